This is an optimization exercise on Yosys and OpenROAD, whose aim is small area, not a production implementation.
At most, simulation tests tie the RTL to the original design; equivalence was not proved.
Runs are listed by start time; runs that overlapped did not see each other's results, and the first one shown may already differ from the original design.
Some runs may be left out. An edit can pass the tests and still lose a function that they never use.
Only the layout flow was run in run 4; the RTL was not checked for function there.
The clock cells of runs 8 to 11 come from the design's own scripts or RTL, not from TritonCTS.
The clock input has no modelled driver; a real chip could not lean on it and would need a root buffer or a full tree.
Power and IR drop assume default switching activity.

File: config.mk
export PLATFORM = sky130hd
export DESIGN_NAME = ex4_t
export DESIGN_NICKNAME = ex4_t
export VERILOG_FILES = /design/flow/design.v
export SDC_FILE = /design/flow/constraint.sdc
export NUM_CORES = 4
export LEC_CHECK = 0
export CAP_MARGIN = 20
export CORE_MARGIN = 2
export CORE_UTILIZATION = 40
export PLACE_DENSITY = 0.6
export SLEW_MARGIN = 20
File: constraint.sdc
create_clock -name core_clock -period 30.0 [get_ports {clk}]
set_input_delay 6.0000 -clock core_clock [delete_from_list [all_inputs] [get_ports {clk}]]
set_output_delay 6.0000 -clock core_clock [all_outputs]
set_load 0.01 [all_outputs]
File: design.v
`timescale 1ns / 1ps
module ex4_s(    
input [3:0] NUM, 
output reg[6:0] a_to_g 
); 
always @(*) 
case(NUM) 
0:a_to_g=7'b0000001; 
1:a_to_g=7'b1001111; 
2:a_to_g=7'b0010010; 
3:a_to_g=7'b0000110; 
4:a_to_g=7'b1001100; 
5:a_to_g=7'b0100100; 
6:a_to_g=7'b0100000; 
7:a_to_g=7'b0001111; 
8:a_to_g=7'b0000000; 
9:a_to_g=7'b0000100; 
'hA: a_to_g=7'b0001000; 
'hB: a_to_g=7'b1100000; 
'hC: a_to_g=7'b0110001; 
'hD: a_to_g=7'b1000010; 
'hE: a_to_g=7'b0110000; 
'hF: a_to_g=7'b0111000; 
default: a_to_g=7'b0000001; 
endcase 
endmodule 
module ex4_t( 
input clk,       
input rst,       
input temp_a,    
input temp_b,
input temp_c,
input temp_d,
input switch1,   
input switch2,
input switch5,   
input switch6,
input switch7,
input switch8,
output[3:0]ans, 
output[6:0]a_to_g,  
output reg[7:0]light 
); 
reg[3:0]an;  
reg[7:0] clk_cnt;  
reg[9:0] delay;    
reg [3:0] NUM;      
reg [3:0] equal;    
reg [2:0]rightpos;  
reg [2:0]rightnum; 
reg [4:0] s ;     
reg [16:0] t;
reg [16:0] r;
reg [3:0]answer1; 
reg [3:0]answer2;
reg [3:0]answer3;
reg [3:0]answer4;
reg [3:0] temp_1 ;  
reg [3:0] temp_2 ; 
reg [3:0] temp_3 ; 
reg [3:0] temp_4 ; 
reg[3:0] life;  
reg flag;       
reg flag1;
reg [3:0] an_v, NUM_v, equal_v, life_v;
reg [2:0] rightpos_v, rightnum_v;
reg [7:0] light_v;
reg [9:0] delay_v;
reg flag_v, flag1_v;
reg [16:0] tv;
wire tick = (clk_cnt == 8'h7f);
always @(posedge clk) 
begin 
if(rst) clk_cnt <= 0;
else clk_cnt <= clk_cnt + 1; 
end
always @(posedge clk)  
begin
if(rst) temp_1 <= 0;
else if(tick)
begin
if((switch1)&(~switch2)&(temp_a)) temp_1 <= (temp_1+4'd1 == 4'd10) ? 4'd0 : temp_1+4'd1;
if(~switch1)temp_1 <= 0;
end
end 
always @(posedge clk) 
begin 
if(rst) temp_2 <= 0;
else if(tick)
begin
if((switch1)&(~switch2)&(temp_b)) temp_2 <= (temp_2+4'd1 == 4'd10) ? 4'd0 : temp_2+4'd1;
if(~switch1)temp_2 <= 0;
end
end 
always @(posedge clk) 
begin 
if(rst) temp_3 <= 0;
else if(tick)
begin
if((switch1)&(~switch2)&(temp_c)) temp_3 <= (temp_3+4'd1 == 4'd10) ? 4'd0 : temp_3+4'd1;
if(~switch1)temp_3 <= 0;
end
end 
always @(posedge clk) 
begin 
if(rst) temp_4 <= 0;
else if(tick)
begin
if((switch1)&(~switch2)&(temp_d)) temp_4 <= (temp_4+4'd1 == 4'd10) ? 4'd0 : temp_4+4'd1;
if(~switch1)temp_4 <= 0;
end
end 
always @( posedge clk)  
begin 
if(rst) s <= 0;
else if(s[3:0] == 4'hf) s <= 0;
else s <= s+1; 
end
always @( posedge clk) 
begin
if(rst) r <= 0;
else if(~switch1)
begin 
if(r[15:0] == 16'hffff) r <= 0;
else r <= r+1;
end 
end
always @( posedge clk)  
begin
if(rst)
begin
t <= 0;
answer1 <= 0; answer2 <= 0; answer3 <= 0; answer4 <= 0;
end
else if(tick & (switch1)&(life>0))
begin 
tv = t;
if(r[3:0]>9)tv[3:0]=r[3:0]-8;
if(r[7:4]>9)tv[7:4]=r[7:4]-9; 
if(r[11:8]>9)tv[11:8]=r[11:8]-6;
if(r[15:12]>9)tv[15:12]=r[15:12]-7;
if(r[3:0]<9)tv[3:0]=r[3:0];
if(r[7:4]<9)tv[7:4]=r[7:4]; 
if(r[11:8]<9)tv[11:8]=r[11:8];
if(r[15:12]<9)tv[15:12]=r[15:12];
if(tv[15:12]==tv[11:8])begin if(tv[11:8]==9)tv[11:8]=0;tv[11:8]=tv[11:8]+1;end
if(tv[15:12]==tv[11:8])begin if(tv[11:8]==9)tv[11:8]=0;tv[11:8]=tv[11:8]+1;end
if(tv[15:12]==tv[11:8])begin if(tv[11:8]==9)tv[11:8]=0;tv[11:8]=tv[11:8]+1;end
if(tv[15:12]==tv[11:8])begin if(tv[11:8]==9)tv[11:8]=0;tv[11:8]=tv[11:8]+1;end
if(tv[15:12]==tv[11:8])begin if(tv[11:8]==9)tv[11:8]=0;tv[11:8]=tv[11:8]+1;end
if(tv[15:12]==tv[11:8])begin if(tv[11:8]==9)tv[11:8]=0;tv[11:8]=tv[11:8]+1;end
if(tv[15:12]==tv[11:8])begin if(tv[11:8]==9)tv[11:8]=0;tv[11:8]=tv[11:8]+1;end
if(tv[15:12]==tv[11:8])begin if(tv[11:8]==9)tv[11:8]=0;tv[11:8]=tv[11:8]+1;end
if(tv[15:12]==tv[11:8])begin if(tv[11:8]==9)tv[11:8]=0;tv[11:8]=tv[11:8]+1;end
if((tv[7:4]==tv[15:12])|(tv[7:4]==tv[11:8]))begin if(tv[7:4]==9)tv[7:4]=0;tv[7:4]=tv[7:4]+1; end
if((tv[7:4]==tv[15:12])|(tv[7:4]==tv[11:8]))begin if(tv[7:4]==9)tv[7:4]=0;tv[7:4]=tv[7:4]+1; end
if((tv[7:4]==tv[15:12])|(tv[7:4]==tv[11:8]))begin if(tv[7:4]==9)tv[7:4]=0;tv[7:4]=tv[7:4]+1; end
if((tv[7:4]==tv[15:12])|(tv[7:4]==tv[11:8]))begin if(tv[7:4]==9)tv[7:4]=0;tv[7:4]=tv[7:4]+1; end
if((tv[7:4]==tv[15:12])|(tv[7:4]==tv[11:8]))begin if(tv[7:4]==9)tv[7:4]=0;tv[7:4]=tv[7:4]+1; end
if((tv[7:4]==tv[15:12])|(tv[7:4]==tv[11:8]))begin if(tv[7:4]==9)tv[7:4]=0;tv[7:4]=tv[7:4]+1; end
if((tv[7:4]==tv[15:12])|(tv[7:4]==tv[11:8]))begin if(tv[7:4]==9)tv[7:4]=0;tv[7:4]=tv[7:4]+1; end
if((tv[7:4]==tv[15:12])|(tv[7:4]==tv[11:8]))begin if(tv[7:4]==9)tv[7:4]=0;tv[7:4]=tv[7:4]+1; end
if((tv[7:4]==tv[15:12])|(tv[7:4]==tv[11:8]))begin if(tv[7:4]==9)tv[7:4]=0;tv[7:4]=tv[7:4]+1; end
if((tv[3:0]==tv[15:12])|(tv[3:0]==tv[11:8])|(tv[3:0]==tv[7:4]))begin if(tv[3:0]==9)tv[3:0]=0;tv[3:0]=tv[3:0]+1; end 
if((tv[3:0]==tv[15:12])|(tv[3:0]==tv[11:8])|(tv[3:0]==tv[7:4]))begin if(tv[3:0]==9)tv[3:0]=0;tv[3:0]=tv[3:0]+1; end 
if((tv[3:0]==tv[15:12])|(tv[3:0]==tv[11:8])|(tv[3:0]==tv[7:4]))begin if(tv[3:0]==9)tv[3:0]=0;tv[3:0]=tv[3:0]+1; end 
if((tv[3:0]==tv[15:12])|(tv[3:0]==tv[11:8])|(tv[3:0]==tv[7:4]))begin if(tv[3:0]==9)tv[3:0]=0;tv[3:0]=tv[3:0]+1; end 
if((tv[3:0]==tv[15:12])|(tv[3:0]==tv[11:8])|(tv[3:0]==tv[7:4]))begin if(tv[3:0]==9)tv[3:0]=0;tv[3:0]=tv[3:0]+1; end 
if((tv[3:0]==tv[15:12])|(tv[3:0]==tv[11:8])|(tv[3:0]==tv[7:4]))begin if(tv[3:0]==9)tv[3:0]=0;tv[3:0]=tv[3:0]+1; end 
if((tv[3:0]==tv[15:12])|(tv[3:0]==tv[11:8])|(tv[3:0]==tv[7:4]))begin if(tv[3:0]==9)tv[3:0]=0;tv[3:0]=tv[3:0]+1; end 
if((tv[3:0]==tv[15:12])|(tv[3:0]==tv[11:8])|(tv[3:0]==tv[7:4]))begin if(tv[3:0]==9)tv[3:0]=0;tv[3:0]=tv[3:0]+1; end 
if((tv[3:0]==tv[15:12])|(tv[3:0]==tv[11:8])|(tv[3:0]==tv[7:4]))begin if(tv[3:0]==9)tv[3:0]=0;tv[3:0]=tv[3:0]+1; end 
t <= tv;
answer1 <= tv[3:0];
answer2 <= tv[7:4];
answer3 <= tv[11:8];
answer4 <= tv[15:12];
end 
end
assign ans=an; 
always @(posedge clk)
begin
an_v=an; NUM_v=NUM; equal_v=equal; life_v=life; rightpos_v=rightpos; rightnum_v=rightnum;
light_v=light; delay_v=delay; flag_v=flag; flag1_v=flag1;
if(rst)
begin
an_v=4'b1111; NUM_v=0; equal_v=0; life_v=8; rightpos_v=0; rightnum_v=0;
light_v=8'b11111111; delay_v=0; flag_v=0; flag1_v=0;
end
else
begin
if((switch1)&(~switch5)&(~switch2)&(life_v>0)&(rightpos_v<4)) 
begin 
equal_v=0;
flag_v=0;
rightpos_v=0;
rightnum_v=0;
case(s[3:2]) 
0:begin NUM_v = temp_1;an_v[0]=1;an_v[1]=1;an_v[2]=1;an_v[3]=0;end  
1:begin NUM_v = temp_2;an_v[0]=1;an_v[1]=1;an_v[2]=0;an_v[3]=1;end 
2:begin NUM_v = temp_3;an_v[0]=1;an_v[1]=0;an_v[2]=1;an_v[3]=1;end  
3:begin NUM_v = temp_4;an_v[0]=0;an_v[1]=1;an_v[2]=1;an_v[3]=1;end 
endcase
end
else if((switch1)&(switch5)&(switch6)&(switch7)&(switch8)&(~switch2)) 
begin
case(s[3:2]) 
0:begin NUM_v = answer1;an_v[0]=1;an_v[1]=1;an_v[2]=1;an_v[3]=0;end  
1:begin NUM_v = answer2;an_v[0]=1;an_v[1]=1;an_v[2]=0;an_v[3]=1;end 
2:begin NUM_v = answer3;an_v[0]=1;an_v[1]=0;an_v[2]=1;an_v[3]=1;end  
3:begin NUM_v = answer4;an_v[0]=0;an_v[1]=1;an_v[2]=1;an_v[3]=1;end
endcase 
end
else if(~switch1) 
begin
an_v[0]=1;an_v[1]=1;an_v[2]=1;an_v[3]=1;flag_v=0;life_v=8;
light_v=8'b11111111;delay_v=0;flag1_v=0;rightnum_v=0;rightpos_v=0;equal_v=0;
end
else if((switch1)&(switch2)) 
	begin 
	if(temp_1==temp_2)begin equal_v[0]=1;equal_v[1]=1;end
	if(temp_1==temp_3)begin equal_v[0]=1;equal_v[2]=1;end
	if(temp_1==temp_4)begin equal_v[0]=1;equal_v[3]=1;end
	if(temp_2==temp_3)begin equal_v[1]=1;equal_v[2]=1;end
	if(temp_2==temp_4)begin equal_v[1]=1;equal_v[3]=1;end
	if(temp_3==temp_4)begin equal_v[2]=1;equal_v[3]=1;end
	if(equal_v[3:0]==0) 
		begin
		if(flag_v==0)
		begin
		flag_v=1; 
		if(life_v>0)life_v=life_v-1;
		if(life_v==8)light_v=8'b11111111;
		else if(life_v==7)light_v=8'b11111110;
		else if(life_v==6)light_v=8'b11111100;
		else if(life_v==5)light_v=8'b11111000;
		else if(life_v==4)light_v=8'b11110000;
		else if(life_v==3)light_v=8'b11100000;
		else if(life_v==2)light_v=8'b11000000;
		else if(life_v==1)light_v=8'b10000000;
		else if(life_v==0)light_v=8'b00000000;
		end
		rightpos_v=(temp_1==answer1)+(temp_4==answer4)+(temp_2==answer2)+(temp_3==answer3);
		rightnum_v=(temp_1==answer2)+(temp_1==answer3)+(temp_1==answer4)+(temp_2==answer1)+(temp_2==answer3)+(temp_2==answer4)+(temp_3==answer1)+(temp_3==answer2)+(temp_3==answer4)+(temp_4==answer1)+(temp_4==answer2)+(temp_4==answer3);
		case(s[3:2])  
		0:begin NUM_v = 11;an_v[0]=1;an_v[1]=1;an_v[2]=1;an_v[3]=0;end  
		1:begin NUM_v = rightnum_v;an_v[0]=1;an_v[1]=1;an_v[2]=0;an_v[3]=1;end 
		2:begin NUM_v = 10;an_v[0]=1;an_v[1]=0;an_v[2]=1;an_v[3]=1;end  
		3:begin NUM_v = rightpos_v;an_v[0]=0;an_v[1]=1;an_v[2]=1;an_v[3]=1;end
		endcase
		if(rightpos_v==4)  
			begin
				begin			
				if(clk_cnt[7])
				an_v=4'b1111;
				else
					begin
					case(s[3:2]) 
						0:begin NUM_v = 11;an_v[0]=1;an_v[1]=1;an_v[2]=1;an_v[3]=0;end  
						1:begin NUM_v = rightnum_v;an_v[0]=1;an_v[1]=1;an_v[2]=0;an_v[3]=1;end 
						2:begin NUM_v = 10;an_v[0]=1;an_v[1]=0;an_v[2]=1;an_v[3]=1;end  
						3:begin NUM_v = rightpos_v;an_v[0]=0;an_v[1]=1;an_v[2]=1;an_v[3]=1;end
					endcase
					end
				end
			end
		else if(life_v==0)  
			begin
			if(flag1_v==0)delay_v=delay_v+1;
			if(delay_v[9]==1)
				begin
				flag1_v=1;
				if(clk_cnt[7])
				an_v=4'b1111;
				else
					begin
					case(s[3:2]) 
					0:begin NUM_v = answer1;an_v[0]=1;an_v[1]=1;an_v[2]=1;an_v[3]=0;end  
					1:begin NUM_v = answer2;an_v[0]=1;an_v[1]=1;an_v[2]=0;an_v[3]=1;end 
					2:begin NUM_v = answer3;an_v[0]=1;an_v[1]=0;an_v[2]=1;an_v[3]=1;end  
					3:begin NUM_v = answer4;an_v[0]=0;an_v[1]=1;an_v[2]=1;an_v[3]=1;end 
					endcase
					end
				end
			end
		end
	else
		begin
		if(clk_cnt[7])
	    an_v=4'b1111;
		else
			begin
				case(s[3:2]) 
			0:begin NUM_v = temp_1;an_v[0]=1;an_v[1]=1;an_v[2]=1;an_v[3]=~equal_v[0];end  
			1:begin NUM_v = temp_2;an_v[0]=1;an_v[1]=1;an_v[2]=~equal_v[1];an_v[3]=1;end 
			2:begin NUM_v = temp_3;an_v[0]=1;an_v[1]=~equal_v[2];an_v[2]=1;an_v[3]=1;end  
			3:begin NUM_v = temp_4;an_v[0]=~equal_v[3];an_v[1]=1;an_v[2]=1;an_v[3]=1;end 
				endcase
			end
		end
	end
	else if((switch1)&(~switch5)&(~switch2)&(life_v==0)&(rightpos_v<4)) 
		begin			
			if(clk_cnt[7])
			an_v=4'b1111;
			else
				begin
				case(s[3:2]) 
				0:begin NUM_v = answer1;an_v[0]=1;an_v[1]=1;an_v[2]=1;an_v[3]=0;end  
				1:begin NUM_v = answer2;an_v[0]=1;an_v[1]=1;an_v[2]=0;an_v[3]=1;end 
				2:begin NUM_v = answer3;an_v[0]=1;an_v[1]=0;an_v[2]=1;an_v[3]=1;end  
				3:begin NUM_v = answer4;an_v[0]=0;an_v[1]=1;an_v[2]=1;an_v[3]=1;end 
				endcase
				end
		end
	else if((switch1)&(~switch5)&(~switch2)&(rightpos_v==4))  
		begin			
					if(clk_cnt[7])
					an_v=4'b1111;
					else
					begin
						case(s[3:2]) 
						0:begin NUM_v = 11;an_v[0]=1;an_v[1]=1;an_v[2]=1;an_v[3]=0;end  
						1:begin NUM_v = rightnum_v;an_v[0]=1;an_v[1]=1;an_v[2]=0;an_v[3]=1;end 
						2:begin NUM_v = 10;an_v[0]=1;an_v[1]=0;an_v[2]=1;an_v[3]=1;end  
						3:begin NUM_v = rightpos_v;an_v[0]=0;an_v[1]=1;an_v[2]=1;an_v[3]=1;end
						endcase
					end
		end
end
an <= an_v; NUM <= NUM_v; equal <= equal_v; life <= life_v; rightpos <= rightpos_v; rightnum <= rightnum_v;
light <= light_v; delay <= delay_v; flag <= flag_v; flag1 <= flag1_v;
end
ex4_s A1(.NUM(NUM),
.a_to_g(a_to_g));
endmodule
File: run.sh
#!/bin/bash
# synth_recipe.tcl (not shown) runs the flow's synth.tcl, then flattens the netlist and writes it again
# the make line also repeats each setting of config.mk as NAME=value (left out here)
make -C /OpenROAD-flow-scripts/flow DESIGN_CONFIG=/design/flow/config.mk WORK_HOME=/design/flow/orfs CLKGATE_MAP_FILE= SYNTH_SCRIPT=/design/flow/synth_recipe.tcl finish
==> summary.md, run 1 <==
| Metric | Value |
|---|---|
| Cts repair resizes | 0 |
| Worst Skew | 17.7 ps |
| Global-route wire length before repair | 71200 µm |
| Upper clock frequency limit | 0.0380 GHz |
| WP data required | 30220 ps |
| Antenna violations before repair | 0 |
| Post-synth top flop | dfxtp_1 |
| Slowest stage cell on the critical path | o31ai_4 |
| CP arrival | 26510 ps |
| Setup TNS | 0 ps |
| Slew margin rel. | 32.6% |
| Clock Latency Late Sink | 380 ps |
| Drt total wl | 44300 µm |
| Die area | 38600 µm² |
| GR Util All Layers | 22.5% |
| Mapped Cells | 1962 |
| Worst Reg-to-Reg Cells | 102 |
| # IOs | 31 |
| Hold Path Stages | 2 |
| Hold Path Origin | rightnum[1]$_SDFFE_PP0P_ |
| CTS tree | yes |
| Asr flop ratio synth | 0% |
| R2r setup slk | 3720 ps |
| Hold buffers post-CTS | 0 |
| Diodes inserted | 0 |
| Final setup viols | 0 |
| Total gr overflow | 0 |
| Ys Warns | 2 |
| DR iter-0 viols | 1093 |
| Mapped cell area | 14800 µm² |
| Endpoints failing hold | 0 |
| Distinct cells, synth | 136 |
| Period utilization | 87.6% |
| Min Tclk post-route | 26280 ps |
| CP top delay family | compound AO/OA/AOI/OAI gates |
| Clk slew on worst S/H paths | 80 ps |
| Initial Util | 40.5% |
| CP Capture Type | register |
| # DRC | 0 |
| DR vias/cell | 6.11 |
| # rows | 70 |
| Max cap viols | 0 |
| Most used cell, CP | ha_1 |
| Synth Register Bits | 109 |
| Longest Clk Path Bufs | 2 |
| Worst-path maximum fanout | 16 |
| Die W | 196 µm |
| Die Ht | 196 µm |
| TritonCTS Buffers | 9 |
| Final Wtd Congestion | 0.885 |
| Hold Path Class | reg -> reg |
| RSZ-0062 raised after global routing | no |
| Area grow syn2layout | 5.81% |
| Hold EP | rightnum[1]$_SDFFE_PP0P_ |
| Htree depth | 3 |
| Reg2reg end | t[3]$_SDFFE_PP0P_ |
| Seq/Total Area, Yosys | 14.7% |
| Syn_nets | 2036 |
| Max stage delay on crit path | 860 ps |
| Post-Synthesis Mean Instance Area | 7.55 µm² |
| R2R Path Start | r[13]$_SDFFE_PP0N_ |
| Nets | 1977 |
| Buffer count from post-CTS setup fixing | 0 |
| Status | timing/DRC/antenna clean |
| Buffers and inverters on the worst path | 9 |
| Post-route ant nets | 0 |
| Hpwl dp | 31900 µm |
| Worst-Margin Slew | 1010 ps |
| Crit path from | r[13]$_SDFFE_PP0N_ |
| Largest net degree at the start of global routing | 60 |
| Vias | 14527 |
| Number of synthesized flops with an enable pin | 0 |
| CTS Root Buffer Type | clkbuf_16 |
| Clock net sink count | 109 |
| Share of layout cells above drive strength 1 | 9.12% |
| Number of global-route vias before repair | 13439 |
| Pre-antenna DRT Iters | 5 |
| IO buf count | 30 |
| Routed length per instance | 18.7 µm |
| Setup CP Type | reg -> reg |
| Startpoint types | register |
| Core area | 36500 µm² |
| Slew Viols, Final | 0 |
==> layer usage <==
metal / part of all wire (%) / wire [µm] / global-route usage, % / up-vias
met3: 5.1 / 2280 / 2.34 / 85
met4: 3.1 / 1400 / 8.75 / 0
li1: - / - / - / 7082
met5: 0 / 0 / 0 / -
met2: 47 / 20900 / 38.4 / 437
met1: 45 / 19800 / 29.1 / 6923
==> stage by stage <==
step / cells / hold WS [ps] / util, % / area (µm²) / setup WS, ps
global placement: 2360 / 443 / 42.0 / 15400 / 4790
CTS: 2376 / 462 / 42.9 / 15700 / 3910
finish: 2376 / 465 / 42.9 / 15700 / 3720
global route: 2376 / 471 / 42.9 / 15700 / 1440
detailed placement: 2360 / 448 / 42.0 / 15400 / 4020
floorplan: 1962 / 426 / - / 14800 / 7910
==> Yosys cell counts, types with 10 or more instances <==
cell type | number | area [µm²]
nor4_1 | 31 | 194
o2111ai_1 | 17 | 149
a31o_2 | 10 | 87.6
nor3_1 | 52 | 260
a211oi_1 | 30 | 225
nand2b_1 | 27 | 169
xnor2_1 | 178 | 1560
nor2_1 | 193 | 724
o21ai_1 | 12 | 60.1
mux2_2 | 16 | 180
buf_1 | 14 | 52.6
a21o_1 | 13 | 97.6
buf_2 | 17 | 85.1
o31ai_1 | 13 | 97.6
nor2b_1 | 15 | 93.8
and3_1 | 22 | 138
inv_1 | 67 | 251
mux2i_1 | 42 | 420
dfxtp_1 | 109 | 2180
and2_1 | 32 | 200
nand4_1 | 30 | 188
o21ai_0 | 64 | 320
a22oi_1 | 13 | 97.6
o21a_1 | 10 | 75.1
ha_1 | 54 | 676
or3_1 | 25 | 156
a31oi_1 | 30 | 188
a21oi_1 | 126 | 631
nand2_1 | 166 | 623
clkbuf_1 | 88 | 330
nand3_1 | 50 | 250
xor2_1 | 68 | 596
a211o_1 | 13 | 114
o211ai_1 | 24 | 180
o22ai_1 | 19 | 119
==> area by class of cell <==
| class | instances | area (µm²) |
|---|---|---|
| clock inverter | 6 | 62.6 |
| sequential | 109 | 2180 |
| fill | 3685 | 20900 |
| clock buffer | 10 | 239 |
| inverter | 74 | 278 |
| multi-input combinational | 1653 | 11800 |
| timing repair buffer | 56 | 490 |
| tap | 468 | 586 |
==> logic make-up (layout without fill, tap and decap cells) <==
family / after synthesis / in the layout / share of synthesized area [%]
multiplexers: 76 / 76 / 6.40
adder cells (fa/ha/maj): 62 / 62 / 5.64
buffers and inverters: 200 / 146 / 5.47
flip-flops: 109 / 109 / 14.7
AO/OA/AOI/OAI: 541 / 541 / 26.8
XOR/XNOR: 259 / 259 / 16.3
AND/OR/NAND/NOR: 715 / 715 / 24.7
==> layout by cell type, fill, tap and decap left out, types with 52 or more instances in the layout <==
cell type / netlist / layout
a21oi_1: 126 / 126
dfxtp_1: 109 / 109
ha_1: 54 / 54
inv_1: 67 / 67
nand2_1: 166 / 166
nor2_1: 193 / 193
nor3_1: 52 / 52
o21ai_0: 64 / 64
xnor2_1: 178 / 178
xor2_1: 68 / 68
==> how the worst max path moves through the flow <==
stage / end / depth (start not counted) / slack, ps
2_1_floorplan: t[3]$_SDFFE_PP0P_ / 106 / 7910
3_3_place_gp: t[3]$_SDFFE_PP0P_ / 94 / 4790
3_5_place_dp: t[3]$_SDFFE_PP0P_ / 97 / 4020
4_1_cts: t[3]$_SDFFE_PP0P_ / 97 / 3910
5_1_grt: t[3]$_SDFFE_PP0P_ / 100 / 1440
6_report: t[3]$_SDFFE_PP0P_ / 102 / 3720
==> state kept, by name, summed over array words and instances (netlist names), 6 cells and up <==
signal	cells
a_to_g	7
r	16
t	6
clk_cnt	8
delay	10
light	8
==> worst register-to-register path: cells and delay by family (launching register included) <==
kind            cells  cell delay (ps)
compound gates     38            11040
xor+xnor           12             3280
fa+ha+maj          12             3440
buf+inv             9              990
flops               1              480
mux                 6             2220
simple gates       25             4640
Power of run 1 is not shown: default switching activity piles up to over one toggle a cycle in this logic, so the estimate is an artifact.
==> run 2, diff against run 1 <==
==> design.v (replaced) <==
module ex4_t(
input clk,
input rst,
input temp_a,
input temp_b,
input temp_c,
input temp_d,
input switch1,
input switch2,
input switch5,
input switch6,
input switch7,
input switch8,
output [3:0] ans,
output [6:0] a_to_g,
output [7:0] light
);
reg [7:0] cnt;
wire tick = (cnt == 8'h7f);
wire blink = cnt[7];
wire [1:0] sel = cnt[3:2];
always @(posedge clk)
  if (rst) cnt <= 8'd0;
  else cnt <= cnt + 8'd1;
reg [3:0] d1, d2, d3, d4;
function [3:0] inc10(input [3:0] x);
  inc10 = (x == 4'd9) ? 4'd0 : x + 4'd1;
endfunction
wire tclr = rst | (tick & ~switch1);
wire tinc = tick & switch1 & ~switch2;
always @(posedge clk) begin
  if (tclr) begin d1 <= 0; d2 <= 0; d3 <= 0; d4 <= 0; end
  else if (tinc) begin
    if (temp_a) d1 <= inc10(d1);
    if (temp_b) d2 <= inc10(d2);
    if (temp_c) d3 <= inc10(d3);
    if (temp_d) d4 <= inc10(d4);
  end
end
reg [15:0] r;
always @(posedge clk)
  if (rst) r <= 16'd0;
  else if (~switch1) r <= r + 16'd1;
reg [3:0] a1, a2, a3, a4;
reg [3:0] life;
wire life_nz = |life;
function [3:0] inc9(input [3:0] x);
  inc9 = (x == 4'd9) ? 4'd1 : x + 4'd1;
endfunction
wire [3:0] m1 = (r[3:0]   < 9) ? r[3:0]   : (r[3:0]   == 9) ? a1 : r[3:0]   - 4'd8;
wire [3:0] m2 = (r[7:4]   < 9) ? r[7:4]   : (r[7:4]   == 9) ? a2 : r[7:4]   - 4'd9;
wire [3:0] m3 = (r[11:8]  < 9) ? r[11:8]  : (r[11:8]  == 9) ? a3 : r[11:8]  - 4'd6;
wire [3:0] m4 = (r[15:12] < 9) ? r[15:12] : (r[15:12] == 9) ? a4 : r[15:12] - 4'd7;
wire [3:0] n3  = (m3 == m4) ? inc9(m3) : m3;
wire [3:0] n2a = ((m2 == m4) | (m2 == n3)) ? inc9(m2) : m2;
wire [3:0] n2  = ((n2a == m4) | (n2a == n3)) ? inc9(n2a) : n2a;
wire [3:0] n1a = ((m1 == m4) | (m1 == n3) | (m1 == n2)) ? inc9(m1) : m1;
wire [3:0] n1b = ((n1a == m4) | (n1a == n3) | (n1a == n2)) ? inc9(n1a) : n1a;
wire [3:0] n1  = ((n1b == m4) | (n1b == n3) | (n1b == n2)) ? inc9(n1b) : n1b;
always @(posedge clk)
  if (rst) begin a1 <= 0; a2 <= 0; a3 <= 0; a4 <= 0; end
  else if (tick & switch1 & life_nz) begin a1 <= n1; a2 <= n2; a3 <= n3; a4 <= m4; end
wire e12 = d1 == d2, e13 = d1 == d3, e14 = d1 == d4;
wire e23 = d2 == d3, e24 = d2 == d4, e34 = d3 == d4;
reg [3:0] equal;
wire [3:0] eqn = equal | {e14 | e24 | e34, e13 | e23 | e34, e12 | e23 | e24, e12 | e13 | e14};
wire eqz = ~|eqn;
wire [3:0] p = {d4 == a4, d3 == a3, d2 == a2, d1 == a1};
wire [3:0] q = {(d1 == a4) | (d2 == a4) | (d3 == a4),
                (d1 == a3) | (d2 == a3) | (d4 == a3),
                (d1 == a2) | (d3 == a2) | (d4 == a2),
                (d2 == a1) | (d3 == a1) | (d4 == a1)};
wire [2:0] rp = p[0] + p[1] + p[2] + p[3];
wire [2:0] rn = q[0] + q[1] + q[2] + q[3];
wire rp4 = &p;
reg flag, win;
reg [9:0] delay;
reg [3:0] NUM;
reg [3:0] an;
wire [3:0] life_dec = life_nz ? life - 4'd1 : life;
wire [3:0] life_n = (~flag) ? life_dec : life;
wire life_n_z = ~|life_n;
wire dly_inc = ~rp4 & life_n_z & ~delay[9];
wire [9:0] delay_n = delay + {9'd0, dly_inc};
wire lose_show = ~rp4 & life_n_z & delay_n[9];
reg [3:0] dsel, asel, mab;
always @(*) begin
  case (sel)
    2'd0: begin dsel = d1; asel = a1; mab = 4'd11; end
    2'd1: begin dsel = d2; asel = a2; mab = {1'b0, rn}; end
    2'd2: begin dsel = d3; asel = a3; mab = 4'd10; end
    default: begin dsel = d4; asel = a4; mab = {1'b0, rp}; end
  endcase
end
wire [3:0] oh = ~(4'b1000 >> sel);
wire [3:0] mab6 = {~sel[0], sel == 2'd3, ~sel[0], sel == 2'd0};
wire eqsel = eqn[sel];
always @(posedge clk) begin
  if (rst) begin
    an <= 4'b1111; NUM <= 0; equal <= 0; life <= 8; win <= 0;
    delay <= 0; flag <= 0;
  end else if (~switch1) begin
    an <= 4'b1111; flag <= 0; life <= 8; delay <= 0; win <= 0; equal <= 0;
  end else if (switch2) begin
    equal <= eqn;
    if (eqz) begin
      flag <= 1;
      life <= life_n;
      win <= rp4;
      delay <= delay_n;
      NUM <= (lose_show & ~blink) ? asel : mab;
      an <= ((rp4 | lose_show) & blink) ? 4'b1111 : oh;
    end else if (blink) begin
      an <= 4'b1111;
    end else begin
      NUM <= dsel;
      an <= eqsel ? oh : 4'b1111;
    end
  end else if (~switch5) begin
    if (~win & life_nz) begin
      equal <= 0; flag <= 0;
      NUM <= dsel; an <= oh;
    end else if (blink) begin
      an <= 4'b1111;
    end else begin
      NUM <= win ? mab6 : asel;
      an <= oh;
    end
  end else if (switch6 & switch7 & switch8) begin
    NUM <= asel; an <= oh;
  end
end
assign ans = an;
assign light = {life_nz, life > 1, life > 2, life > 3, life > 4, life > 5, life > 6, life > 7};
wire [6:0] seg_lo = (NUM[2:0] == 3'd0) ? 7'b0000001 :
                    (NUM[2:0] == 3'd1) ? 7'b1001111 :
                    (NUM[2:0] == 3'd2) ? 7'b0010010 :
                    (NUM[2:0] == 3'd3) ? 7'b0000110 :
                    (NUM[2:0] == 3'd4) ? 7'b1001100 :
                    (NUM[2:0] == 3'd5) ? 7'b0100100 :
                    (NUM[2:0] == 3'd6) ? 7'b0100000 : 7'b0001111;
wire [6:0] seg_hi = (NUM[1:0] == 2'd0) ? 7'b0000000 :
                    (NUM[1:0] == 2'd1) ? 7'b0000100 :
                    (NUM[1:0] == 2'd2) ? 7'b0001000 : 7'b1100000;
wire [6:0] seg = NUM[3] ? seg_hi : seg_lo;
assign a_to_g = seg;
endmodule
--- a/config.mk
+++ b/config.mk
@@ -6,4 +6,5 @@
 export NUM_CORES = 4
 export LEC_CHECK = 0
+export ABC_AREA = 1
 export CAP_MARGIN = 20
 export CORE_MARGIN = 2
==> summary.md, run 2 <==
| Metric | Value |
|---|---|
| Yosys top cell area share | 20.5% |
| Cts repair resizes | 0 |
| Endpoints failing hold | 0 |
| Clock Latency Late Sink | 350 ps |
| Most frequent cells after synthesis | nand2_1 (325), inv_1 (158), nand3_1 (124) |
| Biggest register | r |
| Slew margin rel. | 39.8% |
| Hold Path Class | reg -> reg |
| Die Ht | 147 µm |
| Die W | 147 µm |
| Largest registers | r: 16 flops, delay: 10 flops, cnt: 8 flops |
| Mapped Cells | 1332 |
| TritonCTS Buffers | 9 |
| Buffer count from post-CTS setup fixing | 0 |
| Min Tclk post-route | 9090 ps |
| CP arrival | 9350 ps |
| Worst-Margin Slew | 900 ps |
| Hold Path Origin | cnt[0]$_SDFF_PP0_ |
| CTS tree | yes |
| Post-synth top flop | dfxtp_1 |
| Hold Path Stages | 1 |
| Most frequent cell after synthesis | nand2_1 |
| Number of synthesized flops with an enable pin | 0 |
| Synth Register Bits | 84 |
| Setup CP Type | in -> reg |
| Hold EP | cnt[0]$_SDFF_PP0_ |
| Upper clock frequency limit | 0.110 GHz |
| R2R Path Start | r[12]$_SDFFE_PP0N_ |
| CTS Root Buffer Type | clkbuf_16 |
| Buffers and inverters on the worst path | 3 |
| IO buf count | 30 |
| Max IR drop VDD | 0.0258 mV |
| Worst Skew | 10.8 ps |
| Total gr overflow | 0 |
| # DRC | 0 |
| Distinct cells, synth | 52 |
| Worst Reg-to-Reg Cells | 46 |
| Hpwl dp | 17700 µm |
| Global-route wire length before repair | 38900 µm |
| Post-synth top area cell | dfxtp_1 |
| Initial Util | 40.6% |
| # IOs | 31 |
| Worst path cell trace | clkdlybuf4s50_1, nor2_1, inv_1, o21ai_0, inv_1, nor4_1 |
| FILL cells | 2168 |
| Vias | 8454 |
| Share of layout cells above drive strength 1 | 6.55% |
| Final Wtd Congestion | 0.866 |
| Syn_nets | 1375 |
| Die area | 21600 µm² |
| Most used cell, CP | inv_1 |
| R2r setup slk | 24020 ps |
| Worst slack, placed | 20570 ps |
| Setup ws final | 20910 ps |
| Asr flop ratio synth | 0% |
| Synth area leaders | dfxtp_1 (21%), nand2_1 (15%), xnor2_1 (8.5%) |
| Number of global-route vias before repair | 7665 |
| CP Capture Type | register |
| Power Dens Cells | 35.0 nW/µm² |
| RSZ-0062 raised after global routing | no |
| Max FFs per register | 16 |
| Max cap viols | 0 |
| DR iter-0 viols | 646 |
| GR Util All Layers | 22.0% |
| Most frequent cells in the layout | nand2_1 (325), inv_1 (158), nand3_1 (124) |
| Pre-antenna DRT Iters | 5 |
| Largest net degree at the start of global routing | 28 |
| Seq/Total Area, Yosys | 20.5% |
| Status | timing/DRC/antenna clean |
| Clk slew on worst S/H paths | 60 ps |
| Hold buffers post-CTS | 0 |
| WP data required | 30260 ps |
| Reg2reg end | a1[2]$_SDFFE_PP0P_ |
| Htree depth | 3 |
| Diodes inserted | 0 |
| Max stage delay on crit path | 900 ps |
| # rows | 52 |
| Drt total wl | 23500 µm |
| Mapped cell area | 8180 µm² |
| Post-route ant nets | 0 |
| Period utilization | 30.3% |
| Slew Viols, Final | 0 |
| Ys Warns | 1 |
| Worst-path maximum fanout | 20 |
| DR vias/cell | 5.29 |
| Longest Clk Path Bufs | 2 |
| Nets | 1367 |
| Post-Synthesis Mean Instance Area | 6.14 µm² |
| Setup TNS | 0 ps |
| Antenna violations before repair | 0 |
| Commonest non-fill, non-tap cell in the layout | nand2_1 |
| Startpoint types | input pin |
| Core area | 20200 µm² |
| CP top delay family | buffers and inverters |
| Slowest stage cell on the critical path | nor2_1 |
| Area grow syn2layout | 9.42% |
| Final setup viols | 0 |
| Clock net sink count | 84 |
| Static leakage | 3.82 nW |
| Routed length per instance | 14.7 µm |
## run 2: cell types whose count changed after synthesis, sizes merged, moves of 58 or more
cell,change
inv,+94
nand2,+202
nor2,-70
a21oi,-58
xnor2,-106
nand3,+75
## run 2: area by class of cell
class / instances / area, µm² / share of cell area [%]
clock buffer: 12 / 267 / 2.98
tap: 270 / 338 / 3.77
sequential: 84 / 1680 / 18.8
timing repair buffer: 32 / 315 / 3.52
multi-input combinational: 1030 / 5670 / 63.3
inverter: 167 / 627 / 7.00
clock inverter: 4 / 55.1 / 0.615
## run 2: kinds of logic (layout without fill, tap and decap cells)
logic type	Yosys count	count (layout)	share of synthesized area, %
AO/OA/AOI/OAI	197	197	14.1
XOR/XNOR	102	102	10.9
adder cells (fa/ha/maj)	31	31	4.92
flip-flops	84	84	20.5
buffers and inverters	218	215	10.2
AND/OR/NAND/NOR	700	700	39.4
## run 2: worst max-delay path by stage
stage	start	end	depth (start not counted)
after floorplan	switch2	NUM[1]$_SDFFE_PP0P_	7
after global placement	rst	d4[1]$_SDFFE_PP0P_	6
after detailed placement	rst	d4[1]$_SDFFE_PP0P_	6
after CTS	rst	d4[1]$_SDFFE_PP0P_	6
after global routing	rst	d1[3]$_SDFFE_PP0P_	6
final	rst	d4[1]$_SDFFE_PP0P_	6
## run 2: through the flow
step	hold slack [ps]	total power, mW	instances	cell area [µm²]	util [%]
final	448	0.313	1599	8950	44.4
after floorplan	418	0.178	1332	8180	-
after global routing	492	0.331	1599	8950	44.4
after CTS	455	0.315	1599	8950	44.4
after global placement	435	0.195	1583	8630	42.8
after detailed placement	440	0.195	1583	8630	42.8
## run 2: per-layer routing
| layer | up-vias | share of wire (%) | GRT usage [%] |
|---|---|---|---|
| met4 | 0 | 1.9 | 6.49 |
| met3 | 34 | 4.3 | 2.80 |
| met5 | - | 0 | 0 |
| met1 | 3863 | 47 | 29.1 |
| li1 | 4356 | - | - |
| met2 | 201 | 47 | 37.5 |
## run 2: report_power, final
part | switching [mW] | internal (mW)
registers | 0.00134 | 0.113
logic | 0.0520 | 0.0271
clock network | 0.0479 | 0.0718
==> run 3, diff against run 2 <==
==> flow/run.sh (new file) <==
#!/bin/bash
# Own flow: the standard synthesis, then its combinational logic mapped again for area
# (registers kept as they are, by name and cell), then the standard layout steps.
set -euo pipefail
W=$(pwd)
R=$W/orfs/results/$FLOW_PLATFORM/ex4_t/base
LIB=$FLOW_HOME/platforms/$FLOW_PLATFORM/lib/sky130_fd_sc_hd__tt_025C_1v80.lib
F=$W/flow

bash standard.sh synth > $W/log_1_synth.txt 2>&1
cp $R/1_2_yosys.v $W/std_synth.v

# 1: cells back to logic, registers left as cells
cat > $W/remap1.ys <<EOY
read_liberty -ignore_miss_func $LIB
blackbox sky130_fd_sc_hd__df* sky130_fd_sc_hd__edf* sky130_fd_sc_hd__sdf* sky130_fd_sc_hd__dl* sky130_fd_sc_hd__conb_1
read_verilog $W/std_synth.v
hierarchy -top $FLOW_TOP
flatten
opt_clean -purge
select -module $FLOW_TOP
write_verilog -noattr -selected $W/generic.v
EOY
yosys -s $W/remap1.ys > $W/log_2_remap1.txt 2>&1

# 2: map the logic again for area
cat > $W/remap2.ys <<EOY
read_liberty -lib $LIB
read_verilog $W/generic.v
hierarchy -top $FLOW_TOP
techmap
opt -fast -purge
abc -liberty $LIB -dont_use *lpflow* -dont_use *probe* -script $F/area.abc
setundef -zero
splitnets
opt_clean -purge
hilomap -singleton -hicell sky130_fd_sc_hd__conb_1 HI -locell sky130_fd_sc_hd__conb_1 LO
insbuf -buf sky130_fd_sc_hd__buf_4 A X
check -assert -mapped
stat -liberty $LIB
write_verilog -noattr -nohex -nodec $W/remapped.v
EOY
yosys -s $W/remap2.ys > $W/log_3_remap2.txt 2>&1

cp $W/remapped.v $R/1_2_yosys.v
rm -f $R/1_synth.odb $R/1_synth.sdc
export BUFFER_PORTS_ARGS="-buffer_cell sky130_fd_sc_hd__buf_1"
bash standard.sh > $W/log_4_layout.txt 2>&1
==> flow/area.abc (new file) <==
strash
&get -n
&deepsyn -T 60
&put
dch -f
amap
==> standard.sh (new file) <==
#!/bin/bash
# synth_recipe.tcl (not shown) runs the flow's synth.tcl, then flattens the netlist and writes it again
# the make line also repeats each setting of config.mk as NAME=value (left out here)
make -C /OpenROAD-flow-scripts/flow DESIGN_CONFIG=/design/flow/config.mk WORK_HOME=/design/flow/orfs CLKGATE_MAP_FILE= SYNTH_SCRIPT=/design/flow/synth_recipe.tcl "${@:-finish}"
removed: run.sh
==> summary.md, run 3 <==
| Metric | Value |
|---|---|
| Share of layout cells above drive strength 1 | 2.27% |
| Final Wtd Congestion | 1.06 |
| CP Capture Type | register |
| Biggest register | r |
| Diodes inserted | 0 |
| DR iter-0 viols | 942 |
| Core area | 13700 µm² |
| Mapped cell area | 5550 µm² |
| Max cap viols | 0 |
| Die area | 14800 µm² |
| Period utilization | 41.2% |
| # rows | 43 |
| Setup TNS | 0 ps |
| Post-route ant nets | 0 |
| Clock Latency Late Sink | 350 ps |
| Post-Synthesis Mean Instance Area | 6.87 µm² |
| CP arrival | 12610 ps |
| Syn_nets | 819 |
| Slowest stage cell on the critical path | o32ai_1 |
| IO buf count | 30 |
| RSZ-0062 raised after global routing | no |
| Routed length per instance | 18.7 µm |
| Upper clock frequency limit | 0.0809 GHz |
| Cts repair resizes | 0 |
| CTS Root Buffer Type | clkbuf_16 |
| Largest registers | r: 16 flops, delay: 10 flops, cnt: 8 flops |
| Hpwl dp | 13900 µm |
| Largest net degree at the start of global routing | 24 |
| Drt total wl | 19000 µm |
| Setup CP Type | reg -> reg |
| CTS tree | yes |
| Longest Clk Path Bufs | 2 |
| Power Total | 0.246 mW |
| Antenna violations before repair | 0 |
| Initial Util | 40.4% |
| Global-route wire length before repair | 30800 µm |
| Pre-antenna DRT Iters | 8 |
| Most used cell, CP | clkinv_1 |
| Number of global-route vias before repair | 5761 |
| GR Util All Layers | 26.2% |
| Slew margin rel. | 40.7% |
| Commonest non-fill, non-tap cell in the layout | o22ai_1 |
| Area grow syn2layout | 9.07% |
| TritonCTS Buffers | 9 |
| Max FFs per register | 16 |
| Max stage delay on crit path | 760 ps |
| Vias | 6597 |
| Mapped Cells | 807 |
| Status | timing/DRC/antenna clean |
| Clock net sink count | 84 |
| Power Dens Cells | 40.6 nW/µm² |
| # IOs | 31 |
| Most frequent cells in the layout | o22ai_1 (136), nor2_1 (127), clkinv_1 (112) |
| Static leakage | 1.93 nW |
| Slew Viols, Final | 0 |
| Nets | 845 |
| Max IR drop VDD | 0.0281 mV |
| WP data required | 30250 ps |
| Buffer count from post-CTS setup fixing | 0 |
| Total gr overflow | 0 |
| Clk slew on worst S/H paths | 60 ps |
| Htree depth | 3 |
| Endpoints failing hold | 0 |
| Startpoint types | register |
| Worst-path maximum fanout | 7 |
| Die Ht | 122 µm |
| Min Tclk post-route | 12360 ps |
| Die W | 122 µm |
| DR vias/cell | 6.48 |
| Hold buffers post-CTS | 0 |
| Ys Warns | 1 |
| Worst-Margin Slew | 884 ps |
| Hold Path Class | reg -> reg |
| # DRC | 0 |
| Final setup viols | 0 |
| Worst Skew | 8.66 ps |
-- run 3: path summary, 6_finish.rpt --
path / from / end / slack, ps / cells after the start
worst max-delay path: r[13]$_SDFFE_PP0N_ / a1[0]$_SDFFE_PP0P_ / 17640 / 46
worst min-delay path: delay[8]$_SDFFE_PP0P_ / delay[8]$_SDFFE_PP0P_ / 450 / 1
worst max register to register: r[13]$_SDFFE_PP0N_ / a1[0]$_SDFFE_PP0P_ / 17640 / 46
worst min register to register: delay[8]$_SDFFE_PP0P_ / delay[8]$_SDFFE_PP0P_ / 450 / 1
-- run 3: layout make-up --
type                       instances  area (µm²)
multi-input combinational        592        3300
timing repair buffer              34         143
inverter                         112         420
clock buffer                      11         243
sequential                        84        1680
fill                            1448        7670
tap                              180         225
clock inverter                     5        35.0
-- run 3: metal layers --
metal | vias to the layer above | part of all wire, % | track usage [%]
li1 | 3133 | - | -
met1 | 2941 | 44 | 37.5
met2 | 443 | 41 | 38.0
met3 | 80 | 11 | 5.66
met4 | 0 | 3.7 | 10.3
met5 | - | 0 | 0
-- run 3: stage by stage --
| step | setup slack, ps | utilization [%] | instances | cell area (µm²) | hold slack [ps] |
|---|---|---|---|---|---|
| 6_report | 17640 | 44.1 | 1018 | 6050 | 451 |
| 5_1_grt | 16450 | 44.1 | 1018 | 6050 | 483 |
| 4_1_cts | 18170 | 44.1 | 1018 | 6050 | 456 |
| 3_5_place_dp | 18250 | 42.1 | 1002 | 5770 | 441 |
| 3_3_place_gp | 18310 | 42.1 | 1002 | 5770 | 438 |
| 2_1_floorplan | 20170 | - | 807 | 5550 | 423 |
-- run 3: worst max-delay path: cells and delay by family (launching register included) --
family | cells | cell delay (ps)
AOI/OAI and AO/OA | 23 | 7220
and+or+nand+nor | 10 | 2390
buffers and inverters | 13 | 2270
DFF | 1 | 360
-- run 3: where the power goes --
part           switching (mW)  internal, mW  leakage [nW]
logic                  0.0181       0.00869          1.12
registers             0.00116         0.113         0.679
clock network          0.0463        0.0585         0.136
total                  0.0656         0.180          1.93
==> run 4, diff against run 3 <==
==> design.v (replaced) <==
module ex4_t(
input clk,
input rst,
input temp_a,
input temp_b,
input temp_c,
input temp_d,
input switch1,
input switch2,
input switch5,
input switch6,
input switch7,
input switch8,
output [3:0] ans,
output [6:0] a_to_g,
output [7:0] light
);
reg [7:0] cnt;
wire tick = (cnt == 8'h7f);
wire blink = cnt[7];
wire [1:0] sel = cnt[3:2];
always @(posedge clk)
  if (rst) cnt <= 8'd0;
  else cnt <= cnt + 8'd1;
reg [3:0] d1, d2, d3, d4;
function [3:0] inc10(input [3:0] x);
  inc10 = {(x[0] & x[1] & x[2]) | (~x[0] & x[3]), (~x[0] & x[2]) | (~x[1] & x[2]) | (x[0] & x[1] & ~x[2]), (~x[0] & x[1]) | (x[0] & ~x[1] & ~x[3]), (~x[0])};
endfunction
wire tclr = rst | (tick & ~switch1);
wire tinc = tick & switch1 & ~switch2;
always @(posedge clk) begin
  if (tclr) begin d1 <= 0; d2 <= 0; d3 <= 0; d4 <= 0; end
  else if (tinc) begin
    if (temp_a) d1 <= inc10(d1);
    if (temp_b) d2 <= inc10(d2);
    if (temp_c) d3 <= inc10(d3);
    if (temp_d) d4 <= inc10(d4);
  end
end
reg [15:0] r;
always @(posedge clk)
  if (rst) r <= 16'd0;
  else if (~switch1) r <= r + 16'd1;
reg [3:0] a1, a2, a3, a4;
reg [9:0] z;
wire life_nz = ~|z[9:3];
function [3:0] inc9(input [3:0] x);
  inc9 = {(x[0] & x[1] & x[2]) | (~x[0] & x[3]), (~x[0] & x[2]) | (~x[1] & x[2]) | (x[0] & x[1] & ~x[2]), (~x[0] & x[1]) | (x[0] & ~x[1] & ~x[3]), (~x[0]) | (x[3])};
endfunction
function [3:0] g0(input [3:0] x);
  g0 = {(~x[1] & ~x[2] & x[3]), (x[2]), (x[1]), (x[0])};
endfunction
function [3:0] g1(input [3:0] x);
  g1 = {(~x[1] & ~x[2] & x[3]), (x[0] & x[2]) | (x[1] & x[2]) | (x[2] & ~x[3]), (x[0] & x[1]) | (x[1] & ~x[3]) | (~x[0] & ~x[1] & x[2] & x[3]), (x[0] & ~x[3]) | (~x[0] & x[1] & x[3]) | (~x[0] & x[2] & x[3])};
endfunction
function [3:0] g2(input [3:0] x);
  g2 = {(~x[1] & ~x[2] & x[3]) | (x[1] & x[2] & x[3]), (~x[1] & x[2]) | (x[2] & ~x[3]) | (x[1] & ~x[2] & x[3]), (x[1] & ~x[3]) | (~x[1] & x[2] & x[3]), (x[0])};
endfunction
function [3:0] g3(input [3:0] x);
  g3 = {(~x[1] & ~x[2] & x[3]) | (x[0] & x[1] & x[2] & x[3]), (~x[0] & x[2]) | (~x[1] & x[2]) | (x[2] & ~x[3]) | (x[0] & ~x[2] & x[3]), (~x[0] & x[1]) | (x[1] & ~x[3]) | (x[0] & ~x[1] & x[3]), (x[0] & ~x[3]) | (~x[0] & x[1] & x[3]) | (~x[0] & x[2] & x[3])};
endfunction
wire [3:0] m1 = (r[3:0]   == 4'd9) ? a1 : g0(r[3:0]);
wire [3:0] m2 = (r[7:4]   == 4'd9) ? a2 : g1(r[7:4]);
wire [3:0] m3 = (r[11:8]  == 4'd9) ? a3 : g2(r[11:8]);
wire [3:0] m4 = (r[15:12] == 4'd9) ? a4 : g3(r[15:12]);
wire [3:0] n3  = (m3 == m4) ? inc9(m3) : m3;
wire [3:0] n2a = ((m2 == m4) | (m2 == n3)) ? inc9(m2) : m2;
wire [3:0] n2  = ((n2a == m4) | (n2a == n3)) ? inc9(n2a) : n2a;
wire [3:0] n1a = ((m1 == m4) | (m1 == n3) | (m1 == n2)) ? inc9(m1) : m1;
wire [3:0] n1b = ((n1a == m4) | (n1a == n3) | (n1a == n2)) ? inc9(n1a) : n1a;
wire [3:0] n1  = ((n1b == m4) | (n1b == n3) | (n1b == n2)) ? inc9(n1b) : n1b;
always @(posedge clk)
  if (rst) begin a1 <= 0; a2 <= 0; a3 <= 0; a4 <= 0; end
  else if (tick & switch1 & life_nz) begin a1 <= n1; a2 <= n2; a3 <= n3; a4 <= m4; end
wire e12 = d1 == d2, e13 = d1 == d3, e14 = d1 == d4;
wire e23 = d2 == d3, e24 = d2 == d4, e34 = d3 == d4;
reg [3:0] equal;
wire [3:0] eqn = equal | {e14 | e24 | e34, e13 | e23 | e34, e12 | e23 | e24, e12 | e13 | e14};
wire eqz = ~|eqn;
wire [3:0] p = {d4 == a4, d3 == a3, d2 == a2, d1 == a1};
wire [2:0] rp = p[0] + p[1] + p[2] + p[3];
reg [2:0] rnacc;
wire [3:0] aj = cnt[1] ? (cnt[0] ? a4 : a3) : (cnt[0] ? a2 : a1);
wire [3:0] hit = {d4 == aj, d3 == aj, d2 == aj, d1 == aj};
wire qj = |(hit & ~(4'b0001 << cnt[1:0]));
always @(posedge clk)
  if (cnt[3:2] == 2'd0) rnacc <= (cnt[1:0] == 2'd0 ? 3'd0 : rnacc) + {2'd0, qj};
wire [2:0] rn = rnacc;
wire rp4 = &p;
reg flag, win;
reg [3:0] NUM;
reg dark;
reg [1:0] pos;
wire judge_ok = switch1 & switch2 & eqz;
wire lose1 = judge_ok & ~flag;
wire z_lt8 = ~|z[9:3];
wire life_n_z = ~z_lt8 | (lose1 & (z[2:0] == 3'd7));
wire done = z[9] & z[3];
wire dly_inc = judge_ok & ~rp4 & life_n_z & ~done;
wire [9:0] z_n = z + {8'd0, lose1 & dly_inc, lose1 ^ dly_inc};
wire lose_show = ~rp4 & life_n_z & (done | (z == 10'd519));
reg [3:0] dsel, asel, mab;
always @(*) begin
  case (sel)
    2'd0: begin dsel = d1; asel = a1; mab = 4'd11; end
    2'd1: begin dsel = d2; asel = a2; mab = {1'b0, rn}; end
    2'd2: begin dsel = d3; asel = a3; mab = 4'd10; end
    default: begin dsel = d4; asel = a4; mab = {1'b0, rp}; end
  endcase
end
wire [3:0] mab6 = {~sel[0], sel == 2'd3, ~sel[0], sel == 2'd0};
wire eqsel = eqn[sel];
always @(posedge clk) begin
  if (rst) begin
    dark <= 1; NUM <= 0; equal <= 0; z <= 0; win <= 0; flag <= 0;
  end else if (~switch1) begin
    dark <= 1; flag <= 0; z <= 0; win <= 0; equal <= 0;
  end else if (switch2) begin
    equal <= eqn;
    if (eqz) begin
      flag <= 1;
      z <= z_n;
      win <= rp4;
      NUM <= (lose_show & ~blink) ? asel : mab;
      dark <= (rp4 | lose_show) & blink;
    end else begin
      if (~blink) NUM <= dsel;
      dark <= blink | ~eqsel;
    end
  end else if (~switch5) begin
    if (~win & life_nz) begin
      equal <= 0; flag <= 0;
      NUM <= dsel; dark <= 0;
    end else begin
      if (~blink) NUM <= win ? mab6 : asel;
      dark <= blink;
    end
  end else if (switch6 & switch7 & switch8) begin
    NUM <= asel; dark <= 0;
  end
end
wire hold_an = switch1 & ~switch2 & switch5 & ~(switch6 & switch7 & switch8);
always @(posedge clk)
  if (~hold_an) pos <= sel;
assign ans = dark ? 4'b1111 : ~(4'b1000 >> pos);
assign light = {8{life_nz}} & {1'b1, z[2:0] <= 3'd6, z[2:0] <= 3'd5, z[2:0] <= 3'd4,
                               z[2:0] <= 3'd3, z[2:0] <= 3'd2, z[2:0] <= 3'd1, z[2:0] == 3'd0};
wire [6:0] seg = {(~NUM[0] & ~NUM[1] & NUM[2]) | (NUM[0] & NUM[1] & NUM[3]) | (NUM[0] & ~NUM[1] & ~NUM[2] & ~NUM[3]), (NUM[0] & ~NUM[1] & NUM[2]) | (~NUM[0] & NUM[1] & NUM[2]) | (NUM[0] & NUM[1] & NUM[3]), (~NUM[0] & NUM[1] & ~NUM[2] & ~NUM[3]), (~NUM[0] & ~NUM[1] & NUM[2]) | (NUM[0] & NUM[1] & NUM[2]) | (~NUM[0] & NUM[1] & NUM[3]) | (NUM[0] & ~NUM[1] & ~NUM[2] & ~NUM[3]), (NUM[0] & ~NUM[1]) | (~NUM[1] & NUM[2]) | (NUM[0] & ~NUM[3]), (NUM[0] & NUM[1] & NUM[2]) | (NUM[0] & ~NUM[2] & ~NUM[3]) | (NUM[1] & ~NUM[2] & ~NUM[3]), (NUM[0] & NUM[1] & NUM[2]) | (~NUM[1] & ~NUM[2] & ~NUM[3])};
assign a_to_g = seg;
endmodule
--- a/flow/run.sh
+++ b/flow/run.sh
@@ -1,5 +1,6 @@
 #!/bin/bash
-# Own flow: the standard synthesis, then its combinational logic mapped again for area
-# (registers kept as they are, by name and cell), then the standard layout steps.
+# Own flow: the standard synthesis, then its combinational logic mapped again for
+# area (every register kept as the same cell under the same name), then the standard
+# layout steps. Each tool writes its full output to a log_*.txt file here.
 set -euo pipefail
 W=$(pwd)
@@ -7,9 +8,10 @@
 LIB=$FLOW_HOME/platforms/$FLOW_PLATFORM/lib/sky130_fd_sc_hd__tt_025C_1v80.lib
 F=$W/flow
+source $F/knobs.sh
 
 bash standard.sh synth > $W/log_1_synth.txt 2>&1
 cp $R/1_2_yosys.v $W/std_synth.v
 
-# 1: cells back to logic, registers left as cells
+# 1: the standard netlist's cells back to logic; registers stay cells
 cat > $W/remap1.ys <<EOY
 read_liberty -ignore_miss_func $LIB
@@ -18,4 +20,5 @@
 hierarchy -top $FLOW_TOP
 flatten
+rename -hide w:*.*
 opt_clean -purge
 select -module $FLOW_TOP
@@ -24,5 +27,5 @@
 yosys -s $W/remap1.ys > $W/log_2_remap1.txt 2>&1
 
-# 2: map the logic again for area
+# 2: map that logic again, for area
 cat > $W/remap2.ys <<EOY
 read_liberty -lib $LIB
@@ -36,5 +39,5 @@
 opt_clean -purge
 hilomap -singleton -hicell sky130_fd_sc_hd__conb_1 HI -locell sky130_fd_sc_hd__conb_1 LO
-insbuf -buf sky130_fd_sc_hd__buf_4 A X
+insbuf -buf sky130_fd_sc_hd__buf_1 A X
 check -assert -mapped
 stat -liberty $LIB
@@ -46,3 +49,4 @@
 rm -f $R/1_synth.odb $R/1_synth.sdc
 export BUFFER_PORTS_ARGS="-buffer_cell sky130_fd_sc_hd__buf_1"
+export CTS_ARGS="-sink_clustering_enable -repair_clock_nets $CTS_EXTRA"
 bash standard.sh > $W/log_4_layout.txt 2>&1
==> flow/area.abc (replaced) <==
strash
&get -n
&deepsyn -T 10
&put
dc2
dch -f
amap
==> flow/knobs.sh (new file) <==
CTS_EXTRA="-buf_list sky130_fd_sc_hd__clkbuf_8 -dont_use_dummy_load"
==> summary.md, run 4 <==
| Metric | Value |
|---|---|
| Total gr overflow | 0 |
| FILL cells | 1391 |
| Largest net degree at the start of global routing | 29 |
| Share of layout cells above drive strength 1 | 1.84% |
| Fin area | 5720 µm² |
| Die W | 118 µm |
| DR vias/cell | 6.42 |
| CP arrival | 12050 ps |
| Buffer count from post-CTS setup fixing | 0 |
| Clk slew on worst S/H paths | 70 ps |
| Ys Warns | 1 |
| Nets | 830 |
| GR Util All Layers | 26.4% |
| Sw Ratio | 29.5% |
| Most frequent cells in the layout | clkinv_1 (137), nor2_1 (135), o22ai_1 (116) |
| Routed length per instance | 19.4 µm |
| Hold buffers post-CTS | 0 |
| Upper clock frequency limit | 0.0845 GHz |
| Psw | 0.0638 mW |
| Flop pwr share | 53.4% |
| Cts repair resizes | 0 |
| Syn_nets | 786 |
| Post-route ant nets | 0 |
| Slowest stage cell on the critical path | o22ai_1 |
| Vias | 6339 |
| Max IR drop VDD | 0.0248 mV |
| Die Ht | 118 µm |
| Power Total | 0.216 mW |
| DR iter-0 viols | 675 |
| # rows | 41 |
| Top layer in use | met4 |
| Clock Latency Late Sink | 370 ps |
| Worst-path maximum fanout | 8 |
| Power Dens Cells | 37.8 nW/µm² |
| Period utilization | 39.4% |
| Endpoints failing hold | 0 |
| Max FFs per register | 16 |
| Global-route wire length before repair | 29200 µm |
| Core area | 12700 µm² |
| Max cap viols | 0 |
| Biggest register | r |
| Htree depth | 3 |
| Number of global-route vias before repair | 5471 |
| Mapped cell area | 5240 µm² |
| Final Wtd Congestion | 0.991 |
| Worst Skew | 22.4 ps |
| Clk pwr share | 29.3% |
| Clock net sink count | 82 |
| Largest registers | r: 16 flops, z: 10 flops, cnt: 8 flops |
| Startpoint types | register |
| Mapped Cells | 774 |
| Met3 routed WL | 1330 µm |
| RSZ-0062 raised after global routing | no |
| Routed metal-1 wire length | 8270 µm |
| Setup TNS | 0 ps |
| Most used cell, CP | nor2_1 |
| Min Tclk post-route | 11830 ps |
| Pre-antenna DRT Iters | 6 |
| WP data required | 30210 ps |
| Hold Path Class | reg -> reg |
| Diodes inserted | 0 |
| Worst-Margin Slew | 917 ps |
| Max stage delay on crit path | 560 ps |
| Antenna violations before repair | 0 |
| Final setup viols | 0 |
| Area post-placement | 5600 µm² |
| Combinational share of power | 17.2% |
| Metal2 WL | 8570 µm |
| Slew Viols, Final | 0 |
| CP Capture Type | register |
| # IOs | 31 |
| Die area | 14000 µm² |
| TritonCTS Buffers | 9 |
| Initial Util | 41.2% |
| Setup CP Type | reg -> reg |
| Drt total wl | 19100 µm |
| # DRC | 0 |
| CTS Root Buffer Type | clkbuf_8 |
| CTS tree | yes |
| Post-Synthesis Mean Instance Area | 6.77 µm² |
| Commonest non-fill, non-tap cell in the layout | clkinv_1 |
| Static leakage | 1.85 nW |
| Status | timing/DRC/antenna clean |
| Slew margin rel. | 38.9% |
| Power Internal | 0.153 mW |
| Area grow syn2layout | 9.27% |
| IO buf count | 30 |
| Hpwl dp | 14500 µm |
| Longest Clk Path Bufs | 2 |
==> run 4: worst paths after layout <==
kind	from	endpoint	slack, ps	cells past startpoint
setup / recovery	r[15]$_SDFFE_PP0N_	a1[2]$_SDFFE_PP0P_	18170	56
hold / removal	cnt[0]$_SDFF_PP0_	cnt[0]$_SDFF_PP0_	470	1
setup reg to reg	r[15]$_SDFFE_PP0N_	a1[2]$_SDFFE_PP0P_	18170	56
hold reg to reg	cnt[0]$_SDFF_PP0_	cnt[0]$_SDFF_PP0_	470	1
==> run 4: power by group through the flow <==
| stage | sequential [mW] | combinational, mW | clock [mW] |
|---|---|---|---|
| final | 0.116 | 0.0373 | 0.0635 |
| after global routing | 0.116 | 0.0410 | 0.0696 |
| after CTS | 0.116 | 0.0358 | 0.0657 |
| after detailed placement | 0.118 | 0.0358 | 0 |
| after global placement | 0.118 | 0.0357 | 0 |
| after floorplan | 0.117 | 0.0268 | 0 |
==> run 4: critical path, delay by kind of cell, from the launching register on <==
kind | cells | cell delay [ps]
AO/OA/AOI/OAI | 20 | 5540
AND/OR/NAND/NOR | 23 | 3110
buffers and inverters | 13 | 2660
flip-flops | 1 | 360
==> run 4: per-stage QoR <==
stage	hold WS, ps	utilization, %	setup WS, ps	std cells
after floorplan	425	-	20960	774
after global placement	444	44.0	18680	979
after detailed placement	454	44.0	18620	979
after CTS	468	45.0	18610	988
after global routing	485	45.0	17120	988
final	468	45.0	18170	988
==> run 4: cell type report <==
cell class                      instances  area, µm²  area share, %
Multi-Input combinational cell        552       3020           52.8
Sequential cell                        82       1690           29.6
Inverter                              137        514           8.99
Tap cell                              172        215           3.76
Timing Repair Buffer                   36        158           2.76
Clock buffer                            9        124           2.16
==> run 4: metal layers <==
| layer | track usage, % | vias to the layer above |
|---|---|---|
| met4 | 13.4 | 0 |
| met5 | 0 | - |
| met3 | 5.74 | 64 |
| met1 | 33.7 | 2953 |
| li1 | - | 2975 |
| met2 | 42.0 | 347 |
==> run 5, diff against run 4 <==
--- a/design.v
+++ b/design.v
@@ -79,12 +79,11 @@
 wire eqz = ~|eqn;
 wire [3:0] p = {d4 == a4, d3 == a3, d2 == a2, d1 == a1};
-wire [2:0] rp = p[0] + p[1] + p[2] + p[3];
-reg [2:0] rnacc;
+reg [2:0] acc;
 wire [3:0] aj = cnt[1] ? (cnt[0] ? a4 : a3) : (cnt[0] ? a2 : a1);
 wire [3:0] hit = {d4 == aj, d3 == aj, d2 == aj, d1 == aj};
-wire qj = |(hit & ~(4'b0001 << cnt[1:0]));
+wire [3:0] jmask = 4'b0001 << cnt[1:0];
+wire bitj = cnt[3] ? |(hit & jmask) : |(hit & ~jmask);
 always @(posedge clk)
-  if (cnt[3:2] == 2'd0) rnacc <= (cnt[1:0] == 2'd0 ? 3'd0 : rnacc) + {2'd0, qj};
-wire [2:0] rn = rnacc;
+  if (~cnt[2]) acc <= (cnt[1:0] == 2'd0 ? 3'd0 : acc) + {2'd0, bitj};
 wire rp4 = &p;
 reg flag, win;
@@ -104,7 +103,7 @@
   case (sel)
     2'd0: begin dsel = d1; asel = a1; mab = 4'd11; end
-    2'd1: begin dsel = d2; asel = a2; mab = {1'b0, rn}; end
+    2'd1: begin dsel = d2; asel = a2; mab = {1'b0, acc}; end
     2'd2: begin dsel = d3; asel = a3; mab = 4'd10; end
-    default: begin dsel = d4; asel = a4; mab = {1'b0, rp}; end
+    default: begin dsel = d4; asel = a4; mab = {1'b0, acc}; end
   endcase
 end
==> flow/knobs.sh (replaced) <==
CTS_EXTRA="-buf_list sky130_fd_sc_hd__clkbuf_4 sky130_fd_sc_hd__clkbuf_8 -dont_use_dummy_load"
--- a/config.mk
+++ b/config.mk
@@ -10,4 +10,5 @@
 export CORE_MARGIN = 2
 export CORE_UTILIZATION = 40
+export GPL_TIMING_DRIVEN = 0
 export PLACE_DENSITY = 0.6
 export SLEW_MARGIN = 20
==> summary.md, run 5 <==
| Metric | Value |
|---|---|
| Last stage | 4_1_cts |
| Hpwl dp | 13400 µm |
| Initial Util | 40.8% |
| Error msg | [ERROR STA-0564] clock_tree_synthesis positional arguments not supported. |
| # IOs | 31 |
| Status | stopped before the end |
| Syn_nets | 759 |
| Mapped Cells | 747 |
| Die W | 117 µm |
| DP Cell Count | 949 |
| Ys Warns | 1 |
| Worst slack, placed | 17860 ps |
| Mapped cell area | 5150 µm² |
| Die Ht | 117 µm |
| IO buf count | 30 |
| Post-Synthesis Mean Instance Area | 6.90 µm² |
| # rows | 41 |
| Final Wtd Congestion | 0.965 |
[run 5: worst min-delay path by stage]
stage	start	endpoint
detailed placement	cnt[0]$_SDFF_PP0_	cnt[0]$_SDFF_PP0_
global placement	equal[0]$_SDFFE_PP0P_	equal[0]$_SDFFE_PP0P_
floorplan	equal[0]$_SDFFE_PP0P_	equal[0]$_SDFFE_PP0P_
[run 5: stage by stage]
stage	hold slack, ps	instance area [µm²]
detailed placement	449	5480
global placement	440	5480
floorplan	425	5150
==> run 6, diff against run 5 <==
==> flow/knobs.sh (replaced) <==
CTS_EXTRA="-buf_list {sky130_fd_sc_hd__clkbuf_4 sky130_fd_sc_hd__clkbuf_8} -dont_use_dummy_load"
==> summary.md, run 6 <==
| Metric | Value |
|---|---|
| Clk slew on worst S/H paths | 80 ps |
| Clock Latency Late Sink | 370 ps |
| Largest registers | r: 16 flops, z: 10 flops, cnt: 8 flops |
| Drt total wl | 17700 µm |
| Most frequent cells in the layout | clkinv_1 (131), nor2_1 (109), o22ai_1 (107) |
| Min Tclk post-route | 12680 ps |
| # DRC | 0 |
| Initial Util | 40.8% |
| Setup TNS | 0 ps |
| IO buf count | 30 |
| Routed length per instance | 18.5 µm |
| # rows | 41 |
| Area grow syn2layout | 8.84% |
| Setup CP Type | reg -> reg |
| CTS Root Buffer Type | clkbuf_8 |
| Post-route ant nets | 0 |
| Hold buffers post-CTS | 0 |
| Worst-Margin Slew | 1040 ps |
| Vias | 6041 |
| WP data required | 30290 ps |
| Largest net degree at the start of global routing | 23 |
| CP arrival | 12970 ps |
| Syn_nets | 759 |
| Max cap viols | 0 |
| Sw Ratio | 28.7% |
| DR vias/cell | 6.31 |
| Diodes inserted | 0 |
| Global-route wire length before repair | 28100 µm |
| CP Capture Type | register |
| Status | timing/DRC/antenna clean |
| Most used cell, CP | clkinv_1 |
| Clock net sink count | 82 |
| Max IR drop VDD | 0.0237 mV |
| Final setup viols | 0 |
| Max stage delay on crit path | 820 ps |
| Psw | 0.0611 mW |
| Crit path from | r[12]$_SDFFE_PP0N_ |
| Post-route insts no fill | 958 |
| Cts repair resizes | 0 |
| Flop pwr share | 54.2% |
| GR Util All Layers | 25.2% |
| Power Internal | 0.152 mW |
| Fin area | 5610 µm² |
| # IOs | 31 |
| TritonCTS Buffers | 9 |
| Longest Clk Path Bufs | 2 |
| Combinational share of power | 16.4% |
| Startpoint types | register |
| Mapped Cells | 747 |
| Antenna violations before repair | 0 |
| Die W | 117 µm |
| Power Dens Cells | 37.9 nW/µm² |
| Htree depth | 3 |
| Hpwl dp | 13400 µm |
| Nets | 800 |
| Worst slack, placed | 17860 ps |
| Power Total | 0.213 mW |
| Die area | 13800 µm² |
| Max FFs per register | 16 |
| Endpoints failing hold | 0 |
| Setup ws final | 17320 ps |
| CTS tree | yes |
| R2R Path Start | r[12]$_SDFFE_PP0N_ |
| Final Util | 44.4% |
| Mapped cell area | 5150 µm² |
| Static leakage | 1.74 nW |
| DP Cell Count | 949 |
| Hold_ws | 462 ps |
| Upper clock frequency limit | 0.0788 GHz |
| Number of global-route vias before repair | 5457 |
| Clk pwr share | 29.4% |
| Ys Warns | 1 |
| Post-Synthesis Mean Instance Area | 6.90 µm² |
| Hold Path Origin | cnt[0]$_SDFF_PP0_ |
| Pre-antenna DRT Iters | 5 |
| Total gr overflow | 0 |
| Final Wtd Congestion | 0.965 |
| FILL cells | 1363 |
| Slew margin rel. | 30.6% |
| Die Ht | 117 µm |
| Hold Path Class | reg -> reg |
| Core area | 12600 µm² |
| Area post-placement | 5480 µm² |
| DR iter-0 viols | 679 |
| Slew Viols, Final | 0 |
| Worst-path maximum fanout | 8 |
| Buffer count from post-CTS setup fixing | 0 |
| Worst Skew | 17.0 ps |
| Slowest stage cell on the critical path | o22ai_1 |
| RSZ-0062 raised after global routing | no |
| Period utilization | 42.3% |
| Biggest register | r |
| Commonest non-fill, non-tap cell in the layout | clkinv_1 |
| Share of layout cells above drive strength 1 | 1.27% |
run 6: metal layers:
metal | routed length (µm) | GRT usage (%) | vias up
met5 | 0 | 0 | -
met4 | 442 | 8.89 | 0
met2 | 8100 | 39.9 | 295
met1 | 7640 | 34.1 | 2794
met3 | 1510 | 5.28 | 36
li1 | - | - | 2916
run 6: layout make-up:
| class | count | area, µm² | area share, % |
|---|---|---|---|
| plain buffers | 3 | 11.3 | 0.201 |
| multi-input cells | 531 | 2960 | 52.8 |
| inverters | 131 | 492 | 8.77 |
| repair buffers | 30 | 113 | 2.01 |
| well taps | 172 | 215 | 3.84 |
| flip-flops and latches | 82 | 1690 | 30.2 |
| clock buffers | 9 | 124 | 2.21 |
run 6: power by group through the flow:
stage	clock, mW	sequential (mW)	combinational [mW]
floorplan	0	0.117	0.0257
global placement	0	0.118	0.0331
detailed placement	0	0.118	0.0336
CTS	0.0642	0.115	0.0338
global route	0.0684	0.116	0.0381
finish	0.0625	0.115	0.0348
run 6: path summary, 6_finish.rpt:
kind	slack, ps	end	cells past startpoint
min	460	cnt[0]$_SDFF_PP0_	1
max reg2reg	17320	a1[2]$_SDFFE_PP0P_	49
max	17320	a1[2]$_SDFFE_PP0P_	49
min reg2reg	460	cnt[0]$_SDFF_PP0_	1
run 6: worst max-delay path: cells and delay by family, from the launching register on:
family                 cells  cell delay [ps]
AOI/OAI and AO/OA         20             6770
and+or+nand+nor           17             2700
buffers and inverters     12             2680
DFF                        1              410
==> run 7, diff against run 6 <==
==> flow/area.abc (replaced) <==
strash
&get -n
&deepsyn -T 60
&put
dc2
dch -f
amap
==> flow/knobs.sh (replaced) <==
CTS_EXTRA="-buf_list sky130_fd_sc_hd__clkbuf_8 -dont_use_dummy_load"
==> summary.md, run 7 <==
| Metric | Value |
|---|---|
| FILL cells | 1330 |
| Die Ht | 118 µm |
| Status | timing/DRC/antenna clean |
| Clock Latency Late Sink | 390 ps |
| # rows | 41 |
| Largest net degree at the start of global routing | 21 |
| Cts repair resizes | 0 |
| TritonCTS Buffers | 9 |
| Met3 routed WL | 1480 µm |
| Worst-Margin Slew | 972 ps |
| Mapped Cells | 739 |
| Startpoint types | register |
| Biggest register | r |
| CTS Root Buffer Type | clkbuf_8 |
| Share of layout cells above drive strength 1 | 1.54% |
| Slowest stage cell on the critical path | a2111oi_0 |
| Htree depth | 3 |
| Vias | 6140 |
| Initial Util | 40.8% |
| WP data required | 30290 ps |
| Routed length per instance | 19.1 µm |
| # IOs | 31 |
| Worst Skew | 29.3 ps |
| Hpwl dp | 13600 µm |
| CTS tree | yes |
| Pre-antenna DRT Iters | 7 |
| Syn_nets | 751 |
| Final Wtd Congestion | 0.988 |
| GR Util All Layers | 25.7% |
| Longest Clk Path Bufs | 2 |
| CP Capture Type | register |
| Sequential cell area | 1690 µm² |
| Upper clock frequency limit | 0.0859 GHz |
| Endpoints failing hold | 0 |
| Area grow syn2layout | 9.03% |
| Clock net sink count | 82 |
| Buffers and inverters on the worst path | 11 |
| Metal2 WL | 8340 µm |
| IO buf count | 30 |
| Ys Warns | 1 |
| Most used cell, CP | clkinv_1 |
| Hold buffers post-CTS | 0 |
| Antenna violations before repair | 0 |
| Nets | 794 |
| Most frequent cells in the layout | clkinv_1 (129), nor2_1 (104), o22ai_1 (94) |
| DP Cell Count | 943 |
| Largest registers | r: 16 flops, z: 10 flops, cnt: 8 flops |
| Mapped cell area | 5150 µm² |
| Buffer count from post-CTS setup fixing | 0 |
| Total gr overflow | 0 |
| Die area | 13800 µm² |
| Post-route insts no fill | 952 |
| CP arrival | 11930 ps |
| Multi-input combinational cell area | 2970 µm² |
| # DRC | 0 |
| Clk slew on worst S/H paths | 100 ps |
| Post-Synthesis Mean Instance Area | 6.97 µm² |
| Setup CP Type | reg -> reg |
| Hold Path Class | reg -> reg |
| RSZ-0062 raised after global routing | no |
| Slew Viols, Final | 0 |
| Period utilization | 38.8% |
| Die W | 118 µm |
| Top layer in use | met4 |
| Diodes inserted | 0 |
| CP top delay family | compound AO/OA/AOI/OAI gates |
| Global-route wire length before repair | 28900 µm |
| Routed metal-1 wire length | 7680 µm |
| Final Util | 44.5% |
| DR vias/cell | 6.45 |
| Max IR drop VDD | 0.0296 mV |
| Number of global-route vias before repair | 5702 |
| Drt total wl | 18200 µm |
| R2r setup slk | 18360 ps |
| Worst-path maximum fanout | 8 |
| Power Dens Cells | 38.2 nW/µm² |
| DR iter-0 viols | 794 |
| Setup TNS | 0 ps |
| Static leakage | 1.73 nW |
| Commonest non-fill, non-tap cell in the layout | clkinv_1 |
| Worst slack, placed | 18980 ps |
| Post-route ant nets | 0 |
| Max cap viols | 0 |
| Max stage delay on crit path | 550 ps |
| Max FFs per register | 16 |
| Core area | 12600 µm² |
| Min Tclk post-route | 11640 ps |
| Final setup viols | 0 |
| Setup ws final | 18360 ps |
| Slew margin rel. | 34.5% |
## run 7: worst register-to-register path, delay by kind of cell (launching register included)
kind | cells | cell delay [ps]
AND/OR/NAND/NOR | 17 | 3750
flip-flops | 1 | 360
buffers and inverters | 11 | 2440
AO/OA/AOI/OAI | 20 | 4970
## run 7: per-stage QoR
step	hold slack, ps	total power, mW	cell area, µm²
2_1_floorplan	425	0.143	5150
3_3_place_gp	441	0.151	5480
3_5_place_dp	454	0.152	5500
6_report	470	0.215	5620
4_1_cts	469	0.215	5620
5_1_grt	499	0.224	5620
## run 7: where the power goes
| group | internal, mW | switching, mW | total, mW |
|---|---|---|---|
| clock network | 0.0269 | 0.0375 | 0.0643 |
| registers | 0.113 | 0.00226 | 0.116 |
| logic | 0.0118 | 0.0229 | 0.0348 |
| total | 0.152 | 0.0627 | 0.215 |
## run 7: worst paths after layout
kind	from	end	cells after the start
worst min register to register	equal[2]$_SDFFE_PP0P_	equal[2]$_SDFFE_PP0P_	2
worst min-delay path	equal[2]$_SDFFE_PP0P_	equal[2]$_SDFFE_PP0P_	2
worst max-delay path	r[14]$_SDFFE_PP0N_	a1[2]$_SDFFE_PP0P_	48
worst max register to register	r[14]$_SDFFE_PP0N_	a1[2]$_SDFFE_PP0P_	48
## run 7: cell type report
| type | count | area share [%] |
|---|---|---|
| Sequential cell | 82 | 30.1 |
| Multi-Input combinational cell | 525 | 52.9 |
| Timing Repair Buffer | 32 | 2.18 |
| Tap cell | 172 | 3.83 |
| Buffer | 3 | 0.200 |
| Inverter | 129 | 8.62 |
| Clock buffer | 9 | 2.20 |
## run 7: metal layers
metal,global-route usage (%),vias to the layer above
li1,-,2896
met1,32.8,2832
met2,42.0,337
met3,5.18,75
met4,11.7,0
met5,0,-
==> run 8, diff against run 7 <==
--- a/flow/run.sh
+++ b/flow/run.sh
@@ -49,4 +49,8 @@
 rm -f $R/1_synth.odb $R/1_synth.sdc
 export BUFFER_PORTS_ARGS="-buffer_cell sky130_fd_sc_hd__buf_1"
-export CTS_ARGS="-sink_clustering_enable -repair_clock_nets $CTS_EXTRA"
+if [[ -n "${CLKTREE_N:-}" ]]; then
+  export PRE_CTS_TCL=$F/clktree.tcl CLKTREE_ROOT CLKTREE_LEAF CLKTREE_N
+else
+  export CTS_ARGS="-sink_clustering_enable -repair_clock_nets $CTS_EXTRA"
+fi
 bash standard.sh > $W/log_4_layout.txt 2>&1
==> flow/area.abc (replaced) <==
strash
&get -n
&deepsyn -T 10
&put
dc2
dch -f
amap
==> flow/clktree.tcl (new file) <==
# Clock distribution: the clock port drives one inverter, which drives NLEAF inverters, each
# driving the clock pins of the registers nearest to it (grouped by position).
proc build_clock_tree {root_master leaf_master nleaf} {
  set db [ord::get_db]
  set block [ord::get_db_block]
  set clkport [$block findBTerm clk]
  set clknet [$clkport getNet]
  set sinks {}
  foreach it [$clknet getITerms] { lappend sinks $it }
  # positions of the sinks
  set pts {}
  foreach it $sinks {
    set inst [$it getInst]
    set bb [$inst getBBox]
    lappend pts [list $it [expr {([$bb xMin] + [$bb xMax]) / 2}] [expr {([$bb yMin] + [$bb yMax]) / 2}]]
  }
  # k-means on the sink positions
  set n [llength $pts]
  set cent {}
  set sorted [lsort -real -index 1 $pts]
  for {set k 0} {$k < $nleaf} {incr k} {
    set p [lindex $sorted [expr {int(($k + 0.5) * $n / $nleaf)}]]
    lappend cent [list [lindex $p 1] [lindex $p 2]]
  }
  for {set iter 0} {$iter < 50} {incr iter} {
    set groups {}
    for {set k 0} {$k < $nleaf} {incr k} { lappend groups {} }
    foreach p $pts {
      set best -1; set bd 0
      for {set k 0} {$k < $nleaf} {incr k} {
        set c [lindex $cent $k]
        set d [expr {abs([lindex $p 1] - [lindex $c 0]) + abs([lindex $p 2] - [lindex $c 1])}]
        if {$best < 0 || $d < $bd} { set best $k; set bd $d }
      }
      lset groups $best [concat [lindex $groups $best] [list $p]]
    }
    set newc {}
    for {set k 0} {$k < $nleaf} {incr k} {
      set g [lindex $groups $k]
      if {[llength $g] == 0} { lappend newc [lindex $cent $k]; continue }
      set sx 0; set sy 0
      foreach p $g { set sx [expr {$sx + [lindex $p 1]}]; set sy [expr {$sy + [lindex $p 2]}] }
      lappend newc [list [expr {$sx / [llength $g]}] [expr {$sy / [llength $g]}]]
    }
    set cent $newc
  }
  set rm [$db findMaster $root_master]
  set lm [$db findMaster $leaf_master]
  set root [odb::dbInst_create $block $rm clktree_root]
  set rnet [odb::dbNet_create $block clktree_root_net]
  $rnet setSigType CLOCK
  set sx 0; set sy 0
  foreach c $cent { set sx [expr {$sx + [lindex $c 0]}]; set sy [expr {$sy + [lindex $c 1]}] }
  $root setLocation [expr {int($sx / $nleaf)}] [expr {int($sy / $nleaf)}]
  $root setPlacementStatus PLACED
  [$root findITerm A] connect $clknet
  [$root findITerm Y] connect $rnet
  for {set k 0} {$k < $nleaf} {incr k} {
    set leaf [odb::dbInst_create $block $lm clktree_leaf_$k]
    set lnet [odb::dbNet_create $block clktree_leaf_net_$k]
    $lnet setSigType CLOCK
    set c [lindex $cent $k]
    $leaf setLocation [expr {int([lindex $c 0])}] [expr {int([lindex $c 1])}]
    $leaf setPlacementStatus PLACED
    [$leaf findITerm A] connect $rnet
    [$leaf findITerm Y] connect $lnet
    foreach p [lindex $groups $k] {
      set it [lindex $p 0]
      $it disconnect
      $it connect $lnet
    }
    puts "clock leaf $k: [llength [lindex $groups $k]] registers"
  }
}

# Sourced by ORFS's cts.tcl before clock_tree_synthesis (PRE_CTS_TCL): build the tree above,
# keep repair_clock_inverters (next in cts.tcl) from cloning its inverters once per register,
# and let the clock_tree_synthesis call that follows do nothing but mark the clock propagated.
build_clock_tree $::env(CLKTREE_ROOT) $::env(CLKTREE_LEAF) $::env(CLKTREE_N)
rename repair_clock_inverters repair_clock_inverters_unused
proc repair_clock_inverters {args} {
  puts "clock tree inverters kept as built"
}
rename clock_tree_synthesis clock_tree_synthesis_unused
proc clock_tree_synthesis {args} {
  puts "clock tree built by PRE_CTS_TCL"
  set_propagated_clock [all_clocks]
}
==> flow/knobs.sh (replaced) <==
CLKTREE_ROOT=sky130_fd_sc_hd__inv_6; CLKTREE_LEAF=sky130_fd_sc_hd__inv_8; CLKTREE_N=6
==> summary.md, run 8 <==
| Metric | Value |
|---|---|
| Hold Path Stages | 1 |
| GR Util All Layers | 24.1% |
| Startpoint types | register |
| Period utilization | 42.2% |
| Setup TNS | 0 ps |
| # IOs | 31 |
| Syn_nets | 759 |
| # DRC | 0 |
| Flop pwr share | 57.3% |
| IO buf count | 30 |
| Die area | 13800 µm² |
| DR iter-0 viols | 736 |
| # rows | 41 |
| Setup CP Type | reg -> reg |
| Worst Reg-to-Reg Cells | 49 |
| Status | timing/DRC/antenna clean |
| Area grow syn2layout | 7.92% |
| Share of layout cells above drive strength 1 | 1.02% |
| Most frequent cells in the layout | clkinv_1 (131), nor2_1 (109), o22ai_1 (107) |
| Psw | 0.0688 mW |
| Power Internal | 0.133 mW |
| Worst-Margin Slew | 1040 ps |
| Worst-path maximum fanout | 8 |
| Commonest non-fill, non-tap cell in the layout | clkinv_1 |
| Initial Util | 40.8% |
| Clk pwr share | 25.5% |
| Setup ws final | 17350 ps |
| Nets | 798 |
| CP arrival | 12800 ps |
| Clk slew on worst S/H paths | 90 ps |
| Antenna violations before repair | 0 |
| Drt total wl | 17600 µm |
| Die W | 117 µm |
| Max IR drop VDD | 0.0168 mV |
| Largest registers | r: 16 flops, z: 10 flops, cnt: 8 flops |
| Sw Ratio | 34.2% |
| Hpwl dp | 13400 µm |
| Combinational share of power | 17.2% |
| CP Capture Type | register |
| Die Ht | 117 µm |
| Buffer count from post-CTS setup fixing | 0 |
| WP data required | 30150 ps |
| Diodes inserted | 0 |
| Worst Skew | 26.7 ps |
| Total gr overflow | 0 |
| Biggest register | r |
| Slew Viols, Final | 0 |
| Power Dens Cells | 36.2 nW/µm² |
| Number of global-route vias before repair | 5420 |
| Final Wtd Congestion | 0.965 |
| Upper clock frequency limit | 0.0790 GHz |
| Mapped cell area | 5150 µm² |
| Post-Synthesis Mean Instance Area | 6.90 µm² |
| Pre-antenna DRT Iters | 7 |
| DR vias/cell | 6.32 |
| Largest net degree at the start of global routing | 23 |
| Static leakage | 1.72 nW |
| Max cap viols | 0 |
| Worst slack, placed | 17860 ps |
| Most used cell, CP | clkinv_1 |
| Routed length per instance | 18.5 µm |
| Hold buffers post-CTS | 0 |
| Core area | 12600 µm² |
| Slew margin rel. | 30.4% |
| Endpoints failing hold | 0 |
| Max stage delay on crit path | 820 ps |
| Ys Warns | 1 |
| Post-route ant nets | 0 |
| Clock Latency Late Sink | 220 ps |
| Hold Path Class | reg -> reg |
| Slowest stage cell on the critical path | o22ai_1 |
| Max FFs per register | 16 |
| Mapped Cells | 747 |
| RSZ-0062 raised after global routing | no |
| Vias | 6042 |
| Power Total | 0.201 mW |
| Cts repair resizes | 0 |
| Global-route wire length before repair | 27900 µm |
| Final setup viols | 0 |
| Min Tclk post-route | 12650 ps |
run 8: layout make-up:
type,count,area (µm²)
Buffer,3,11.3
Timing Repair Buffer,30,113
Fill cell,1368,7060
Multi-Input combinational cell,531,2960
Inverter,138,568
Sequential cell,82,1690
Tap cell,172,215
run 8: routing by layer:
metal | GRT usage [%] | up-vias | part of all wire (%)
met4 | 6.40 | 0 | 2.5
met2 | 39.4 | 285 | 46
met3 | 2.47 | 44 | 7.9
met5 | 0 | - | 0
met1 | 33.9 | 2802 | 44
li1 | - | 2911 | -
run 8: path summary, 6_finish.rpt:
check | start | end | slack [ps]
max | r[12]$_SDFFE_PP0N_ | a1[2]$_SDFFE_PP0P_ | 17350
min | cnt[0]$_SDFF_PP0_ | cnt[0]$_SDFF_PP0_ | 470
max reg2reg | r[12]$_SDFFE_PP0N_ | a1[2]$_SDFFE_PP0P_ | 17350
min reg2reg | cnt[0]$_SDFF_PP0_ | cnt[0]$_SDFF_PP0_ | 470
run 8: worst max-delay path, delay by kind of cell (launching register included):
family,cells,cell delay [ps]
AOI/OAI and AO/OA,20,6790
buffers and inverters,12,2700
and+or+nand+nor,17,2690
DFF,1,410
run 8: stage by stage:
stage               cell area, µm²  hold slack, ps  util [%]  instances
floorplan                     5150             425         -        747
global placement              5480             440      43.4        949
detailed placement            5480             449      43.5        949
CTS                           5560             469      44.1        956
global route                  5560             481      44.1        956
finish                        5560             466      44.1        956
run 8: power by group through the flow:
stage / clock network (mW) / logic [mW] / registers [mW]
finish: 0.0513 / 0.0347 / 0.115
global placement: 0 / 0.0331 / 0.118
global route: 0.0572 / 0.0381 / 0.116
detailed placement: 0 / 0.0336 / 0.118
CTS: 0.0531 / 0.0338 / 0.115
floorplan: 0 / 0.0257 / 0.117
==> run 9, diff against run 8 <==
--- a/flow/run.sh
+++ b/flow/run.sh
@@ -8,4 +8,5 @@
 LIB=$FLOW_HOME/platforms/$FLOW_PLATFORM/lib/sky130_fd_sc_hd__tt_025C_1v80.lib
 F=$W/flow
+SEEDS="1 2 3 4"
 source $F/knobs.sh
 
@@ -27,6 +28,10 @@
 yosys -s $W/remap1.ys > $W/log_2_remap1.txt 2>&1
 
-# 2: map that logic again, for area
-cat > $W/remap2.ys <<EOY
+# 2: map that logic again, for area: a few runs of the script with different seeds, in
+# parallel, keeping the smallest
+remap2() {
+  local k=$1
+  sed "s/@SEED@/$k/" $F/area.abc > $W/area_$k.abc
+  cat > $W/remap2_$k.ys <<EOY
 read_liberty -lib $LIB
 read_verilog $W/generic.v
@@ -34,5 +39,5 @@
 techmap
 opt -fast -purge
-abc -liberty $LIB -dont_use *lpflow* -dont_use *probe* -script $F/area.abc
+abc -liberty $LIB -dont_use *lpflow* -dont_use *probe* -script $W/area_$k.abc
 setundef -zero
 splitnets
@@ -41,8 +46,19 @@
 insbuf -buf sky130_fd_sc_hd__buf_1 A X
 check -assert -mapped
-stat -liberty $LIB
-write_verilog -noattr -nohex -nodec $W/remapped.v
+tee -o $W/area_$k.txt stat -liberty $LIB
+write_verilog -noattr -nohex -nodec $W/remapped_$k.v
 EOY
-yosys -s $W/remap2.ys > $W/log_3_remap2.txt 2>&1
+  yosys -s $W/remap2_$k.ys > $W/log_3_remap2_$k.txt 2>&1
+}
+for k in $SEEDS; do remap2 $k & done
+wait
+best=""; bestarea=""
+for k in $SEEDS; do
+  a=$(awk '/Chip area for module/ {print $NF}' $W/area_$k.txt)
+  echo "seed $k: area $a" >> $W/log_3_remap2_choice.txt
+  if [[ -z "$best" ]] || awk -v x="$a" -v y="$bestarea" 'BEGIN {exit !(x < y)}'; then best=$k; bestarea=$a; fi
+done
+echo "kept seed $best" >> $W/log_3_remap2_choice.txt
+cp $W/remapped_$best.v $W/remapped.v
 
 cp $W/remapped.v $R/1_2_yosys.v
==> flow/area.abc (replaced) <==
strash
&get -n
&deepsyn -T 60 -S @SEED@
&put
dc2
dch -f
amap
==> summary.md, run 9 <==
| Metric | Value |
|---|---|
| Total gr overflow | 0 |
| Die area | 13700 µm² |
| Commonest non-fill, non-tap cell in the layout | clkinv_1 |
| Antenna violations before repair | 0 |
| Slowest stage cell on the critical path | a32oi_1 |
| Clock Latency Late Sink | 220 ps |
| Slew Viols, Final | 0 |
| Setup CP Type | reg -> reg |
| # IOs | 31 |
| Most used cell, CP | nor2_1 |
| Mapped Cells | 733 |
| Drt total wl | 17300 µm |
| FILL cells | 1311 |
| DR iter-0 viols | 702 |
| GR Util All Layers | 25.3% |
| CP arrival | 12230 ps |
| Worst-Margin Slew | 1110 ps |
| Max FFs per register | 16 |
| Psw | 0.0704 mW |
| Die Ht | 117 µm |
| CP Capture Type | register |
| Endpoints failing hold | 0 |
| Initial Util | 40.7% |
| Slew margin rel. | 25.9% |
| Final setup viols | 0 |
| Hpwl dp | 13100 µm |
| # DRC | 0 |
| # rows | 41 |
| Clk pwr share | 26.3% |
| Static leakage | 1.67 nW |
| Hold Path Class | reg -> reg |
| Final Wtd Congestion | 0.952 |
| Cts repair resizes | 0 |
| Core area | 12600 µm² |
| Post-route ant nets | 0 |
| Routed length per instance | 18.4 µm |
| Vias | 5922 |
| Most frequent cells in the layout | clkinv_1 (130), nor2_1 (104), o22ai_1 (102) |
| Max stage delay on crit path | 910 ps |
| Post-route insts no fill | 942 |
| Max cap viols | 0 |
| Min Tclk post-route | 12130 ps |
| Clk slew on worst S/H paths | 100 ps |
| Flop pwr share | 56.9% |
| DR vias/cell | 6.29 |
| Status | timing/DRC/antenna clean |
| Mapped cell area | 5110 µm² |
| Worst-path maximum fanout | 8 |
| Nets | 784 |
| Power Internal | 0.133 mW |
| Biggest register | r |
| Power Dens Cells | 36.8 nW/µm² |
| Number of global-route vias before repair | 5399 |
| Global-route wire length before repair | 28000 µm |
| Sw Ratio | 34.6% |
| Worst Skew | 24.1 ps |
| WP data required | 30100 ps |
| Period utilization | 40.4% |
| Die W | 117 µm |
| Post-Synthesis Mean Instance Area | 6.97 µm² |
| Diodes inserted | 0 |
| Ys Warns | 1 |
| Area grow syn2layout | 8.10% |
| Combinational share of power | 16.8% |
| Largest registers | r: 16 flops, z: 10 flops, cnt: 8 flops |
| Syn_nets | 745 |
| RSZ-0062 raised after global routing | no |
| Max IR drop VDD | 0.0255 mV |
| Share of layout cells above drive strength 1 | 1.17% |
| Buffer count from post-CTS setup fixing | 0 |
| Setup TNS | 0 ps |
| Largest net degree at the start of global routing | 20 |
| DP Cell Count | 935 |
| Startpoint types | register |
| IO buf count | 30 |
| Upper clock frequency limit | 0.0824 GHz |
| Pre-antenna DRT Iters | 6 |
| Hold buffers post-CTS | 0 |
[run 9: final timing paths]
check                                   startpoint                  to  slack (ps)  cells after the start
worst max-delay path            r[14]$_SDFFE_PP0N_  a1[2]$_SDFFE_PP0P_       17870                     50
worst min-delay path             cnt[0]$_SDFF_PP0_   cnt[0]$_SDFF_PP0_         460                      1
worst max register to register  r[14]$_SDFFE_PP0N_  a1[2]$_SDFFE_PP0P_       17870                     50
worst min register to register   cnt[0]$_SDFF_PP0_   cnt[0]$_SDFF_PP0_         460                      1
[run 9: layer usage]
metal / track usage [%] / wire, µm / vias up
met5: 0 / 0 / -
li1: - / - / 2876
met1: 35.7 / 7660 / 2697
met3: 2.27 / 1320 / 60
met4: 7.53 / 553 / 0
met2: 41.3 / 7790 / 289
[run 9: power by group through the flow]
stage                     logic (mW)  clock network, mW  registers [mW]
after floorplan               0.0255                  0           0.117
after global placement        0.0329                  0           0.118
after detailed placement      0.0335                  0           0.118
after CTS                     0.0336             0.0538           0.116
after global routing          0.0386             0.0584           0.116
final                         0.0342             0.0534           0.116
[run 9: critical path, delay by kind of cell (launching register included)]
family,cells,cell delay (ps)
simple gates,21,3640
compound gates,18,5570
buf+inv,11,2420
flops,1,420
[run 9: layout make-up]
class	instances	area, µm²	share of cell area [%]
multi-input combinational	518	2930	53.0
sequential	82	1690	30.6
inverter	137	564	10.2
tap	172	215	3.90
timing repair buffer	30	113	2.04
buffer	3	11.3	0.204
[run 9: per-stage QoR]
step                      util (%)  hold WS, ps  cell area [µm²]  power [mW]  setup WS (ps)
after floorplan                  -          425             5110       0.143          21130
after global routing          44.0          498             5520       0.213          16590
final                         44.0          465             5520       0.203          17870
after global placement        43.3          438             5440       0.151          18550
after CTS                     44.0          468             5520       0.203          18310
after detailed placement      43.3          453             5450       0.152          18320
==> run 10, diff against run 9 <==
--- a/flow/run.sh
+++ b/flow/run.sh
@@ -44,5 +44,5 @@
 opt_clean -purge
 hilomap -singleton -hicell sky130_fd_sc_hd__conb_1 HI -locell sky130_fd_sc_hd__conb_1 LO
-insbuf -buf sky130_fd_sc_hd__buf_1 A X
+
 check -assert -mapped
 tee -o $W/area_$k.txt stat -liberty $LIB
==> flow/area.abc (replaced) <==
strash
&get -n
&deepsyn -T 10 -S @SEED@
&put
dc2
dch -f
amap
==> flow/knobs.sh (replaced) <==
CLKTREE_ROOT=sky130_fd_sc_hd__inv_6; CLKTREE_LEAF=sky130_fd_sc_hd__inv_8; CLKTREE_N=6; SEEDS="1"
==> summary.md, run 10 <==
| Metric | Value |
|---|---|
| Status | timing/DRC/antenna clean |
| Pre-antenna DRT Iters | 6 |
| Clock Latency Late Sink | 230 ps |
| WP data required | 30080 ps |
| Most used cell, CP | clkinv_1 |
| Die area | 13700 µm² |
| Hold Path Class | reg -> reg |
| Mapped Cells | 736 |
| Area post-placement | 5450 µm² |
| Drt total wl | 17800 µm |
| Share of layout cells above drive strength 1 | 1.16% |
| Antenna violations before repair | 0 |
| IO buf count | 30 |
| CP arrival | 12220 ps |
| DR iter-0 viols | 749 |
| Hold_ws | 473 ps |
| Met2 global-route usage | 43.2% |
| Largest registers | r: 16 flops, z: 10 flops, cnt: 8 flops |
| Hold buffers post-CTS | 0 |
| Syn_nets | 748 |
| GR Util All Layers | 25.7% |
| Nets | 788 |
| Setup CP Type | reg -> reg |
| Worst-path maximum fanout | 8 |
| Slowest stage cell on the critical path | a221oi_1 |
| Global-route wire length before repair | 28400 µm |
| Period utilization | 40.5% |
| Power Dens Cells | 37.3 nW/µm² |
| DR vias/cell | 6.40 |
| Diodes inserted | 0 |
| R2r setup slk | 17860 ps |
| Die Ht | 117 µm |
| Max stage delay on crit path | 930 ps |
| Cts repair resizes | 0 |
| Core area | 12500 µm² |
| Post-Synthesis Mean Instance Area | 6.93 µm² |
| Worst Skew | 33.3 ps |
| Fin area | 5520 µm² |
| Max IR drop VDD | 0.0232 mV |
| Final Wtd Congestion | 0.980 |
| Most Used Layer, Global Route | met2 |
| Setup ws final | 17860 ps |
| RSZ-0062 raised after global routing | no |
| Routed length per instance | 18.8 µm |
| Vias | 6051 |
| Clk slew on worst S/H paths | 70 ps |
| # rows | 41 |
| Max cap viols | 0 |
| # DRC | 0 |
| Ys Warns | 1 |
| Startpoint types | register |
| Post-route ant nets | 0 |
| Initial Util | 40.8% |
| Mapped cell area | 5100 µm² |
| Setup TNS | 0 ps |
| Number of global-route vias before repair | 5540 |
| Final setup viols | 0 |
| Most frequent cells in the layout | clkinv_1 (129), o22ai_1 (114), nor2_1 (105) |
| Die W | 117 µm |
| Total gr overflow | 0 |
| Biggest register | r |
| Multi-input combinational cell area | 2930 µm² |
| Hpwl dp | 13300 µm |
| Slew Viols, Final | 0 |
| # IOs | 31 |
| Upper clock frequency limit | 0.0824 GHz |
| Sequential cell area | 1690 µm² |
| FILL cells | 1330 |
| Worst-Margin Slew | 1050 ps |
| CP Capture Type | register |
| Endpoints failing hold | 0 |
| GRT met1 Usage | 34.5% |
| Met3 Use GR | 2.94% |
| Largest net degree at the start of global routing | 22 |
| Min Tclk post-route | 12140 ps |
| Commonest non-fill, non-tap cell in the layout | clkinv_1 |
| Max FFs per register | 16 |
| Static leakage | 1.71 nW |
| Worst slack, placed | 18360 ps |
| Area grow syn2layout | 8.24% |
| Buffer count from post-CTS setup fixing | 0 |
| Slew margin rel. | 29.2% |
-- run 10: metrics by stage --
| step | std cells | power [mW] | util (%) |
|---|---|---|---|
| after floorplan | 736 | 0.146 | - |
| after global placement | 938 | 0.154 | 43.4 |
| after detailed placement | 939 | 0.155 | 43.5 |
| after CTS | 946 | 0.206 | 44.1 |
| after global routing | 946 | 0.217 | 44.1 |
| final | 946 | 0.206 | 44.1 |
-- run 10: path summary, 6_finish.rpt --
path,start,cells past startpoint,endpoint
hold reg to reg,cnt[0]$_SDFF_PP0_,1,cnt[0]$_SDFF_PP0_
hold / removal,cnt[0]$_SDFF_PP0_,1,cnt[0]$_SDFF_PP0_
setup reg to reg,a4[1]$_SDFFE_PP0P_,54,a1[2]$_SDFFE_PP0P_
setup / recovery,a4[1]$_SDFFE_PP0P_,54,a1[2]$_SDFFE_PP0P_
-- run 10: per-layer routing --
layer  wire length, µm  share of wire [%]  vias up
met2              8160                 46      327
li1                  -                  -     2879
met1              7620                 43     2793
met5                 0                  0        -
met4               571                3.2        0
met3              1420                8.0       52
-- run 10: layout make-up --
class,instances,area share [%]
timing repair buffer,31,2.24
multi-input combinational,525,53.1
tap,172,3.90
inverter,136,10.1
sequential,82,30.6
-- run 10: report_power, final --
group | total (mW) | switching, mW | internal [mW]
registers | 0.116 | 0.00222 | 0.113
logic | 0.0383 | 0.0254 | 0.0129
clock network | 0.0521 | 0.0443 | 0.00776
-- run 10: worst max-delay path: cells and delay by family (launching register included) --
| family | cells | cell delay (ps) |
|---|---|---|
| AO/OA/AOI/OAI | 22 | 6350 |
| buffers and inverters | 14 | 2820 |
| AND/OR/NAND/NOR | 18 | 2400 |
| flip-flops | 1 | 410 |
==> run 11, diff against run 10 <==
==> flow/area.abc (replaced) <==
strash
&get -n
&deepsyn -T 90 -S @SEED@
&put
dc2
dch -f
amap
==> flow/knobs.sh (replaced) <==
CLKTREE_ROOT=sky130_fd_sc_hd__inv_6; CLKTREE_LEAF=sky130_fd_sc_hd__inv_8; CLKTREE_N=6
==> summary.md, run 11 <==
| Metric | Value |
|---|---|
| Status | timing/DRC/antenna clean |
| Clk pwr share | 25.7% |
| Reg2reg end | a1[2]$_SDFFE_PP0P_ |
| CP top delay family | compound AO/OA/AOI/OAI gates |
| Post-route insts no fill | 941 |
| Ys Warns | 1 |
| Hpwl dp | 13900 µm |
| Min Tclk post-route | 11450 ps |
| Setup TNS | 0 ps |
| Hold_ws | 465 ps |
| Die W | 117 µm |
| Hold Path Class | reg -> reg |
| Core area | 12500 µm² |
| Area post-placement | 5450 µm² |
| Cts repair resizes | 0 |
| Sw Ratio | 34.0% |
| Slowest stage cell on the critical path | a221oi_1 |
| Worst slack, placed | 18920 ps |
| Max cap viols | 0 |
| Final Util | 44.1% |
| Vias | 5958 |
| Hold EP | equal[3]$_SDFFE_PP0P_ |
| Mapped Cells | 730 |
| Number of global-route vias before repair | 5238 |
| Post-route ant nets | 0 |
| Pre-antenna DRT Iters | 6 |
| Die area | 13700 µm² |
| Combinational share of power | 16.3% |
| Slew margin rel. | 29.1% |
| Commonest non-fill, non-tap cell in the layout | clkinv_1 |
| Initial Util | 40.8% |
| Area grow syn2layout | 8.24% |
| Clock Latency Late Sink | 220 ps |
| Endpoints failing hold | 0 |
| Slew Viols, Final | 0 |
| Period utilization | 38.2% |
| Worst Skew | 38.9 ps |
| CP Capture Type | register |
| Max FFs per register | 16 |
| Nets | 783 |
| Clk slew on worst S/H paths | 90 ps |
| Syn_nets | 742 |
| Hold buffers post-CTS | 0 |
| Power Total | 0.199 mW |
| Mapped cell area | 5100 µm² |
| Hold Path Origin | equal[3]$_SDFFE_PP0P_ |
| Biggest register | r |
| Post-Synthesis Mean Instance Area | 6.99 µm² |
| Buffers and inverters on the worst path | 7 |
| Drt total wl | 18400 µm |
| DR vias/cell | 6.33 |
| Max IR drop VDD | 0.0225 mV |
| Most frequent cells in the layout | clkinv_1 (126), nor2_1 (97), o22ai_1 (97) |
| Hold Path Stages | 2 |
| WP data required | 30080 ps |
| Largest net degree at the start of global routing | 20 |
| Final Wtd Congestion | 0.960 |
| # IOs | 31 |
| Most used cell, CP | clkinv_1 |
| Startpoint types | register |
| Total gr overflow | 0 |
| Buffer count from post-CTS setup fixing | 0 |
| IO buf count | 30 |
| Diodes inserted | 0 |
| Antenna violations before repair | 0 |
| Die Ht | 117 µm |
| Worst Reg-to-Reg Cells | 42 |
| CP arrival | 11520 ps |
| # rows | 41 |
| Worst-Margin Slew | 1060 ps |
| Psw | 0.0678 mW |
| Fin area | 5520 µm² |
| Static leakage | 1.73 nW |
| Routed length per instance | 19.5 µm |
| DR iter-0 viols | 697 |
| Flop pwr share | 58.0% |
| R2r setup slk | 18550 ps |
| Final setup viols | 0 |
| Number of cells on the critical path | 42 |
| Worst-path maximum fanout | 7 |
| Power Dens Cells | 36.1 nW/µm² |
| Max stage delay on crit path | 690 ps |
| Global-route wire length before repair | 28600 µm |
| DP Cell Count | 934 |
| # DRC | 0 |
| Setup ws final | 18550 ps |
| Setup CP Type | reg -> reg |
| Share of layout cells above drive strength 1 | 1.30% |
| Upper clock frequency limit | 0.0874 GHz |
| Power Internal | 0.132 mW |
| Largest registers | r: 16 flops, z: 10 flops, cnt: 8 flops |
| RSZ-0062 raised after global routing | no |
| GR Util All Layers | 26.4% |
| R2R Path Start | a4[1]$_SDFFE_PP0P_ |
## run 11: cell types whose count changed in the layout (fill, tap and decap cells not counted), moves of 4 or more
cell	change
o22ai_1	-17
o21ai_0	+11
nor2_1	-8
a221oi_1	+7
nand2_1	+7
a2111oi_0	+6
a211oi_1	-6
a222oi_1	+5
nor4_1	-4
## run 11: worst reg2reg max path: cells and delay by family (launching register included)
family | cells | cell delay, ps
AND/OR/NAND/NOR | 13 | 2130
flip-flops | 1 | 420
buffers and inverters | 7 | 2010
AO/OA/AOI/OAI | 22 | 6740
## run 11: area by class of cell
type	count	area [µm²]
repair buffers	32	125
well taps	172	215
inverters	133	549
multi-input cells	522	2940
flip-flops and latches	82	1690
fillers	1338	6990
## run 11: power by group through the flow
stage          registers (mW)  clock network (mW)  logic (mW)
6_report                0.116              0.0512      0.0326
5_1_grt                 0.116              0.0583      0.0366
4_1_cts                 0.116              0.0538      0.0319
3_5_place_dp            0.118                   0      0.0318
3_3_place_gp            0.118                   0      0.0312
2_1_floorplan           0.117                   0      0.0238
## run 11: how the worst max path moves through the flow
stage	startpoint	to	slack (ps)
after floorplan	r[12]$_SDFFE_PP0N_	a1[2]$_SDFFE_PP0P_	21060
after global placement	a4[1]$_SDFFE_PP0P_	a1[2]$_SDFFE_PP0P_	18520
after detailed placement	a4[1]$_SDFFE_PP0P_	a1[2]$_SDFFE_PP0P_	18920
after CTS	a4[1]$_SDFFE_PP0P_	a1[2]$_SDFFE_PP0P_	18860
after global routing	r[12]$_SDFFE_PP0N_	a1[2]$_SDFFE_PP0P_	17530
final	a4[1]$_SDFFE_PP0P_	a1[2]$_SDFFE_PP0P_	18550
## run 11: per-layer routing
| metal | part of all wire (%) | up-vias | track usage, % |
|---|---|---|---|
| met5 | 0 | - | 0 |
| li1 | - | 2872 | - |
| met2 | 46 | 287 | 44.9 |
| met1 | 43 | 2759 | 36.0 |
| met3 | 7.8 | 40 | 2.73 |
| met4 | 2.7 | 0 | 7.06 |

==> what the ideal ports hide <==
The results above use ideal ports. As a check the final layouts listed here were re-extracted and re-timed, cells and wires unchanged.
Step 1 assumes that a clkbuf_16 drives the clock port and a buf_2 every other input.
Step 2 moves the port delays by t, midway between the first and last clock arrival at a register: inputs arrive t later, outputs are due t later. That takes back most of the time a late clock gives input paths.
Three values: no drivers, after step 1, after step 2; two values: the first two.
| run | t (ns) | setup WS [ns] | latest minus earliest clock arrival (ns) |
|---|---|---|---|
| run 1 | 0.414 | 3.717 / 3.717 / 3.717 | 0.018 / 0.019 |
| run 2 | 0.392 | 20.910 / 20.923 / 20.532 | 0.011 / 0.011 |
| run 3 | 0.384 | 17.639 / 17.639 / 17.639 | 0.008 / 0.009 |
| run 4 | 0.396 | 18.168 / 18.168 / 18.168 | 0.022 / 0.022 |
| run 6 | 0.399 | 17.316 / 17.316 / 17.316 | 0.018 / 0.018 |
| run 7 | 0.406 | 18.362 / 18.362 / 18.362 | 0.029 / 0.029 |
| run 8 | 0.251 | 17.349 / 17.349 / 17.349 | 0.027 / 0.027 |
| run 9 | 0.256 | 17.870 / 17.870 / 17.870 | 0.024 / 0.024 |
| run 10 | 0.255 | 17.858 / 17.858 / 17.858 | 0.033 / 0.034 |
| run 11 | 0.242 | 18.554 / 18.554 / 18.554 | 0.039 / 0.039 |
After both steps every run listed still meets setup and hold. For run 2, which loses most, drivers alone change the setup slack by +0.013 ns; drivers and shift together by -0.378 ns.
